Context: an optimization exercise on an open-source flow, tuned for small area. The choices shown serve that exercise and are no tape-out recipe.
The RTL was checked by simulation tests, not by an equivalence proof against the original design.
Order is by start time. A run may have started before the one above it ended, and the first run may already hold edits.
Some runs may be left out. An edit can pass the tests and still lose a function that they never use.
The clock port is modelled as an ideal driver; clocking choices that lean on that would not hold on a real chip.
Power is estimated from default activity; no workload was simulated.

File: config.mk
export PLATFORM = sky130hd
export DESIGN_NAME = pcore_id
export DESIGN_NICKNAME = pcore_id
export VERILOG_FILES = /design/flow/design.v
export SDC_FILE = /design/flow/constraint.sdc
export NUM_CORES = 4
export LEC_CHECK = 0
export CAP_MARGIN = 20
export CORE_MARGIN = 2
export CORE_UTILIZATION = 40
export SETUP_SLACK_MARGIN = 0.3
export SLEW_MARGIN = 20
File: constraint.sdc
create_clock -name core_clock -period 10.0 [get_ports {clk}]
set_input_delay 2.0000 -clock core_clock [delete_from_list [all_inputs] [get_ports {clk}]]
set_output_delay 2.0000 -clock core_clock [all_outputs]
set_load 0.01 [all_outputs]
File: design.v
typedef enum logic [16-1:0] {
    MTIME_LOW_R     = 16'hbff8,
    MTIME_HIGH_R    = 16'hbffc,
    MTIMECMP_LOW_R  = 16'h4000,
    MTIMECMP_HIGH_R = 16'h4004
} type_mtime_regs_e;
localparam int unsigned CSR_MTVEC_BASE_ALIGN_VECTOR = 6;
localparam int unsigned CSR_MTVEC_BASE_ALIGN_DIRECT = 2;
localparam int unsigned MODE_BIT = 0;
localparam int unsigned CSR_STVEC_BASE_ALIGN_VECTOR = 6;
localparam int unsigned CSR_STVEC_BASE_ALIGN_DIRECT = 2;
typedef enum logic [11:0] {
    CSR_ADDR_MVENDORID  = 12'hF11,
    CSR_ADDR_MARCHID    = 12'hF12,
    CSR_ADDR_MIMPID     = 12'hF13,
    CSR_ADDR_MHARTID    = 12'hF14,
    CSR_ADDR_MSTATUS    = 12'h300,   
    CSR_ADDR_MISA       = 12'h301,   
    CSR_ADDR_MEDELEG    = 12'h302,   
    CSR_ADDR_MIDELEG    = 12'h303,   
    CSR_ADDR_MIE        = 12'h304,   
    CSR_ADDR_MTVEC      = 12'h305,   
    CSR_ADDR_MCOUNTEREN = 12'h306,   
    CSR_ADDR_MSTATUSH   = 12'h310,   
    CSR_ADDR_MSCRATCH   = 12'h340,   
    CSR_ADDR_MEPC       = 12'h341,   
    CSR_ADDR_MCAUSE     = 12'h342,   
    CSR_ADDR_MTVAL      = 12'h343,   
    CSR_ADDR_MIP        = 12'h344,   
    CSR_ADDR_SSTATUS    = 12'h100,
    CSR_ADDR_SIE        = 12'h104,
    CSR_ADDR_STVEC      = 12'h105,
    CSR_ADDR_SCOUNTEREN = 12'h106,
    CSR_ADDR_SSCRATCH   = 12'h140,
    CSR_ADDR_SEPC       = 12'h141,
    CSR_ADDR_SCAUSE     = 12'h142,
    CSR_ADDR_STVAL      = 12'h143,
    CSR_ADDR_SIP        = 12'h144,
    CSR_ADDR_SATP       = 12'h180,
    CSR_ADDR_PMPCFG0   = 12'h3A0,
    CSR_ADDR_PMPADDR0  = 12'h3B0,
    CSR_ADDR_PMPADDR1  = 12'h3B1,
    CSR_ADDR_PMPADDR2  = 12'h3B2,
    CSR_ADDR_PMPADDR3  = 12'h3B3,
    CSR_ADDR_MCYCLE        = 12'hB00,
    CSR_ADDR_MINSTRET      = 12'hB02,
    CSR_ADDR_MHPMCOUNTER3  = 12'hB03,
    CSR_ADDR_MINSTRETH     = 12'hB82,
    CSR_ADDR_MCYCLEH       = 12'hB80,
    CSR_ADDR_MHPMCOUNTER3H = 12'hB83,
    CSR_ADDR_MCOUNTINHIBIT = 12'h320,
    CSR_ADDR_CYCLE         = 12'hC00,
    CSR_ADDR_TIME          = 12'hC01,
    CSR_ADDR_INSTRET       = 12'hC02,
    CSR_ADDR_CYCLEH        = 12'hC80,
    CSR_ADDR_TIMEH         = 12'hC81,
    CSR_ADDR_INSTRETH      = 12'hC82
} type_csr_addr_e;
localparam int unsigned EXC_CODE_WIDTH = 4;
typedef enum logic [EXC_CODE_WIDTH-1:0] {
    EXC_CODE_INSTR_MISALIGN        = 4'd0,      
    EXC_CODE_INSTR_ACCESS_FAULT    = 4'd1,      
    EXC_CODE_ILLEGAL_INSTR         = 4'd2,      
    EXC_CODE_BREAKPOINT            = 4'd3,      
    EXC_CODE_LD_ADDR_MISALIGN      = 4'd4,      
    EXC_CODE_LD_ACCESS_FAULT       = 4'd5,      
    EXC_CODE_ST_ADDR_MISALIGN      = 4'd6,      
    EXC_CODE_ST_ACCESS_FAULT       = 4'd7,      
    EXC_CODE_ECALL_UMODE           = 4'd8,      
    EXC_CODE_ECALL_SMODE           = 4'd9,      
    EXC_CODE_ECALL_MMODE           = 4'd11,     
    EXC_CODE_INST_PAGE_FAULT       = 4'd12,     
    EXC_CODE_LD_PAGE_FAULT         = 4'd13,     
    EXC_CODE_ST_PAGE_FAULT         = 4'd15,     
    EXC_CODE_NO_EXCEPTION          = 4'd14      
} type_exc_code_e;
localparam int unsigned S_SOFT_INT_IDX  = 1;
localparam int unsigned M_SOFT_INT_IDX  = 3;
localparam int unsigned S_TIMER_INT_IDX = 5;
localparam int unsigned M_TIMER_INT_IDX = 7;
localparam int unsigned S_EXT_INT_IDX   = 9;
localparam int unsigned M_EXT_INT_IDX   = 11;
localparam logic [32-1:0] MIE_SSIP = 1 << S_SOFT_INT_IDX;
localparam logic [32-1:0] MIE_MSIP = 1 << M_SOFT_INT_IDX;
localparam logic [32-1:0] MIE_STIP = 1 << S_TIMER_INT_IDX;
localparam logic [32-1:0] MIE_MTIP = 1 << M_TIMER_INT_IDX;
localparam logic [32-1:0] MIE_SEIP = 1 << S_EXT_INT_IDX;
localparam logic [32-1:0] MIE_MEIP = 1 << M_EXT_INT_IDX;
localparam logic [32-1:0] MIE_MASK = MIE_SSIP | MIE_STIP | MIE_SEIP | MIE_MSIP | MIE_MTIP | MIE_MEIP;
localparam logic [32-1:0] MIP_MASK = MIE_MASK;
localparam logic [32-1:0] SIE_MASK = MIE_SSIP | MIE_STIP | MIE_SEIP;
localparam logic [32-1:0] SIP_MASK = SIE_MASK;
localparam logic [32-1:0] SIE_SSIP = MIE_SSIP;
localparam logic [32-1:0] SIP_SSIP = SIE_SSIP;
localparam int unsigned IRQ_CODE_WIDTH = 4;
typedef enum logic [IRQ_CODE_WIDTH-1:0] {
    IRQ_CODE_NONE       = 4'd0,
    IRQ_CODE_S_SOFTWARE = 4'd1,      
    IRQ_CODE_M_SOFTWARE = 4'd3,      
    IRQ_CODE_S_TIMER    = 4'd5,      
    IRQ_CODE_M_TIMER    = 4'd7,      
    IRQ_CODE_S_EXTERNAL = 4'd9,      
    IRQ_CODE_M_EXTERNAL = 4'd11      
} type_irq_code_e;
typedef enum logic[1:0] {
    PRIV_MODE_M = 2'b11,
    PRIV_MODE_S = 2'b01,
    PRIV_MODE_U = 2'b00
} type_priv_mode_e;
 typedef struct packed {
    logic              sd;      
    logic [7:0]        wpri3;   
    logic              tsr;     
    logic              tw;      
    logic              tvm;     
    logic              mxr;     
    logic              sum;     
    logic              mprv;    
    logic [1:0]        xs;      
    logic [1:0]        fs;      
    type_priv_mode_e   mpp;     
    logic [1:0]        vs;      
    logic              spp;     
    logic              mpie;    
    logic              ube;     
    logic              spie;    
    logic              wpri2;   
    logic              mie;     
    logic              wpri1;   
    logic              sie;     
    logic              wpri0;   
} type_status_reg_s;
localparam logic [32-1:0] STATUS_SIE  = 'h00000002;
localparam logic [32-1:0] STATUS_SPIE = 'h00000020;
localparam logic [32-1:0] STATUS_UBE  = 'h00000040;
localparam logic [32-1:0] STATUS_SPP  = 'h00000100;
localparam logic [32-1:0] STATUS_VS   = 'h00000600;
localparam logic [32-1:0] STATUS_FS   = 'h00006000;
localparam logic [32-1:0] STATUS_XS   = 'h00018000;
localparam logic [32-1:0] STATUS_SUM  = 'h00040000;
localparam logic [32-1:0] STATUS_MXR  = 'h00080000;
localparam logic [32-1:0] STATUS_SD   = 'h80000000;
localparam logic [32-1:0] SSTATUS_READ_MASK  = STATUS_SIE | STATUS_SPIE
                                                | STATUS_UBE | STATUS_SPP
                                                | STATUS_VS  | STATUS_FS
                                                | STATUS_XS  | STATUS_SUM
                                                | STATUS_MXR | STATUS_SD;
localparam logic [32-1:0] SSTATUS_WRITE_MASK = STATUS_SIE | STATUS_SPIE
                                                | STATUS_SPP | STATUS_FS
                                                | STATUS_SUM | STATUS_MXR;
localparam logic [32-1:0] SATP_ASID_MASK  = 'h803FFFFF;
localparam SATP_MODE_WIDTH = 1;
localparam SATP_ASID_WIDTH = 9;
localparam SATP_PPN_WIDTH  = 22;
localparam MODE_SV32       = 1;
typedef struct packed {
    logic [SATP_MODE_WIDTH-1:0] mode;
    logic [SATP_ASID_WIDTH-1:0] asid;
    logic [SATP_PPN_WIDTH-1:0]  ppn;
} type_satp_reg_s;
localparam TVEC_MODE_WIDTH = 2;
localparam TVEC_BASE_WIDTH = 30;
typedef struct packed {
    logic [TVEC_BASE_WIDTH-1:0] base;
    logic [TVEC_MODE_WIDTH-1:0] mode;
} type_tvec_reg_s;
typedef struct packed {
    logic [14:0]                warl7;    
    logic                       uart;
    logic [3:0]                 warl6;
    logic                       meie;     
    logic                       warl5;
    logic                       seie;     
    logic                       warl4;
    logic                       mtie;     
    logic                       warl3;
    logic                       stie;     
    logic                       warl2;
    logic                       msie;     
    logic                       warl1;
    logic                       ssie;     
    logic                       warl0;
} type_mie_reg_s;
typedef struct packed {
    logic [14:0]                warl7;    
    logic                       uart;
    logic [3:0]                 warl6;
    logic                       meip;     
    logic                       warl5;
    logic                       seip;     
    logic                       warl4;
    logic                       mtip;     
    logic                       warl3;
    logic                       stip;     
    logic                       warl2;
    logic                       msip;     
    logic                       warl1;
    logic                       ssip;     
    logic                       warl0;
} type_mip_reg_s;
typedef struct packed {
    logic [14:0]                warl10;    
    logic                       uart;
    logic [3:0]                 warl9;
    logic                       warl8;   
    logic                       warl7;
    logic                       seie;     
    logic                       warl6;
    logic                       warl5;    
    logic                       warl4;
    logic                       stie;     
    logic                       warl3;
    logic                       warl2;    
    logic                       warl1;
    logic                       ssie;     
    logic                       warl0;
} type_sie_reg_s;
typedef struct packed {
    logic [14:0]                warl10;    
    logic                       uart;
    logic [3:0]                 warl9;
    logic                       warl8;   
    logic                       warl7;
    logic                       seip;     
    logic                       warl6;
    logic                       warl5;    
    logic                       warl4;
    logic                       stip;     
    logic                       warl3;
    logic                       warl2;    
    logic                       warl1;
    logic                       ssip;     
    logic                       warl0;
} type_sip_reg_s;
typedef struct packed {
    logic [27:0]               warl1;
    logic                       hpm3;
    logic                       ir;
    logic                       warl0;
    logic                       cy;
} type_mcountinhibit_reg_s;
 typedef enum logic [3:0] {
    AMO_OPS_NONE = '0,
    AMO_OPS_LR,
    AMO_OPS_SC,
    AMO_OPS_SWAP,
    AMO_OPS_ADD,
    AMO_OPS_XOR,
    AMO_OPS_AND,
    AMO_OPS_OR,
    AMO_OPS_MIN,
    AMO_OPS_MAX,
    AMO_OPS_MINU,
    AMO_OPS_MAXU
} type_amo_ops_e;
typedef enum logic [2:0] {
    AMO_IDLE  = 3'h0,
    AMO_LOAD  = 3'h1,
    AMO_OP    = 3'h2,
    AMO_ST    = 3'h3,
    AMO_DONE  = 3'h4
} type_amo_states_e;
typedef struct packed {                            
    type_amo_ops_e                   amo_ops;              
    logic                            is_amo; 
    logic                            amo_flush; 
    logic                            ack;  
} type_lsu2amo_ctrl_s;
typedef struct packed {                            
    logic [32-1:0]                lsu_addr;
    logic [32-1:0]                rs2_operand;
    logic [32-1:0]                r_data; 
} type_lsu2amo_data_s;
typedef struct packed {                      
    logic                            amo_done;      
    logic                            ld_req;     
    logic                            st_req; 
    logic                            rd_wr_req;
} type_amo2lsu_ctrl_s;
typedef struct packed {                            
    logic [32-1:0]                w_data; 
    logic [32-1:0]                amo_wrb_data; 
} type_amo2lsu_data_s;
typedef enum logic [4:0] {
    OPCODE_LOAD_INST      = 5'b00000,
    OPCODE_STORE_INST     = 5'b01000,
    OPCODE_MEM_FENCE_INST = 5'b00011,
    OPCODE_IMM_INST       = 5'b00100,
    OPCODE_AUIPC_INST     = 5'b00101,
    OPCODE_ARITH_INST     = 5'b01100,
    OPCODE_LUI_INST       = 5'b01101,
    OPCODE_BRANCH_INST    = 5'b11000,
    OPCODE_JALR_INST      = 5'b11001,
    OPCODE_JAL_INST       = 5'b11011,
    OPCODE_AMO_INST       = 5'b01011,
    OPCODE_SYSTEM_INST    = 5'b11100
} type_rv_opcode_e;
typedef enum logic {
    ALU_OPR1_PC = '0,        
    ALU_OPR1_REG             
} type_alu_opr1_sel_e;
typedef enum logic {
    ALU_OPR2_IMM = '0,      
    ALU_OPR2_REG            
} type_alu_opr2_sel_e;
typedef enum logic {
    ALU_CMP_OPR2_IMM = '0,  
    ALU_CMP_OPR2_REG        
} type_alu_cmp_opr2_sel_e;
typedef enum logic [3:0] {
    ALU_I_OPS_NONE = '0,    
    ALU_I_OPS_ADD,           
    ALU_I_OPS_SUB,           
    ALU_I_OPS_AND,           
    ALU_I_OPS_OR,            
    ALU_I_OPS_XOR,           
    ALU_I_OPS_SLT,           
    ALU_I_OPS_SLTU,          
    ALU_I_OPS_SLL,           
    ALU_I_OPS_SRL,           
    ALU_I_OPS_SRA,           
    ALU_I_OPS_COPY_OPR1,     
    ALU_I_OPS_COPY_OPR2      
} type_alu_i_ops_e;
typedef enum logic [2:0] {
    ALU_M_OPS_NONE   = '0,    
    ALU_M_OPS_MUL    =  3'b100,         
    ALU_M_OPS_MULHU  =  3'b101,         
    ALU_M_OPS_MULHSU =  3'b110,         
    ALU_M_OPS_MULH   =  3'b111          
} type_alu_m_ops_e;
typedef enum logic [2:0] {
    ALU_D_OPS_NONE   = '0,    
    ALU_D_OPS_DIV    =  3'b100,          
    ALU_D_OPS_DIVU   =  3'b101,          
    ALU_D_OPS_REM    =  3'b110,          
    ALU_D_OPS_REMU   =  3'b111           
} type_alu_d_ops_e;
typedef enum logic [2:0] {
    BR_OPS_NONE = '0,   
    BR_OPS_EQ,           
    BR_OPS_NE,           
    BR_OPS_GE,           
    BR_OPS_GEU,          
    BR_OPS_LT,           
    BR_OPS_LTU           
} type_br_ops_e;
typedef enum logic [2:0] {
    LD_OPS_NONE = '0,
    LD_OPS_LB,
    LD_OPS_LBU,
    LD_OPS_LH,
    LD_OPS_LHU,
    LD_OPS_LW
} type_ld_ops_e;
typedef enum logic [1:0] {
    ST_OPS_NONE = '0,
    ST_OPS_SB,
    ST_OPS_SH,
    ST_OPS_SW
} type_st_ops_e;
typedef enum logic [2:0] {
    RD_WRB_NONE = '0,
    RD_WRB_ALU,                            
    RD_WRB_INC_PC,                         
    RD_WRB_DMEM,                           
    RD_WRB_CSR,                            
    RD_WRB_D_ALU                           
} type_rd_wrb_sel_e;
 typedef enum logic [2:0] {
    SYS_OPS_NONE = '0,
    SYS_OPS_SFENCE_VMA,
    SYS_OPS_SRET,
    SYS_OPS_MRET,
    SYS_OPS_WFI 
} type_sys_ops_e;
 typedef enum logic [1:0] {
    CSR_OPS_NONE = '0,
    CSR_OPS_WRITE,
    CSR_OPS_SET,
    CSR_OPS_CLEAR
} type_csr_ops_e;
typedef enum logic {
    CSR_OPR_REG = '0,        
    CSR_OPR_IMM              
} type_csr_opr_sel_e;
typedef struct packed {                            
    logic [32-1:0]                addr;
    logic                            req; 
} type_if2imem_s;
typedef struct packed {                            
    logic [32-1:0]                r_data;
    logic                            ack;  
} type_imem2if_s;
typedef struct packed {                            
    logic [32-1:0]                instr;
    logic [32-1:0]                pc;
    logic [32-1:0]                pc_next;
    type_exc_code_e                  exc_code;
    logic                            instr_flushed;
} type_if2id_data_s;
typedef struct packed {                            
    logic                            exc_req;
    logic                            irq_req;
} type_if2id_ctrl_s;
typedef struct packed {                            
    logic [32-1:0]                rs1_data;     
    logic [32-1:0]                rs2_data;
    logic [32-1:0]                instr;
    logic [32-1:0]                pc;
    logic [32-1:0]                pc_next;
    logic [32-1:0]                imm;  
    type_exc_code_e                  exc_code;
    logic                            instr_flushed;   
} type_id2exe_data_s;
typedef struct packed {                           
    type_alu_i_ops_e                 alu_i_ops;
    type_alu_m_ops_e                 alu_m_ops;
    type_alu_d_ops_e                 alu_d_ops;
    type_ld_ops_e                    ld_ops;
    type_st_ops_e                    st_ops;
    type_br_ops_e                    branch_ops;
    type_csr_ops_e                   csr_ops;
    type_amo_ops_e                   amo_ops;
    type_sys_ops_e                   sys_ops;
    type_alu_opr1_sel_e              alu_opr1_sel;
    type_alu_opr2_sel_e              alu_opr2_sel;
    type_alu_cmp_opr2_sel_e          alu_cmp_opr2_sel;
    type_csr_opr_sel_e               csr_opr_sel;
    type_rd_wrb_sel_e                rd_wrb_sel;
    logic                            exc_req;
    logic                            rd_wr_req;
    logic                            jump_req;
    logic                            branch_req;
    logic                            fence_i_req;
    logic                            fence_req;
    logic                            irq_req;
} type_id2exe_ctrl_s;
typedef struct packed {                            
    logic [32-1:0]                alu_result;
    logic [32-1:0]                pc_next;
    logic [32-1:0]                rs2_data;
} type_exe2lsu_data_s;
typedef struct packed {  
    logic [4:0]                      rd_addr;                         
    type_rd_wrb_sel_e                rd_wrb_sel;
    type_ld_ops_e                    ld_ops;
    type_st_ops_e                    st_ops;
    type_amo_ops_e                   amo_ops;
    logic                            rd_wr_req;
    logic                            jump_req;
    logic                            branch_req;
    logic                            fence_req;
} type_exe2lsu_ctrl_s;
typedef struct packed {                            
    logic [11:0]                     csr_addr;
    logic [32-1:0]                pc;
    logic [32-1:0]                instr;
    logic [32-1:0]                csr_wdata;  
    type_exc_code_e                  exc_code; 
    logic                            instr_flushed;     
} type_exe2csr_data_s;
typedef struct packed {                           
    type_csr_ops_e                   csr_ops;
    type_sys_ops_e                   sys_ops;
    logic                            exc_req;
    logic                            irq_req;
    logic                            csr_rd_req;
    logic                            csr_wr_req;
    logic                            fence_i_req;
} type_exe2csr_ctrl_s;
typedef struct packed {                           
    type_ld_ops_e                    ld_ops;
    type_st_ops_e                    st_ops;
    logic                            ld_page_fault;
    logic                            st_page_fault;
    logic                            dcache_flush_ack;  
} type_lsu2csr_ctrl_s;
typedef struct packed {                            
    logic [32-1:0]                dbus_addr;
    logic [32-1:0]                pc_next; 
} type_lsu2csr_data_s;
typedef struct packed {                            
    logic [32-1:0]                csr_rdata;     
} type_csr2wrb_data_s;
typedef struct packed { 
    logic [32-1:0]                csr_mhartid;                           
    logic [1:0]                      ext_irq;   
    logic                            timer_irq;   
    logic                            soft_irq; 
    logic                            uart_irq;    
} type_pipe2csr_s;
typedef struct packed {                            
    logic [32-1:0]                alu_result;
    logic [32-1:0]                pc_next;
    logic [32-1:0]                r_data;  
    logic [5-1:0]           rd_addr; 
} type_lsu2wrb_data_s;
typedef struct packed {                           
    type_rd_wrb_sel_e                rd_wrb_sel;
    logic                            rd_wr_req;
} type_lsu2wrb_ctrl_s;
typedef struct packed {                            
    logic [32-1:0]                addr;
    logic [32-1:0]                w_data;
    type_st_ops_e                    st_ops;
    logic                            ld_req;  
    logic                            st_req;  
} type_lsu2dbus_s;
typedef struct packed {                            
    logic [32-1:0]                r_data;
    logic                            ack;  
} type_dbus2lsu_s;
typedef struct packed {                            
    logic [32-1:0]                addr;
    logic [32-1:0]                w_data;
    logic [3:0]                      sel_byte;  
    logic                            w_en;  
    logic                            req;
} type_dbus2peri_s;
typedef struct packed {                            
    logic [32-1:0]                r_data;
    logic                            ack;  
} type_peri2dbus_s;
typedef struct packed {                            
    logic [32-1:0]                pc_new;
} type_exe2if_fb_s;
typedef struct packed {                            
    logic [32-1:0]                pc_new;
    logic                            icache_flush; 
    logic                            irq_req;
} type_csr2if_fb_s;
typedef struct packed {                            
    type_priv_mode_e                 priv_mode;
} type_csr2id_fb_s;
typedef struct packed {                            
    logic [32-1:0]                rd_data;
    logic [5-1:0]           rd_addr;
    logic                            rd_wr_req;  
} type_wrb2id_fb_s;
typedef struct packed {                        
    logic [5-1:0]           rd_addr;
    logic                            rd_wr_req;  
    logic                            lsu_req;
    logic                            lsu_ack;   
} type_lsu2fwd_s;
typedef struct packed {                            
    logic [5-1:0]           rd_addr;
    logic                            rd_wr_req;    
} type_wrb2fwd_s;
typedef struct packed {                            
    logic [5-1:0]           rs1_addr;
    logic [5-1:0]           rs2_addr;
    logic                            new_pc_req;  
    logic                            use_rs1;
    logic                            use_rs2; 
} type_exe2fwd_s;
typedef struct packed {                            
    logic                            new_pc_req; 
    logic                            irq_flush_lsu;
    logic                            wfi_req; 
    logic                            csr_read_req;
} type_csr2fwd_s;
typedef struct packed {  
    logic                            exe_new_pc_req;                            
    logic                            csr_new_pc_req;
    logic                            wfi_req; 
    logic                            if_stall;
} type_fwd2if_s;
typedef struct packed {                            
    logic                            fwd_wrb_rs1;
    logic                            fwd_wrb_rs2; 
    logic                            fwd_lsu_rs1;
    logic                            fwd_lsu_rs2; 
} type_fwd2exe_s;
typedef struct packed {  
    logic                            if2id_pipe_flush; 
    logic                            if2id_pipe_stall;
    logic                            id2exe_pipe_flush;  
    logic                            id2exe_pipe_stall; 
    logic                            exe2lsu_pipe_stall;
    logic                            exe2lsu_pipe_flush;
    logic                            lsu2wrb_pipe_flush; 
    logic                            pipe_fwd_wrb_rs1; 
    logic                            pipe_fwd_wrb_rs2;                          
} type_fwd2ptop_s;
typedef struct packed {  
    logic                            pipe_stall; 
} type_fwd2csr_s;
typedef struct packed {  
    logic                            lsu_flush;                           
} type_fwd2lsu_s;
typedef struct packed {                            
    logic [22-1:0]           satp_ppn;  
    logic                            en_vaddr;
    logic                            en_ld_st_vaddr;
    logic                            mxr; 
    logic                            lsu_flush;  
    logic                            tlb_flush;
    logic                            dcache_flush;
} type_csr2lsu_data_s;
typedef struct packed {                            
    logic [32-1:0]                timer_val_low;  
    logic [32-1:0]                timer_val_high;  
} type_clint2csr_s;
typedef struct packed {                            
    logic [32-1:0]                reg_data;
    logic [5-1:0]           reg_addr;
    logic                            reg_wr_req;  
} type_debug_port_s;
module reg_file (
    input   logic                      rst_n,                
    input   logic                      clk,                  
    input   logic [5-1:0]     id2rf_rs1_addr_i,     
    input   logic [5-1:0]     id2rf_rs2_addr_i,     
    output  logic [32-1:0]          rf2id_rs1_data_o,     
    output  logic [32-1:0]          rf2id_rs2_data_o,     
    input   logic                      id2rf_rd_wr_req_i,    
    input   logic [5-1:0]     id2rf_rd_addr_i,      
    input   logic [32-1:0]          id2rf_rd_data_i      
);
logic   [32-1:0][32-1:0] register_file;
logic                        rs1_addr_valid;
logic                        rs2_addr_valid;
logic                        rf_wr_valid;
assign  rs1_addr_valid   = |id2rf_rs1_addr_i;
assign  rs2_addr_valid   = |id2rf_rs2_addr_i;
assign  rf_wr_valid      = (|id2rf_rd_addr_i) & id2rf_rd_wr_req_i;
assign  rf2id_rs1_data_o = (rs1_addr_valid) 
                         ? register_file[id2rf_rs1_addr_i] 
                         : '0;
assign  rf2id_rs2_data_o = (rs2_addr_valid) 
                         ? register_file[id2rf_rs2_addr_i] 
                         : '0;
always_ff @( negedge clk) begin
    if (~rst_n) begin
        register_file <= '0;
    end else if (rf_wr_valid) begin
        register_file[id2rf_rd_addr_i] <= id2rf_rd_data_i;
    end
end
endmodule
module decode (
    input   logic                             rst_n,                   
    input   logic                             clk,                     
    input wire type_if2id_data_s              if2id_data_i,
    input wire type_if2id_ctrl_s              if2id_ctrl_i,
    output type_id2exe_data_s                 id2exe_data_o,
    output type_id2exe_ctrl_s                 id2exe_ctrl_o,           
    input wire type_csr2id_fb_s               csr2id_fb_i,
    input wire type_wrb2id_fb_s               wrb2id_fb_i
);
logic [5-1:0]               id2rf_rs1_addr;             
logic [5-1:0]               id2rf_rs2_addr;             
logic [32-1:0]                    instr_codeword;
logic [32-1:0]                    rf2id_rs1_data;             
logic [32-1:0]                    rf2id_rs2_data;             
logic                                illegal_instr;
logic [2:0]                          funct3_opcode;
logic [6:0]                          funct7_opcode;
logic [4:0]                          funct5_opcode;
logic [4:0]                          shift_amt;  
type_if2id_ctrl_s                    if2id_ctrl;
type_if2id_data_s                    if2id_data;
type_id2exe_ctrl_s                   id2exe_ctrl;
type_id2exe_data_s                   id2exe_data;
type_csr2id_fb_s                     csr2id_fb;
type_rv_opcode_e                     instr_opcode;
assign if2id_ctrl = if2id_ctrl_i;
assign if2id_data = if2id_data_i;
assign csr2id_fb  = csr2id_fb_i;
assign instr_codeword = if2id_data.instr;
assign instr_opcode   = type_rv_opcode_e'(instr_codeword[6:2]); 
assign funct7_opcode  = instr_codeword[31:25];
assign funct3_opcode  = instr_codeword[14:12];
assign funct5_opcode  = instr_codeword[24:20];
assign id2rf_rs1_addr = instr_codeword[19:15];
assign id2rf_rs2_addr = instr_codeword[24:20];
assign shift_amt      = instr_codeword[24:20]; 
always_comb begin
    id2exe_ctrl.alu_i_ops  = ALU_I_OPS_NONE;
    id2exe_ctrl.alu_m_ops  = ALU_M_OPS_NONE;
    id2exe_ctrl.alu_d_ops  = ALU_D_OPS_NONE;
    id2exe_ctrl.ld_ops     = LD_OPS_NONE;
    id2exe_ctrl.st_ops     = ST_OPS_NONE;
    id2exe_ctrl.branch_ops = BR_OPS_NONE;
    id2exe_ctrl.csr_ops    = CSR_OPS_NONE;
    id2exe_ctrl.amo_ops    = AMO_OPS_NONE;
    id2exe_ctrl.sys_ops    = SYS_OPS_NONE;
    id2exe_ctrl.alu_opr1_sel     = ALU_OPR1_PC;
    id2exe_ctrl.alu_opr2_sel     = ALU_OPR2_IMM;
    id2exe_ctrl.alu_cmp_opr2_sel = ALU_CMP_OPR2_REG;
    id2exe_ctrl.csr_opr_sel      = CSR_OPR_REG;
    id2exe_ctrl.rd_wrb_sel       = RD_WRB_NONE;
    id2exe_ctrl.rd_wr_req        = 1'b0;
    id2exe_ctrl.jump_req         = 1'b0;
    id2exe_ctrl.branch_req       = 1'b0;
    id2exe_ctrl.exc_req          = 1'b0;
    id2exe_ctrl.fence_i_req      = 1'b0;
    id2exe_ctrl.fence_req        = 1'b0;
    id2exe_ctrl.irq_req          = if2id_ctrl.irq_req;
    id2exe_data.imm      = {{21{instr_codeword[31]}}, instr_codeword[30:20]};
    id2exe_data.rs1_data = rf2id_rs1_data;    
    id2exe_data.rs2_data = rf2id_rs2_data;    
    id2exe_data.instr    = instr_codeword;
    id2exe_data.pc       = if2id_data.pc;
    id2exe_data.pc_next  = if2id_data.pc_next;
    id2exe_data.exc_code = EXC_CODE_NO_EXCEPTION;
    id2exe_data.instr_flushed = if2id_data.instr_flushed;
    illegal_instr       = 1'b0;
       case (instr_opcode)
            OPCODE_ARITH_INST  : begin
                id2exe_ctrl.rd_wrb_sel       = RD_WRB_ALU;
                id2exe_ctrl.alu_opr1_sel     = ALU_OPR1_REG;
                id2exe_ctrl.alu_opr2_sel     = ALU_OPR2_REG;
                id2exe_ctrl.alu_cmp_opr2_sel = ALU_CMP_OPR2_REG;
                id2exe_ctrl.rd_wr_req        = 1'b1;
                 case (funct7_opcode)
                    7'b0000000 : begin
                        case (funct3_opcode)
                            3'b000 : id2exe_ctrl.alu_i_ops = ALU_I_OPS_ADD;    
                            3'b001 : id2exe_ctrl.alu_i_ops = ALU_I_OPS_SLL;    
                            3'b010 : id2exe_ctrl.alu_i_ops = ALU_I_OPS_SLT;    
                            3'b011 : id2exe_ctrl.alu_i_ops = ALU_I_OPS_SLTU;   
                            3'b100 : id2exe_ctrl.alu_i_ops = ALU_I_OPS_XOR;    
                            3'b101 : id2exe_ctrl.alu_i_ops = ALU_I_OPS_SRL;    
                            3'b110 : id2exe_ctrl.alu_i_ops = ALU_I_OPS_OR;     
                            3'b111 : id2exe_ctrl.alu_i_ops = ALU_I_OPS_AND;    
                        endcase  
                    end  
                    7'b0100000 : begin
                        case (funct3_opcode)
                            3'b000  : id2exe_ctrl.alu_i_ops = ALU_I_OPS_SUB;
                            3'b101  : id2exe_ctrl.alu_i_ops = ALU_I_OPS_SRA;
                            default : illegal_instr         = 1'b1;
                        endcase  
                    end  
                    7'b0000001 : begin
                        if (funct3_opcode[2]) begin
                            id2exe_ctrl.rd_wrb_sel = RD_WRB_D_ALU;
                        end
                        case (funct3_opcode)
                            3'b000 : id2exe_ctrl.alu_m_ops = ALU_M_OPS_MUL;
                            3'b001 : id2exe_ctrl.alu_m_ops = ALU_M_OPS_MULH;
                            3'b010 : id2exe_ctrl.alu_m_ops = ALU_M_OPS_MULHSU;
                            3'b011 : id2exe_ctrl.alu_m_ops = ALU_M_OPS_MULHU;
                            3'b100 : id2exe_ctrl.alu_d_ops = ALU_D_OPS_DIV;
                            3'b101 : id2exe_ctrl.alu_d_ops = ALU_D_OPS_DIVU;
                            3'b110 : id2exe_ctrl.alu_d_ops = ALU_D_OPS_REM;
                            3'b111 : id2exe_ctrl.alu_d_ops = ALU_D_OPS_REMU;
                        endcase  
                    end  
                    default : illegal_instr = 1'b1;
                endcase  
            end  
            OPCODE_IMM_INST : begin
                id2exe_ctrl.rd_wrb_sel       = RD_WRB_ALU;
                id2exe_ctrl.alu_opr1_sel     = ALU_OPR1_REG;
                id2exe_ctrl.alu_opr2_sel     = ALU_OPR2_IMM;
                id2exe_ctrl.alu_cmp_opr2_sel = ALU_CMP_OPR2_IMM;
                id2exe_ctrl.rd_wr_req        = 1'b1;
                case (funct3_opcode)
                    3'b000 : id2exe_ctrl.alu_i_ops = ALU_I_OPS_ADD;            
                    3'b010 : id2exe_ctrl.alu_i_ops = ALU_I_OPS_SLT;            
                    3'b011 : id2exe_ctrl.alu_i_ops = ALU_I_OPS_SLTU;           
                    3'b100 : id2exe_ctrl.alu_i_ops = ALU_I_OPS_XOR;            
                    3'b110 : id2exe_ctrl.alu_i_ops = ALU_I_OPS_OR;             
                    3'b111 : id2exe_ctrl.alu_i_ops = ALU_I_OPS_AND;            
                    3'b001 : begin
                              id2exe_data.imm     = 32'(shift_amt);      
                              id2exe_ctrl.alu_i_ops = ALU_I_OPS_SLL;            
                    end
                    3'b101 : begin
                        case (funct7_opcode)
                            7'b0000000 : begin
                                id2exe_data.imm     = 32'(shift_amt);   
                                id2exe_ctrl.alu_i_ops = ALU_I_OPS_SRL;           
                            end
                            7'b0100000 : begin
                                id2exe_data.imm     = 32'(shift_amt);   
                                id2exe_ctrl.alu_i_ops = ALU_I_OPS_SRA;           
                            end
                            default : illegal_instr  =  1'b1;
                        endcase  
                    end
                endcase  
            end  
            OPCODE_AUIPC_INST : begin
                id2exe_ctrl.rd_wrb_sel   = RD_WRB_ALU;
                id2exe_ctrl.alu_opr1_sel = ALU_OPR1_PC;
                id2exe_ctrl.alu_opr2_sel = ALU_OPR2_IMM;
                id2exe_ctrl.alu_i_ops    = ALU_I_OPS_ADD;
                id2exe_ctrl.rd_wr_req    = 1'b1;                 
                id2exe_data.imm          = {instr_codeword[31:12], 12'b0};
            end  
            OPCODE_LUI_INST : begin
                id2exe_ctrl.rd_wrb_sel   = RD_WRB_ALU;
                id2exe_ctrl.alu_opr2_sel = ALU_OPR2_IMM;
                id2exe_ctrl.alu_i_ops    = ALU_I_OPS_COPY_OPR2;
                id2exe_ctrl.rd_wr_req    = 1'b1;                
                id2exe_data.imm          = {instr_codeword[31:12], 12'b0};
            end  
            OPCODE_LOAD_INST : begin
                id2exe_ctrl.rd_wrb_sel   = RD_WRB_DMEM;
                id2exe_ctrl.alu_opr1_sel = ALU_OPR1_REG;
                id2exe_ctrl.alu_opr2_sel = ALU_OPR2_IMM;
                id2exe_ctrl.alu_i_ops    = ALU_I_OPS_ADD;
                id2exe_ctrl.rd_wr_req    = 1'b1;
                case (funct3_opcode)
                    3'b000  : id2exe_ctrl.ld_ops = LD_OPS_LB;             
                    3'b001  : id2exe_ctrl.ld_ops = LD_OPS_LH;             
                    3'b010  : id2exe_ctrl.ld_ops = LD_OPS_LW;             
                    3'b100  : id2exe_ctrl.ld_ops = LD_OPS_LBU;            
                    3'b101  : id2exe_ctrl.ld_ops = LD_OPS_LHU;            
                    default : illegal_instr      =  1'b1;                 
                endcase  
            end  
            OPCODE_STORE_INST : begin
                id2exe_ctrl.alu_opr1_sel = ALU_OPR1_REG;
                id2exe_ctrl.alu_opr2_sel = ALU_OPR2_IMM;
                id2exe_ctrl.alu_i_ops    = ALU_I_OPS_ADD;
                id2exe_data.imm          = {{21{instr_codeword[31]}}, instr_codeword[30:25], instr_codeword[11:7]};
                case (funct3_opcode)
                    3'b000  : id2exe_ctrl.st_ops = ST_OPS_SB;             
                    3'b001  : id2exe_ctrl.st_ops = ST_OPS_SH;             
                    3'b010  : id2exe_ctrl.st_ops = ST_OPS_SW;             
                    default : illegal_instr      =  1'b1;                 
                endcase  
            end  
            OPCODE_MEM_FENCE_INST : begin
                case (funct3_opcode)
                    3'b000  : id2exe_ctrl.fence_req = 1'b1;               
                    3'b001  : id2exe_ctrl.fence_i_req = 1'b1;             
                    default : illegal_instr           = 1'b1;             
                endcase  
            end  
            OPCODE_BRANCH_INST : begin
                id2exe_ctrl.alu_opr1_sel     = ALU_OPR1_PC;
                id2exe_ctrl.alu_opr2_sel     = ALU_OPR2_IMM;
                id2exe_ctrl.alu_cmp_opr2_sel = ALU_CMP_OPR2_REG;
                id2exe_ctrl.alu_i_ops        = ALU_I_OPS_ADD;
                id2exe_ctrl.branch_req       = 1'b1;
                id2exe_data.imm              = {{20{instr_codeword[31]}}, instr_codeword[7], instr_codeword[30:25], instr_codeword[11:8], 1'b0};
                case (funct3_opcode)
                    3'b000  : id2exe_ctrl.branch_ops = BR_OPS_EQ;             
                    3'b001  : id2exe_ctrl.branch_ops = BR_OPS_NE;             
                    3'b100  : id2exe_ctrl.branch_ops = BR_OPS_LT;             
                    3'b101  : id2exe_ctrl.branch_ops = BR_OPS_GE;             
                    3'b110  : id2exe_ctrl.branch_ops = BR_OPS_LTU;            
                    3'b111  : id2exe_ctrl.branch_ops = BR_OPS_GEU;            
                    default : begin                                           
                        illegal_instr          = 1'b1;
                        id2exe_ctrl.branch_req = 1'b0;
                    end
                endcase  
            end  
            OPCODE_JALR_INST : begin
                id2exe_ctrl.rd_wrb_sel   = RD_WRB_INC_PC;
                id2exe_ctrl.alu_opr1_sel = ALU_OPR1_REG;
                id2exe_ctrl.alu_opr2_sel = ALU_OPR2_IMM;
                id2exe_ctrl.alu_i_ops    = ALU_I_OPS_ADD;
                id2exe_ctrl.rd_wr_req    = 1'b1;
                id2exe_ctrl.jump_req     = 1'b1;
            end  
            OPCODE_JAL_INST : begin
                id2exe_ctrl.rd_wrb_sel   = RD_WRB_INC_PC;
                id2exe_ctrl.alu_opr1_sel = ALU_OPR1_PC;
                id2exe_ctrl.alu_opr2_sel = ALU_OPR2_IMM;
                id2exe_ctrl.alu_i_ops    = ALU_I_OPS_ADD;
                id2exe_ctrl.rd_wr_req    = 1'b1;
                id2exe_ctrl.jump_req     = 1'b0;  
                id2exe_data.imm          = {{12{instr_codeword[31]}}, instr_codeword[19:12], instr_codeword[20], instr_codeword[30:21], 1'b0};
            end  
            OPCODE_SYSTEM_INST : begin
                case (funct3_opcode)
                    3'b001 : begin               
                        id2exe_ctrl.alu_opr1_sel = ALU_OPR1_REG;
                        id2exe_ctrl.rd_wrb_sel   = RD_WRB_CSR;
                        id2exe_ctrl.csr_ops      = CSR_OPS_WRITE;
                        id2exe_ctrl.csr_opr_sel  = CSR_OPR_REG;
                    end
                    3'b010 : begin               
                        id2exe_ctrl.alu_opr1_sel = ALU_OPR1_REG;
                        id2exe_ctrl.rd_wrb_sel   = RD_WRB_CSR;
                        id2exe_ctrl.csr_ops      = CSR_OPS_SET;
                        id2exe_ctrl.csr_opr_sel  = CSR_OPR_REG;
                    end
                    3'b011 : begin              
                        id2exe_ctrl.alu_opr1_sel = ALU_OPR1_REG;
                        id2exe_ctrl.rd_wrb_sel   = RD_WRB_CSR;
                        id2exe_ctrl.csr_ops      = CSR_OPS_CLEAR;
                        id2exe_ctrl.csr_opr_sel  = CSR_OPR_REG;
                    end
                    3'b101 : begin              
                        id2exe_ctrl.rd_wrb_sel  = RD_WRB_CSR;
                        id2exe_ctrl.csr_ops     = CSR_OPS_WRITE;
                        id2exe_ctrl.csr_opr_sel = CSR_OPR_IMM;
                    end
                    3'b110 : begin              
                        id2exe_ctrl.rd_wrb_sel  = RD_WRB_CSR;
                        id2exe_ctrl.csr_ops     = CSR_OPS_SET;
                        id2exe_ctrl.csr_opr_sel = CSR_OPR_IMM;
                    end
                    3'b111 : begin              
                        id2exe_ctrl.rd_wrb_sel  = RD_WRB_CSR;
                        id2exe_ctrl.csr_ops     = CSR_OPS_CLEAR;
                        id2exe_ctrl.csr_opr_sel = CSR_OPR_IMM;
                    end
                    3'b000 : begin
                        case (funct7_opcode)
                            7'b0000000 : begin        
                                case (funct5_opcode)
                                    5'b00000 : begin   
                                        id2exe_ctrl.exc_req  = 1'b1;
                                        id2exe_data.exc_code = EXC_CODE_ECALL_MMODE;
                                        case (csr2id_fb.priv_mode)
                                            PRIV_MODE_M: id2exe_data.exc_code = EXC_CODE_ECALL_MMODE;
                                            PRIV_MODE_S: id2exe_data.exc_code = EXC_CODE_ECALL_SMODE;
                                            PRIV_MODE_U: id2exe_data.exc_code = EXC_CODE_ECALL_UMODE;
                                            default:       ;  
                                        endcase
                                    end
                                    5'b00001 : begin   
                                        id2exe_ctrl.exc_req  = 1'b1;
                                        id2exe_data.exc_code = EXC_CODE_BREAKPOINT;
                                    end
                                    default : illegal_instr  =  1'b1; 
                                endcase  
                            end
                            7'b0001000 : begin        
                                case (funct5_opcode)
                                    5'b00010 : begin   
                                        id2exe_ctrl.sys_ops    = SYS_OPS_SRET;
                                    end
                                    5'b00101 : begin   
                                        id2exe_ctrl.sys_ops    = SYS_OPS_WFI;  
                                    end
                                    default : illegal_instr  =  1'b1; 
                                endcase  
                            end
                            7'b0011000 : begin         
                                id2exe_ctrl.sys_ops    = SYS_OPS_MRET;                               
                            end
                            7'b0001001 : begin         
                                id2exe_ctrl.sys_ops    = SYS_OPS_SFENCE_VMA;                               
                            end
                            default : illegal_instr = 1'b1;
                        endcase  
                    end
                    default : illegal_instr = 1'b1;    
                endcase  
            end  
            OPCODE_AMO_INST : begin
                id2exe_ctrl.rd_wrb_sel   = RD_WRB_DMEM;   
                id2exe_ctrl.alu_opr1_sel = ALU_OPR1_REG;
                id2exe_ctrl.alu_opr2_sel = ALU_OPR2_REG;
                id2exe_ctrl.ld_ops       = LD_OPS_LW;     
                id2exe_ctrl.st_ops       = ST_OPS_SW;     
                id2exe_ctrl.alu_i_ops    = ALU_I_OPS_COPY_OPR1;
                id2exe_ctrl.rd_wr_req    = 1'b1;         
                if (funct3_opcode == 3'b010) begin              
                    case (funct7_opcode[6:2])
                        5'b00000  : id2exe_ctrl.amo_ops = AMO_OPS_ADD;                   
                        5'b00001  : id2exe_ctrl.amo_ops = AMO_OPS_SWAP;                  
                        5'b00010  : begin 
                            id2exe_ctrl.amo_ops = AMO_OPS_LR;                            
                            id2exe_ctrl.st_ops  = ST_OPS_NONE;                           
                            if (funct5_opcode != '0) illegal_instr = 1'b1;
                        end
                        5'b00011  : id2exe_ctrl.amo_ops = AMO_OPS_SC;                    
                        5'b00100  : id2exe_ctrl.amo_ops = AMO_OPS_XOR;                   
                        5'b01000  : id2exe_ctrl.amo_ops = AMO_OPS_OR;                    
                        5'b01100  : id2exe_ctrl.amo_ops = AMO_OPS_AND;                   
                        5'b10000  : id2exe_ctrl.amo_ops = AMO_OPS_MIN;                   
                        5'b10100  : id2exe_ctrl.amo_ops = AMO_OPS_MAX;                   
                        5'b11000  : id2exe_ctrl.amo_ops = AMO_OPS_MINU;                  
                        5'b11100  : id2exe_ctrl.amo_ops = AMO_OPS_MAXU;                  
                        default   : illegal_instr       = 1'b1;                          
                    endcase  
                end else begin
                    illegal_instr = 1'b1;
                end  
            end  
            default : begin
                illegal_instr = 1'b1;
            end
        endcase  
   if(illegal_instr | if2id_ctrl.exc_req)  begin
     id2exe_ctrl.alu_i_ops   = ALU_I_OPS_NONE;
     id2exe_ctrl.alu_m_ops   = ALU_M_OPS_NONE;
     id2exe_ctrl.alu_d_ops   = ALU_D_OPS_NONE;
     id2exe_ctrl.ld_ops      = LD_OPS_NONE;
     id2exe_ctrl.st_ops      = ST_OPS_NONE;
     id2exe_ctrl.branch_ops  = BR_OPS_NONE;
     id2exe_ctrl.csr_ops     = CSR_OPS_NONE;
     id2exe_ctrl.amo_ops     = AMO_OPS_NONE;
     id2exe_ctrl.sys_ops     = SYS_OPS_NONE;
     id2exe_ctrl.rd_wrb_sel  = RD_WRB_NONE;
     id2exe_ctrl.exc_req     = 1'b1;
     id2exe_ctrl.rd_wr_req   = 1'b0;
     id2exe_ctrl.jump_req    = 1'b0;
     id2exe_ctrl.branch_req  = 1'b0;
     id2exe_ctrl.fence_i_req = 1'b0;
     id2exe_ctrl.fence_req   = 1'b0;
     if (if2id_ctrl.exc_req) begin
         id2exe_data.exc_code = if2id_data.exc_code; 
     end else begin
     id2exe_data.exc_code    = EXC_CODE_ILLEGAL_INSTR;
     end
   end
end  
assign id2exe_ctrl_o = id2exe_ctrl;
assign id2exe_data_o = id2exe_data; 
reg_file rf_module (
   .rst_n                (rst_n            ),
   .clk                  (clk              ),
   .id2rf_rs1_addr_i     (id2rf_rs1_addr),
   .rf2id_rs1_data_o     (rf2id_rs1_data),
   .id2rf_rs2_addr_i     (id2rf_rs2_addr),
   .rf2id_rs2_data_o     (rf2id_rs2_data),
   .id2rf_rd_wr_req_i    (wrb2id_fb_i.rd_wr_req),
   .id2rf_rd_addr_i      (wrb2id_fb_i.rd_addr ),
   .id2rf_rd_data_i      (wrb2id_fb_i.rd_data)
);
endmodule
module pcore_id (
    input  logic          clk,
    input  logic          rst_n,                  
    input  logic [100:0]  if2id_data_i,           
    input  logic [1:0]    if2id_ctrl_i,           
    input  logic [1:0]    csr2id_fb_i,            
    input  logic [37:0]   wrb2id_fb_i,            
    output logic [196:0]  id2exe_data_o,          
    output logic [40:0]   id2exe_ctrl_o           
);
type_id2exe_data_s    id2exe_data;
type_id2exe_ctrl_s    id2exe_ctrl;
decode decode_module (
    .rst_n          (rst_n),
    .clk            (clk),
    .if2id_data_i   (type_if2id_data_s'(if2id_data_i)),
    .if2id_ctrl_i   (type_if2id_ctrl_s'(if2id_ctrl_i)),
    .id2exe_data_o  (id2exe_data),
    .id2exe_ctrl_o  (id2exe_ctrl),
    .csr2id_fb_i    (type_csr2id_fb_s'(csr2id_fb_i)),
    .wrb2id_fb_i    (type_wrb2id_fb_s'(wrb2id_fb_i))
);
always_ff @(posedge clk) begin
    if (~rst_n) begin
        id2exe_data_o <= '0;
        id2exe_ctrl_o <= '0;
    end else begin
        id2exe_data_o <= id2exe_data;
        id2exe_ctrl_o <= id2exe_ctrl;
    end
end
endmodule
File: run.sh
#!/bin/bash
# synth_recipe.tcl (not shown) runs the flow's synth.tcl, then flattens the netlist and writes it again
# the make line also repeats each setting of config.mk as NAME=value (left out here)
make -C /OpenROAD-flow-scripts/flow DESIGN_CONFIG=/design/flow/config.mk WORK_HOME=/design/flow/orfs CLKGATE_MAP_FILE= SYNTH_SCRIPT=/design/flow/synth_recipe.tcl finish
==> qor.txt, run 1 <==
sequential element share of the synthesized area: 0.431
top post-synthesis cells by area: dfxtp_1 (43%), mux4_2 (25%), nand2_1 (12%), a21oi_1 (7.9%), clkbuf_1 (2.8%)
clock buffer depth: 3
placed insts: 8047
Die X: 387 µm
largest net degree at the start of global routing: 132
ys async rst share: 0
run status: timing/DRC/antenna clean
WL/cell: 24.0 µm
Post-synth top flop: dfxtp_1
WL final: 224000 µm
CP max FO: 17
Post-CTS Setup Inserts: 0
CP delay by family, top: buffers and inverters
grt total ovfl: 0
global-route wire length before repair: 333000 µm
H-tree depth: 4
Max IR drop VDD: 0.000174 V
vias per cell: 5.76
Buf/Inv on CP: 4
Hold Path Stages: 2
post_cts resized: 0
DRC violations left: 0
initial antenna violation count: 14
Hold EP: decode_module.rf_module.register_file[221]$_SDFFE_NN0P_
clock latency at the later pin of the worst-skew pair: 810 ps
Slew HR: 0.261
FP Rows: 140
final slew viol count: 0
Final Instance Count excl. Fillers: 9337
Hold Violations, Final: 0
reg-to-reg startpoint: decode_module.rf_module.register_file[871]$_SDFFE_NN0P_
Tot GR Track Use: 0.295
RSZ-0062 raised after global routing: false
Slew @ Worst Pin: 1110 ps
Num CTS Buffers: 146
distinct cell type count after synthesis: 66
Synth top area share: 0.431
clk slew on worst S/H paths: 30 ps
Yosys warnings: 3
leading area contributor after synthesis: dfxtp_1
cts hold-fix bufs: 0
Layout area overhead: 26.8%
R2R Setup Slk: 2890 ps
I/O pins: 383
Die Y: 387 µm
synthesized flop and latch total: 1262
HP Class: flip-flop to flip-flop
HPWL Detailed: 131000 µm
Mapped Area: 0.0586 mm²
pwr dens: 181 mW/mm²
Final setup violation count: 0
CP arrival: 4780 ps
final setup skew: 60.7 ps
setup TNS: 0 ps
Num Clock Sinks: 1262
CP cell instances: clkdlybuf4s50_1 -> inv_1 -> ha_1 -> nand2b_1 -> nor2_1 -> ha_1 -> nor3_2 -> buf_4 -> nand2_1 -> nor2_4 -> buf_12 -> mux2i_1 -> nor2_1
Final #Nets: 7452
vias in the first global route: 54800
Worst Setup SP: wrb2id_fb_i[2]
Post-Syn Instances: 6125
share of cells above drive strength 1: 0.158
number of flops mapped to enable cells by yosys: 0
required time of the critical path: 5630 ps
net count after synthesis: 6276
final estimated routing congestion in global placement: 0.904
DIE AREA: 0.149 mm²
CP max stage delay: 550 ps
Starting Density: 0.402
Static Leak: 0.0285 µW
Crit-path slowest cell: clkdlybuf4s50_1
Max Cap Viol: 0
Root Driver: clkbuf_16
R2R depth: 4
crit start category: primary input
core area: 0.146 mm²
IO Port Bufs: 382
CTS tree: built
WS Path Type: primary input to flip-flop
syn_area_per_cell: 9.56 µm²
Routed Antenna Nets: 0
DR pass1 iterations: 6
Starting DRT DRC Count: 5954
via count: 53800
hold wc startpoint: decode_module.rf_module.register_file[221]$_SDFFE_NN0P_
CP endpoint kind: flip-flop
reg2reg end: id2exe_data_o[172]$_SDFF_PN0_
[cells in the mapped netlist (all sizes together) (24+ instances only)]
library cell and number:
mux4 640, inv 92, and2 123, nand3 24, a21oi 928, buf 162, nor2 184, mux2i 96
o21ai 90, dfxtp 1262, clkbuf 431, nand2 1928, nor3 24
[per-stage QoR]
step / instance area, µm² / total power (µW) / hold WS [ps] / util / setup WS [ps]
6_report: 74200 / 13400 / 460 / 0.510 / 857
5_1_grt: 74200 / 14200 / 480 / 0.510 / 729
4_1_cts: 74200 / 13600 / 460 / 0.510 / 907
3_5_place_dp: 65300 / 6780 / 456 / 0.449 / 118
3_3_place_gp: 65300 / 6780 / 448 / 0.449 / 111
2_1_floorplan: 58600 / 6370 / 443 / - / 1040
[worst max path at each step]
stage,to,slack (ps),cells past startpoint
3_3_place_gp,decode_module.rf_module.register_file[363]$_SDFFE_NN0P_,110,13
3_5_place_dp,decode_module.rf_module.register_file[364]$_SDFFE_NN0P_,120,13
5_1_grt,decode_module.rf_module.register_file[383]$_SDFFE_NN0P_,730,13
4_1_cts,decode_module.rf_module.register_file[363]$_SDFFE_NN0P_,910,13
2_1_floorplan,decode_module.rf_module.register_file[320]$_SDFFE_NN0P_,1040,12
6_report,decode_module.rf_module.register_file[360]$_SDFFE_NN0P_,860,13
[layer usage]
layer	part of all wire	track usage
met4	0.056	0.183
met2	0.48	0.475
met1	0.36	0.344
met3	0.11	0.0908
met5	0.00011	0
[state kept, by name, indices dropped and copies added, names as in the netlist]
signal	count
decode_module.rf_module.register_file	1024
id2exe_data_o	197
id2exe_ctrl_o	41
[cell type report]
class / count / area [µm²]
Antenna cell: 7 / 17.5
Clock buffer: 161 / 3830
Multi-Input combinational cell: 4178 / 30800
Tap cell: 1917 / 2400
Fill cell: 13200 / 71300
Sequential cell: 1262 / 25300
Inverter: 91 / 349
Clock inverter: 1123 / 5040
Timing Repair Buffer: 598 / 6500
[cell families (layout without fill, tap and decap cells)]
logic type               Yosys count  count (layout)  share of synthesized area
AND/OR/NAND/NOR                 2360            2360                      0.162
flip-flops                      1262            1262                      0.431
AO/OA/AOI/OAI                   1073            1073                     0.0947
multiplexers                     736             736                      0.263
buffers and inverters            685            1973                     0.0471
adder cells (fa/ha/maj)            6               6                    0.00128
XOR/XNOR                           3               3                   0.000449
other                              0               7                          0
[placed cells by master, fill, tap and decap left out, drive strengths merged, types with 123 or more instances in the layout]
cell type      instances
buf                  227
nor2                 184
a21oi                928
inv                 1151
dfxtp               1262
and2                 123
nand2               1928
mux4                 640
clkdlybuf4s50        371
clkbuf               161
[worst min-delay path, delay by kind of cell, from the launching register on]
family,cells,cell delay [ps]
DFF,1,300
and+or+nand+nor,1,50
AOI/OAI and AO/OA,1,50
[report_power, final]
group | switching [µW] | internal, µW | leakage [µW]
Combinational | 588 | 351 | 0.0104
Clock | 3410 | 3890 | 0.00794
Sequential | 34.1 | 5130 | 0.0102
Total | 4040 | 9380 | 0.0285
==> run 2, diff against run 1 <==
--- a/design.v
+++ b/design.v
@@ -612,36 +612,46 @@
     input   logic                      rst_n,                
     input   logic                      clk,                  
-    input   logic [5-1:0]     id2rf_rs1_addr_i,     
-    input   logic [5-1:0]     id2rf_rs2_addr_i,     
-    output  logic [32-1:0]          rf2id_rs1_data_o,     
-    output  logic [32-1:0]          rf2id_rs2_data_o,     
-    input   logic                      id2rf_rd_wr_req_i,    
-    input   logic [5-1:0]     id2rf_rd_addr_i,      
-    input   logic [32-1:0]          id2rf_rd_data_i      
+    input   logic [5-1:0]     rs1_addr_i,           
+    input   logic [5-1:0]     rs2_addr_i,           
+    output  logic [32-1:0]          rs1_data_o,           
+    output  logic [32-1:0]          rs2_data_o,           
+    input   logic                      rd_wr_req_i,          
+    input   logic [5-1:0]     rd_addr_i,            
+    input   logic [32-1:0]          rd_data_i             
 );
-logic   [32-1:0][32-1:0] register_file;
-logic                        rs1_addr_valid;
-logic                        rs2_addr_valid;
-logic                        rf_wr_valid;
-assign  rs1_addr_valid   = |id2rf_rs1_addr_i;
-assign  rs2_addr_valid   = |id2rf_rs2_addr_i;
-assign  rf_wr_valid      = (|id2rf_rd_addr_i) & id2rf_rd_wr_req_i;
-assign  rf2id_rs1_data_o = (rs1_addr_valid) 
-                         ? register_file[id2rf_rs1_addr_i] 
-                         : '0;
-assign  rf2id_rs2_data_o = (rs2_addr_valid) 
-                         ? register_file[id2rf_rs2_addr_i] 
-                         : '0;
-always_ff @( negedge clk) begin
-    if (~rst_n) begin
-        register_file <= '0;
-    end else if (rf_wr_valid) begin
-        register_file[id2rf_rd_addr_i] <= id2rf_rd_data_i;
+logic   [32-1:1][32-1:0] register_file;
+logic                        wb_en;
+logic [5-1:0]       wb_addr;
+logic [32-1:0]            wb_data;
+always_ff @(negedge clk) begin
+    wb_en   <= ~rst_n | (rd_wr_req_i & (|rd_addr_i));
+    wb_addr <= rd_addr_i & {5{rst_n}};
+    wb_data <= rd_data_i & {32{rst_n}};
+end
+logic                        wb_clr;
+assign wb_clr = wb_en & (wb_addr == '0);
+logic   [32-1:1]            row_we, row_keep;
+always_comb begin
+    for (int i = 1; i < 32; i++) begin
+        row_we[i]   = wb_en & (wb_addr == i);
+        row_keep[i] = ~(wb_en & ((wb_addr == i) | (wb_addr == '0)));
+    end
+end
+always_ff @(posedge clk) begin
+    for (int i = 1; i < 32; i++) begin
+        register_file[i] <= (register_file[i] & {32{row_keep[i]}})
+                          | (wb_data & {32{row_we[i]}});
+    end
+end
+always_comb begin
+    rs1_data_o = '0;
+    rs2_data_o = '0;
+    for (int i = 1; i < 32; i++) begin
+        rs1_data_o = rs1_data_o | (register_file[i] & {32{rs1_addr_i == i}});
+        rs2_data_o = rs2_data_o | (register_file[i] & {32{rs2_addr_i == i}});
     end
 end
 endmodule
 module decode (
-    input   logic                             rst_n,                   
-    input   logic                             clk,                     
     input wire type_if2id_data_s              if2id_data_i,
     input wire type_if2id_ctrl_s              if2id_ctrl_i,
@@ -649,11 +659,10 @@
     output type_id2exe_ctrl_s                 id2exe_ctrl_o,           
     input wire type_csr2id_fb_s               csr2id_fb_i,
-    input wire type_wrb2id_fb_s               wrb2id_fb_i
+    input wire [32-1:0]                    rf2id_rs1_data,
+    input wire [32-1:0]                    rf2id_rs2_data
 );
 logic [5-1:0]               id2rf_rs1_addr;             
 logic [5-1:0]               id2rf_rs2_addr;             
 logic [32-1:0]                    instr_codeword;
-logic [32-1:0]                    rf2id_rs1_data;             
-logic [32-1:0]                    rf2id_rs2_data;             
 logic                                illegal_instr;
 logic [2:0]                          funct3_opcode;
@@ -718,14 +727,12 @@
                  case (funct7_opcode)
                     7'b0000000 : begin
-                        case (funct3_opcode)
-                            3'b000 : id2exe_ctrl.alu_i_ops = ALU_I_OPS_ADD;    
-                            3'b001 : id2exe_ctrl.alu_i_ops = ALU_I_OPS_SLL;    
-                            3'b010 : id2exe_ctrl.alu_i_ops = ALU_I_OPS_SLT;    
-                            3'b011 : id2exe_ctrl.alu_i_ops = ALU_I_OPS_SLTU;   
-                            3'b100 : id2exe_ctrl.alu_i_ops = ALU_I_OPS_XOR;    
-                            3'b101 : id2exe_ctrl.alu_i_ops = ALU_I_OPS_SRL;    
-                            3'b110 : id2exe_ctrl.alu_i_ops = ALU_I_OPS_OR;     
-                            3'b111 : id2exe_ctrl.alu_i_ops = ALU_I_OPS_AND;    
-                        endcase  
+                        id2exe_ctrl.alu_i_ops = (funct3_opcode == 3'b000) ? ALU_I_OPS_ADD
+                                              : (funct3_opcode == 3'b001) ? ALU_I_OPS_SLL
+                                              : (funct3_opcode == 3'b010) ? ALU_I_OPS_SLT
+                                              : (funct3_opcode == 3'b011) ? ALU_I_OPS_SLTU
+                                              : (funct3_opcode == 3'b100) ? ALU_I_OPS_XOR
+                                              : (funct3_opcode == 3'b101) ? ALU_I_OPS_SRL
+                                              : (funct3_opcode == 3'b110) ? ALU_I_OPS_OR
+                                              :                             ALU_I_OPS_AND;
                     end  
                     7'b0100000 : begin
@@ -740,14 +747,9 @@
                             id2exe_ctrl.rd_wrb_sel = RD_WRB_D_ALU;
                         end
-                        case (funct3_opcode)
-                            3'b000 : id2exe_ctrl.alu_m_ops = ALU_M_OPS_MUL;
-                            3'b001 : id2exe_ctrl.alu_m_ops = ALU_M_OPS_MULH;
-                            3'b010 : id2exe_ctrl.alu_m_ops = ALU_M_OPS_MULHSU;
-                            3'b011 : id2exe_ctrl.alu_m_ops = ALU_M_OPS_MULHU;
-                            3'b100 : id2exe_ctrl.alu_d_ops = ALU_D_OPS_DIV;
-                            3'b101 : id2exe_ctrl.alu_d_ops = ALU_D_OPS_DIVU;
-                            3'b110 : id2exe_ctrl.alu_d_ops = ALU_D_OPS_REM;
-                            3'b111 : id2exe_ctrl.alu_d_ops = ALU_D_OPS_REMU;
-                        endcase  
+                        if (funct3_opcode[2]) begin
+                            id2exe_ctrl.alu_d_ops = type_alu_d_ops_e'({1'b1, funct3_opcode[1:0]});
+                        end else begin
+                            id2exe_ctrl.alu_m_ops = type_alu_m_ops_e'({1'b1, funct3_opcode[1] ^ funct3_opcode[0], funct3_opcode[0]});
+                        end
                     end  
                     default : illegal_instr = 1'b1;
@@ -1012,15 +1014,4 @@
 assign id2exe_ctrl_o = id2exe_ctrl;
 assign id2exe_data_o = id2exe_data; 
-reg_file rf_module (
-   .rst_n                (rst_n            ),
-   .clk                  (clk              ),
-   .id2rf_rs1_addr_i     (id2rf_rs1_addr),
-   .rf2id_rs1_data_o     (rf2id_rs1_data),
-   .id2rf_rs2_addr_i     (id2rf_rs2_addr),
-   .rf2id_rs2_data_o     (rf2id_rs2_data),
-   .id2rf_rd_wr_req_i    (wrb2id_fb_i.rd_wr_req),
-   .id2rf_rd_addr_i      (wrb2id_fb_i.rd_addr ),
-   .id2rf_rd_data_i      (wrb2id_fb_i.rd_data)
-);
 endmodule
 module pcore_id (
@@ -1034,24 +1025,52 @@
     output logic [40:0]   id2exe_ctrl_o           
 );
+type_wrb2id_fb_s      wrb2id_fb;
+assign wrb2id_fb = type_wrb2id_fb_s'(wrb2id_fb_i);
+logic                 valid_q;                
+logic [100:0]         if2id_data_q;
+logic [1:0]           if2id_ctrl_q;
+logic [1:0]           csr2id_fb_q;
+always_ff @(posedge clk) begin
+    if (~rst_n) begin
+        valid_q      <= 1'b0;
+        if2id_data_q <= '0;
+        if2id_ctrl_q <= '0;
+        csr2id_fb_q  <= '0;
+    end else begin
+        valid_q      <= 1'b1;
+        if2id_data_q <= if2id_data_i;
+        if2id_ctrl_q <= if2id_ctrl_i;
+        csr2id_fb_q  <= csr2id_fb_i;
+    end
+end
+type_if2id_data_s     if2id_data;
+assign if2id_data = type_if2id_data_s'(if2id_data_q);
+logic [32-1:0]     rs1_data, rs2_data;
+reg_file rf_module (
+    .rst_n          (rst_n),
+    .clk            (clk),
+    .rs1_addr_i     (if2id_data.instr[19:15]),
+    .rs2_addr_i     (if2id_data.instr[24:20]),
+    .rs1_data_o     (rs1_data),
+    .rs2_data_o     (rs2_data),
+    .rd_wr_req_i    (wrb2id_fb.rd_wr_req),
+    .rd_addr_i      (wrb2id_fb.rd_addr),
+    .rd_data_i      (wrb2id_fb.rd_data)
+);
 type_id2exe_data_s    id2exe_data;
 type_id2exe_ctrl_s    id2exe_ctrl;
 decode decode_module (
-    .rst_n          (rst_n),
-    .clk            (clk),
-    .if2id_data_i   (type_if2id_data_s'(if2id_data_i)),
-    .if2id_ctrl_i   (type_if2id_ctrl_s'(if2id_ctrl_i)),
+    .if2id_data_i   (if2id_data),
+    .if2id_ctrl_i   (type_if2id_ctrl_s'(if2id_ctrl_q)),
     .id2exe_data_o  (id2exe_data),
     .id2exe_ctrl_o  (id2exe_ctrl),
-    .csr2id_fb_i    (type_csr2id_fb_s'(csr2id_fb_i)),
-    .wrb2id_fb_i    (type_wrb2id_fb_s'(wrb2id_fb_i))
+    .csr2id_fb_i    (type_csr2id_fb_s'(csr2id_fb_q)),
+    .rf2id_rs1_data (rs1_data),
+    .rf2id_rs2_data (rs2_data)
 );
-always_ff @(posedge clk) begin
-    if (~rst_n) begin
-        id2exe_data_o <= '0;
-        id2exe_ctrl_o <= '0;
-    end else begin
-        id2exe_data_o <= id2exe_data;
-        id2exe_ctrl_o <= id2exe_ctrl;
-    end
+always_comb begin
+    id2exe_data_o = id2exe_data;
+    id2exe_ctrl_o = valid_q ? id2exe_ctrl : '0;
+    if (~valid_q) id2exe_data_o[4:1] = '0;
 end
 endmodule
==> flow/run.sh (new file) <==
#!/bin/bash
# Standard ORFS layout (standard.sh) with two changes:
#  - ports are buffered with the smallest buffer (buf_1) instead of ORFS's default pick
#  - clock tree synthesis inserts no dummy loads
set -euo pipefail
bash standard.sh \
  "BUFFER_PORTS_ARGS=-buffer_cell sky130_fd_sc_hd__buf_1" \
  "CTS_ARGS=-sink_clustering_enable -repair_clock_nets -dont_use_dummy_load" \
  finish > standard_flow.log 2>&1
==> standard.sh (new file) <==
#!/bin/bash
# synth_recipe.tcl (not shown) runs the flow's synth.tcl, then flattens the netlist and writes it again
# the make line also repeats each setting of config.mk as NAME=value (left out here)
make -C /OpenROAD-flow-scripts/flow DESIGN_CONFIG=/design/flow/config.mk WORK_HOME=/design/flow/orfs CLKGATE_MAP_FILE= SYNTH_SCRIPT=/design/flow/synth_recipe.tcl "${@:-finish}"
--- a/config.mk
+++ b/config.mk
@@ -7,6 +7,10 @@
 export LEC_CHECK = 0
 export CAP_MARGIN = 20
+export CELL_PAD_IN_SITES_DETAIL_PLACEMENT = 1
+export CELL_PAD_IN_SITES_GLOBAL_PLACEMENT = 1
 export CORE_MARGIN = 2
-export CORE_UTILIZATION = 40
+export CORE_UTILIZATION = 35
+export CTS_BUF_LIST = sky130_fd_sc_hd__clkbuf_4
+export PLACE_DENSITY = 0.45
 export SETUP_SLACK_MARGIN = 0.3
 export SLEW_MARGIN = 20
removed: run.sh
==> run 2 against run 1 <==
  * Still clean on timing, DRC and antenna
  * Via count fell by 4.2%
  * Routed wire length is 49% higher
  * Combinational power grew 6.2%
  * Clock-buffer cell count is 24 lower
  * Total power is 24% lower
  * Synthesized area decreased by 18%
  * Highest routed layer unchanged
==> qor.txt, run 2 <==
Slew HR: 0.134
Die Y: 374 µm
Biggest register: rf_module.register_file
pre-CTS setup slack: 1630 ps
final setup skew: 85.1 ps
R2R Setup Slk: 1630 ps
Post-synth top flop: dfxtp_1
global-route wire length before repair: 440000 µm
core area: 0.136 mm²
Post-CTS Setup Inserts: 0
Num Clock Sinks: 1136
clk slew on worst S/H paths: 60 ps
Num CTS Buffers: 137
Tot GR Track Use: 0.457
commonest non-fill, non-tap cells in the layout: dfxtp_1 (1122), a22o_1 (1017), a22oi_1 (782)
Layout area overhead: 14.8%
via count: 51600
number of flops mapped to enable cells by yosys: 0
DRC violations left: 0
WL/cell: 49.0 µm
Hold Slack: 494 ps
Starting DRT DRC Count: 9956
cts hold-fix bufs: 0
final slew viol count: 0
XOR/XNOR share of the synthesized area: 0.000549
vias per cell: 7.57
Worst Setup SP: rf_module.wb_addr[4]$_DFF_N_
number of flip-flops under the largest register name: 992
final estimated routing congestion in global placement: 0.900
clock latency at the later pin of the worst-skew pair: 790 ps
Post-Syn Instances: 4907
Yosys warnings: 3
net count after synthesis: 5056
synthesized-area fraction occupied by adder cells: 0.00105
Slew @ Worst Pin: 1300 ps
crit start category: flip-flop
run status: timing/DRC/antenna clean
RSZ-0062 raised after global routing: false
Worst Setup Slack, final: 1630 ps
Final #Nets: 5167
synthesized flop and latch total: 1136
reg2reg end: rf_module.register_file[241]$_DFF_P_
Mapped Area: 0.0479 mm²
Hold Violations, Final: 0
distinct cell type count after synthesis: 71
CP cell instances: nor2b_1 -> nand2_1 -> nor3_2 -> buf_12 -> nor2_4 -> buf_4 -> a22o_1
sequential element share of the synthesized area: 0.475
Pint: 7320 µW
clock buffer depth: 3
grt total ovfl: 0
Max Cap Viol: 0
Max IR drop VDD: 0.000114 V
post_cts resized: 0
IO Port Bufs: 382
CP arrival: 9080 ps
Die X: 374 µm
HP Class: flip-flop to flip-flop
top post-synthesis cells by count: dfxtp_1 (1136), a22o_1 (1017), a22oi_1 (782)
top flop regs: rf_module.register_file x992, if2id_data_q x101, rf_module.wb_data x32
CP delay by family, top: simple AND/OR/NAND/NOR gates
I/O pins: 383
pwr dens: 187 mW/mm²
top post-synthesis cells by area: dfxtp_1 (47%), a22o_1 (19%), a22oi_1 (12%), clkbuf_1 (3.6%), nand2_1 (2.4%)
most common cell after layout, fill and taps aside: dfxtp_1
Psw: 2940 µW
Clk pwr share: 0.431
Synth top area share: 0.475
mux cell area share after synthesis: 0.00212
WS Path Type: flip-flop to flip-flop
leading area contributor after synthesis: dfxtp_1
CP max stage delay: 970 ps
H-tree depth: 4
Root Driver: clkbuf_16
post-synthesis simple-gate area fraction: 0.114
required time of the critical path: 10700 ps
initial antenna violation count: 13
Final setup violation count: 0
Crit-path slowest cell: nor2_4
Routed Antenna Nets: 0
share of cells above drive strength 1: 0.101
top-count cell post-synth: dfxtp_1
largest family of logic cells by synthesized area: compound AO/OA/AOI/OAI gates
Starting Density: 0.353
vias in the first global route: 47900
CP endpoint kind: flip-flop
Synth Area in Compound Gates: 0.347
fillers: 15100
ys async rst share: 0
Static Leak: 0.0202 µW
DR pass1 iterations: 9
FP Rows: 135
largest net degree at the start of global routing: 69
WL final: 334000 µm
CP max FO: 30
worst setup path endpoint: rf_module.register_file[241]$_DFF_P_
Reg power frac: 0.472
Switching Share: 0.286
HPWL Detailed: 187000 µm
reg-to-reg startpoint: rf_module.wb_addr[4]$_DFF_N_
setup TNS: 0 ps
syn_area_per_cell: 9.76 µm²
R2R depth: 7
Buf/Inv on CP: 2
CTS tree: built
Gate power share: 0.097
critical path depth in cells: 7
DIE AREA: 0.140 mm²
run 2: cell types whose count changed after synthesis, moves of 87 or more:
cell	before	now
nand2_1	1927	301
a22o_1	0	1017
a21oi_1	928	36
a22oi_1	0	782
mux4_2	640	0
dfxtp_1	1262	1136
nand4_1	3	96
buf_4	9	98
mux2i_1	96	9
run 2: worst min-delay path, delay by kind of cell, from the launching register on:
family             cells  cell delay (ps)
AOI/OAI and AO/OA      1               60
and+or+nand+nor        1               60
DFF                    1              330
run 2: area by class of cell:
cell class              instances  area, µm²  area share
multi-input cells            3110      23100       0.421
flip-flops and latches       1136      22800       0.414
clock buffers                 137       3430      0.0624
repair buffers                579       3170      0.0577
well taps                    1781       2230      0.0405
clock inverters                38        143     0.00259
inverters                      16       60.1     0.00109
diodes                         12       30.0    0.000546
run 2: power by group through the flow:
stage / combinational [µW] / sequential, µW / clock (µW)
6_report: 997 / 4840 / 4420
5_1_grt: 980 / 4840 / 4610
4_1_cts: 942 / 4820 / 4420
3_5_place_dp: 940 / 4920 / 23.8
3_3_place_gp: 921 / 4920 / 23.8
2_1_floorplan: 457 / 4840 / 23.8
run 2: cell families after synthesis:
kind of cell	count (synthesis)
compound gates	2045
xor+xnor	3
fa+ha+maj	4
buf+inv	661
flops	1136
mux	10
simple gates	1048
run 2: layer usage:
metal / part of all wire / track usage / wire (µm) / vias to the layer above
met3: 0.13 / 0.148 / 44100 / 1285
li1: - / - / - / 19200
met2: 0.41 / 0.651 / 136000 / 4824
met4: 0.072 / 0.278 / 23900 / 6
met5: 0.000093 / 0 / 31 / -
met1: 0.39 / 0.596 / 130000 / 26200
run 2: worst min path at each step:
stage	from	slack [ps]	cells after the start	end
2_1_floorplan	rf_module.register_file[497]$_DFF_P_	450	2	rf_module.register_file[497]$_DFF_P_
3_3_place_gp	rf_module.register_file[493]$_DFF_P_	470	2	rf_module.register_file[493]$_DFF_P_
3_5_place_dp	rf_module.register_file[492]$_DFF_P_	480	2	rf_module.register_file[492]$_DFF_P_
4_1_cts	rf_module.register_file[492]$_DFF_P_	490	2	rf_module.register_file[492]$_DFF_P_
5_1_grt	rf_module.register_file[648]$_DFF_P_	520	1	rf_module.register_file[648]$_DFF_P_
6_report	rf_module.register_file[493]$_DFF_P_	490	2	rf_module.register_file[493]$_DFF_P_
run 2: stage by stage:
stage	total power [µW]	utilization	instance area [µm²]	instances
after global routing	10400	0.405	54900	6797
after global placement	5860	0.377	51100	6612
after CTS	10200	0.405	54900	6795
after detailed placement	5880	0.378	51300	6621
final	10300	0.405	55000	6809
after floorplan	5320	-	47900	4907
==> run 3, diff against run 2 <==
==> flow/run.sh (replaced) <==
#!/bin/bash
# Standard ORFS layout (standard.sh) with these changes:
#  - ports are buffered with the smallest buffer (buf_1) instead of ORFS's default pick
#  - clock tree: clkbuf_4 buffers, small sink clusters, no dummy loads
set -euo pipefail
bash standard.sh \
  "BUFFER_PORTS_ARGS=-buffer_cell sky130_fd_sc_hd__buf_1" \
  "CTS_ARGS=-sink_clustering_enable -repair_clock_nets -dont_use_dummy_load -buf_list sky130_fd_sc_hd__clkbuf_4 -sink_clustering_size 8 -sink_clustering_max_diameter 50" \
  finish > standard_flow.log 2>&1
==> run 3 against run 2 <==
  * Still clean
  * Total power decreased by 18%
  * Via count increased by 0.77%
  * Sequential share of layout area is 1.6 points higher
  * Critical path depth stayed put
  * Final cell count is 0.72% higher
  * Critical endpoint is now rf_module.register_file[980]$_DFF_P_
  * Largest power group unchanged
==> qor.txt, run 3 <==
leading area contributor after synthesis: dfxtp_1
Root Driver: clkbuf_4
global-route wire length before repair: 441000 µm
pwr dens: 160 mW/mm²
DR pass1 iterations: 8
share of cells above drive strength 1: 0.108
via count: 52000
clock buffer depth: 3
Max IR drop VDD: 0.000102 V
commonest non-fill, non-tap cells in the layout: dfxtp_1 (1122), a22o_1 (1017), a22oi_1 (782)
required time of the critical path: 11170 ps
largest net degree at the start of global routing: 69
number of flip-flops under the largest register name: 992
HPWL Detailed: 187000 µm
Buf/Inv on CP: 2
Max Cap Viol: 0
DIE AREA: 0.140 mm²
final setup skew: 239 ps
Routed Antenna Nets: 0
top post-synthesis cells by area: dfxtp_1 (47%), a22o_1 (19%), a22oi_1 (12%), clkbuf_1 (3.6%), nand2_1 (2.4%)
post-synthesis simple-gate area fraction: 0.114
Synth Area in Compound Gates: 0.347
placed insts: 6621
WS Path Type: flip-flop to flip-flop
Mapped Area: 0.0479 mm²
top post-synthesis cells by count: dfxtp_1 (1136), a22o_1 (1017), a22oi_1 (782)
clk slew on worst S/H paths: 80 ps
FP Rows: 135
WL final: 334000 µm
Static Leak: 0.0193 µW
DP Area: 0.0513 mm²
Slew HR: 0.153
RSZ-0062 raised after global routing: false
CP max stage delay: 1010 ps
Post-Syn Instances: 4907
Final Instance Count excl. Fillers: 6858
top-count cell post-synth: dfxtp_1
final instance area: 0.0529 mm²
Starting Density: 0.353
largest family of logic cells by synthesized area: compound AO/OA/AOI/OAI gates
distinct cell type count after synthesis: 71
run status: timing/DRC/antenna clean
cts hold-fix bufs: 0
Tot GR Track Use: 0.457
CP delay by family, top: simple AND/OR/NAND/NOR gates
CP max FO: 30
vias in the first global route: 48000
CP arrival: 9380 ps
synthesized flop and latch total: 1136
IO Port Bufs: 382
Yosys warnings: 3
I/O pins: 383
Post-CTS Setup Inserts: 0
final estimated routing congestion in global placement: 0.900
crit start category: flip-flop
synthesized-area fraction occupied by adder cells: 0.00105
Layout area overhead: 10.5%
H-tree depth: 4
core area: 0.136 mm²
post_cts resized: 0
HP Class: flip-flop to flip-flop
Num CTS Buffers: 176
Die Y: 374 µm
Biggest register: rf_module.register_file
Die X: 374 µm
Post-synth top flop: dfxtp_1
XOR/XNOR share of the synthesized area: 0.000549
Num Clock Sinks: 1136
DRC violations left: 0
mux cell area share after synthesis: 0.00212
net count after synthesis: 5056
WL/cell: 48.6 µm
top flop regs: rf_module.register_file x992, if2id_data_q x101, rf_module.wb_data x32
setup TNS: 0 ps
CP endpoint kind: flip-flop
Final setup violation count: 0
final slew viol count: 0
Synth top area share: 0.475
clock latency at the later pin of the worst-skew pair: 1280 ps
ys async rst share: 0
grt total ovfl: 0
most common cell after layout, fill and taps aside: dfxtp_1
CP cell instances: nor2b_1 -> nand2_1 -> nor3_2 -> buf_12 -> nor2_4 -> buf_4 -> a22o_1
Final #Nets: 5207
CTS tree: built
Crit-path slowest cell: nor2_4
Slew @ Worst Pin: 1270 ps
number of flops mapped to enable cells by yosys: 0
Core Util, Final: 0.390
Hold Violations, Final: 0
Hold Slack: 494 ps
sequential element share of the synthesized area: 0.475
vias per cell: 7.58
Starting DRT DRC Count: 9622
syn_area_per_cell: 9.76 µm²
initial antenna violation count: 16
==> run 3: final timing paths <==
check | startpoint | end | slack [ps] | cells past startpoint
worst min register to register | rf_module.register_file[493]$_DFF_P_ | rf_module.register_file[493]$_DFF_P_ | 490 | 2
worst max register to register | rf_module.wb_addr[4]$_DFF_N_ | rf_module.register_file[980]$_DFF_P_ | 1780 | 7
worst min-delay path | rf_module.register_file[493]$_DFF_P_ | rf_module.register_file[493]$_DFF_P_ | 490 | 2
worst max-delay path | rf_module.wb_addr[4]$_DFF_N_ | rf_module.register_file[980]$_DFF_P_ | 1780 | 7
==> run 3: stage by stage <==
step	worst slack, ps	total power, µW
after floorplan	2190	5320
after global placement	1720	5860
after detailed placement	1630	5880
after CTS	1730	8380
after global routing	1860	8630
final	1780	8450
==> run 3: layer usage <==
layer,GRT usage,vias to the layer above,routed length [µm]
li1,-,19300,-
met1,0.594,26300,129000
met2,0.652,4985,136000
met3,0.150,1337,44500
met4,0.280,14,23800
met5,0,-,87
==> run 3: report_power, final <==
group          internal [µW]  switching (µW)
combinational            237             762
clock                    822            1800
sequential              4660             168
==> run 3: cell type report <==
cell class | instances | area, µm²
Fill cell | 15400 | 82700
Multi-Input combinational cell | 3110 | 23100
Sequential cell | 1136 | 22800
Timing Repair Buffer | 580 | 3210
Tap cell | 1781 | 2230
Clock buffer | 176 | 1320
Clock inverter | 38 | 143
Inverter | 16 | 60.1
Antenna cell | 21 | 52.6
==> run 3: logic make-up after synthesis <==
group,count (synthesis)
compound gates,2045
simple gates,1048
mux,10
buf+inv,661
xor+xnor,3
fa+ha+maj,4
flops,1136
==> run 3: worst reg2reg max path, stage by stage (launching register included) <==
cell and delay, ps:
dfxtp_4 640, nor2b_1 190, nand2_1 310, nor3_2 100
buf_12 230, nor2_4 1060, buf_4 550, a22o_1 210
==> run 4, diff against run 3 <==
--- a/design.v
+++ b/design.v
@@ -627,5 +627,5 @@
     wb_en   <= ~rst_n | (rd_wr_req_i & (|rd_addr_i));
     wb_addr <= rd_addr_i & {5{rst_n}};
-    wb_data <= rd_data_i & {32{rst_n}};
+    wb_data <= rd_data_i;
 end
 logic                        wb_clr;
--- a/flow/run.sh
+++ b/flow/run.sh
@@ -3,7 +3,9 @@
 #  - ports are buffered with the smallest buffer (buf_1) instead of ORFS's default pick
 #  - clock tree: clkbuf_4 buffers, small sink clusters, no dummy loads
+#  - after clock tree synthesis, cells with spare slack are downsized (flow/post_cts.tcl)
 set -euo pipefail
 bash standard.sh \
   "BUFFER_PORTS_ARGS=-buffer_cell sky130_fd_sc_hd__buf_1" \
   "CTS_ARGS=-sink_clustering_enable -repair_clock_nets -dont_use_dummy_load -buf_list sky130_fd_sc_hd__clkbuf_4 -sink_clustering_size 8 -sink_clustering_max_diameter 50" \
+  "POST_CTS_TCL=$PWD/flow/post_cts.tcl" \
   finish > standard_flow.log 2>&1
==> flow/post_cts.tcl (new file) <==
# Downsize cells that have timing slack to spare (power recovery also
# shrinks area), then legalize the placement again.
repair_timing -recover_power 100 -setup_margin 0.3 -match_cell_footprint
detailed_placement
check_placement -verbose
--- a/config.mk
+++ b/config.mk
@@ -6,11 +6,10 @@
 export NUM_CORES = 4
 export LEC_CHECK = 0
-export CAP_MARGIN = 20
+export CAP_MARGIN = 10
 export CELL_PAD_IN_SITES_DETAIL_PLACEMENT = 1
 export CELL_PAD_IN_SITES_GLOBAL_PLACEMENT = 1
 export CORE_MARGIN = 2
 export CORE_UTILIZATION = 35
-export CTS_BUF_LIST = sky130_fd_sc_hd__clkbuf_4
 export PLACE_DENSITY = 0.45
 export SETUP_SLACK_MARGIN = 0.3
-export SLEW_MARGIN = 20
+export SLEW_MARGIN = 10
==> run 4 against run 3 <==
  * Clock skew grew 1.3 ps
  * Clock power is essentially flat
  * Critical path depth is the same
  * Global-route usage shrank 0.083 points
  * Via count shrank 0.72%
  * Combinational power grew 6%
  * Largest power group unchanged
==> qor.txt, run 4 <==
vias per cell: 7.50
WS Path Type: flip-flop to flip-flop
Psw: 2830 µW
synthesized flop and latch total: 1136
sequential element share of the synthesized area: 0.477
most common cell after layout, fill and taps aside: dfxtp_1
global-route wire length before repair: 442000 µm
Reg power frac: 0.576
DIE AREA: 0.139 mm²
CP max stage delay: 860 ps
Slew HR: 0.0203
Mapped Area: 0.0477 mm²
CP arrival: 10440 ps
CP delay by family, top: simple AND/OR/NAND/NOR gates
Gate power share: 0.123
crit start category: flip-flop
number of flip-flops under the largest register name: 992
XOR/XNOR share of the synthesized area: 0.000551
CTS tree: built
grt total ovfl: 0
run status: timing/DRC/antenna clean
Post-Syn Instances: 4924
CP endpoint kind: flip-flop
via count: 51600
CP cell instances: nor2b_1 -> nand2_1 -> nor2_4 -> buf_1 -> nor2_4 -> buf_2 -> a22o_1
FP Rows: 135
Tot GR Track Use: 0.456
HPWL Detailed: 187000 µm
setup TNS: 0 ps
RSZ-0062 raised after global routing: false
Slew @ Worst Pin: 1470 ps
Num Clock Sinks: 1136
top flop regs: rf_module.register_file x992, if2id_data_q x101, rf_module.wb_data x32
I/O pins: 383
final slew viol count: 0
pre-CTS setup slack: 1450 ps
final estimated routing congestion in global placement: 0.919
commonest non-fill, non-tap cells in the layout: dfxtp_1 (1131), a22o_1 (982), a22oi_1 (857)
top post-synthesis cells by area: dfxtp_1 (48%), a22o_1 (18%), a22oi_1 (13%), clkbuf_1 (3.7%), nand2_1 (3.0%)
Layout area overhead: 10.3%
initial antenna violation count: 27
Crit-path slowest cell: buf_1
DR pass1 iterations: 7
Synth Area in Compound Gates: 0.348
Clk pwr share: 0.301
CP max FO: 37
core area: 0.135 mm²
Pint: 5850 µW
distinct cell type count after synthesis: 64
top post-synthesis cells by count: dfxtp_1 (1136), a22o_1 (982), a22oi_1 (857)
Biggest register: rf_module.register_file
Die X: 373 µm
Die Y: 373 µm
Synth top area share: 0.477
largest family of logic cells by synthesized area: compound AO/OA/AOI/OAI gates
Yosys warnings: 3
Final setup violation count: 0
Final #Nets: 5229
share of cells above drive strength 1: 0.102
Buf/Inv on CP: 2
Static Leak: 0.0197 µW
pwr dens: 165 mW/mm²
clk slew on worst S/H paths: 100 ps
ys async rst share: 0
leading area contributor after synthesis: dfxtp_1
top-count cell post-synth: dfxtp_1
cell repeated most along the worst path: nor2_4
clock latency at the later pin of the worst-skew pair: 1240 ps
Worst Setup Slack, final: 629 ps
required time of the critical path: 11070 ps
post-synthesis simple-gate area fraction: 0.111
net count after synthesis: 5073
WL final: 330000 µm
Starting DRT DRC Count: 10000
Post-synth top flop: dfxtp_1
final setup skew: 240 ps
Hold Violations, Final: 0
WL/cell: 48.0 µm
Core Util, Final: 0.389
Max IR drop VDD: 0.000112 V
number of flops mapped to enable cells by yosys: 0
vias in the first global route: 48700
Hold Slack: 496 ps
Routed Antenna Nets: 0
IO Port Bufs: 382
mux cell area share after synthesis: 0.00244
DRC violations left: 0
Starting Density: 0.352
HP Class: flip-flop to flip-flop
synthesized-area fraction occupied by adder cells: 0.00105
Max Cap Viol: 0
syn_area_per_cell: 9.68 µm²
largest net degree at the start of global routing: 74
Switching Share: 0.326
## run 4: cell types whose count changed after synthesis, moves of 10 or more
cell      previous run  this run
a22o_1            1017       982
nand2_1            301       375
a21oi_1             36        20
a221oi_1            54        16
or4_1               31        16
nor4_1              29        39
buf_1               45        59
buf_2               42         6
and2_1             150       116
nand4_1             96        77
nor2_1             165       193
a22oi_1            782       857
clkbuf_1           457       475
## run 4: worst paths after layout
path | from | to | slack [ps] | depth (start not counted)
setup / recovery | rf_module.wb_addr[4]$_DFF_N_ | rf_module.register_file[629]$_DFF_P_ | 630 | 7
hold / removal | rf_module.register_file[480]$_DFF_P_ | rf_module.register_file[480]$_DFF_P_ | 500 | 2
setup reg to reg | rf_module.wb_addr[4]$_DFF_N_ | rf_module.register_file[629]$_DFF_P_ | 630 | 7
hold reg to reg | rf_module.register_file[480]$_DFF_P_ | rf_module.register_file[480]$_DFF_P_ | 500 | 2
## run 4: tightest hold or removal path, delay by kind of cell, from the launching register on
kind            cells  cell delay, ps
flops               1             340
simple gates        1              50
compound gates      1              60
## run 4: cell families (layout without fill, tap and decap cells)
logic type	Yosys count	count (layout)
AOI/OAI and AO/OA	2043	2043
xor gates and xnor gates	3	3
adders and majority gates	4	4
buffers and inverters	654	808
DFF	1136	1136
muxes	10	10
other	0	17
and+or+nand+nor	1074	1074
## run 4: through the flow
step	area, µm²	power [µW]	cells
floorplan	47700	5520	4924
global placement	50800	6100	6622
detailed placement	51000	6120	6632
global route	52600	8890	6866
finish	52600	8680	6876
## run 4: cell type report
class	count	area, µm²
fillers	15300	82700
multi-input cells	3134	22900
clock inverters	38	143
clock buffers	176	1320
repair buffers	582	3170
inverters	12	45.0
diodes	17	42.5
flip-flops and latches	1136	22800
well taps	1781	2230
## run 4: power groups by stage
stage	logic, µW	clock network, µW	registers (µW)
after detailed placement	1010	23.8	5080
final	1060	2610	5000
after global routing	1070	2810	5010
after global placement	990	23.8	5090
after floorplan	536	23.8	4960
## run 4: routing by layer
layer | part of all wire | routed length (µm) | GRT usage | vias up
met5 | 0.00050 | 164 | 0 | -
met4 | 0.073 | 24100 | 0.286 | 22
met3 | 0.13 | 42400 | 0.140 | 1402
met2 | 0.41 | 135000 | 0.654 | 4750
met1 | 0.39 | 128000 | 0.594 | 26100
li1 | - | - | - | 19300
==> run 5, diff against run 4 <==
--- a/design.v
+++ b/design.v
@@ -621,19 +621,9 @@
 );
 logic   [32-1:1][32-1:0] register_file;
-logic                        wb_en;
-logic [5-1:0]       wb_addr;
-logic [32-1:0]            wb_data;
-always_ff @(negedge clk) begin
-    wb_en   <= ~rst_n | (rd_wr_req_i & (|rd_addr_i));
-    wb_addr <= rd_addr_i & {5{rst_n}};
-    wb_data <= rd_data_i;
-end
-logic                        wb_clr;
-assign wb_clr = wb_en & (wb_addr == '0);
 logic   [32-1:1]            row_we, row_keep;
 always_comb begin
     for (int i = 1; i < 32; i++) begin
-        row_we[i]   = wb_en & (wb_addr == i);
-        row_keep[i] = ~(wb_en & ((wb_addr == i) | (wb_addr == '0)));
+        row_we[i]   = rst_n & rd_wr_req_i & (rd_addr_i == i);
+        row_keep[i] = rst_n & ~(rd_wr_req_i & (rd_addr_i == i));
     end
 end
@@ -641,5 +631,5 @@
     for (int i = 1; i < 32; i++) begin
         register_file[i] <= (register_file[i] & {32{row_keep[i]}})
-                          | (wb_data & {32{row_we[i]}});
+                          | (rd_data_i & {32{row_we[i]}});
     end
 end
==> run 5 against run 4 <==
  * Largest cell class unchanged
  * Now fails the layout checks on capacitance limit, slew limit
  * Hold slack improved by 14 ps
  * Cell area is 2.2% lower
  * Critical endpoint is now id2exe_data_o[170]
  * Sequential power shrank about 10%
  * Highest routed layer unchanged
  * Critical path type is now flip-flop to output pin
==> qor.txt, run 5 <==
vias in the first global route: 47300
syn_area_per_cell: 9.67 µm²
Register Area: 0.0220 mm²
distinct cell type count after synthesis: 68
Die Y: 370 µm
global-route wire length before repair: 427000 µm
Final Cycle Share: 0.786
CP arrival: 5860 ps
I/O pins: 383
Slew HR: -0.0168
CP max FO: 23
run status: finished with violations
Post-Syn Instances: 4856
WS Path Type: flip-flop to output pin
RSZ-0062 raised after global routing: false
Pint: 5340 µW
largest net degree at the start of global routing: 80
commonest non-fill, non-tap cells in the layout: dfxtp_1 (1098), a22o_1 (999), a22oi_1 (862)
Synth top area share: 0.468
Final min period: 7860 ps
Reg power frac: 0.585
Psw: 2310 µW
final estimated routing congestion in global placement: 0.917
top flop regs: rf_module.register_file x992, if2id_data_q x101
final instance area: 0.0514 mm²
share of cells above drive strength 1: 0.0990
leading area contributor after synthesis: dfxtp_1
Post-synth top flop: dfxtp_1
clock latency at the later pin of the worst-skew pair: 1270 ps
crit start category: flip-flop
DP Area: 0.0500 mm²
setup TNS: 0 ps
number of flip-flops under the largest register name: 992
Max Cap Viol: 1
Num Clock Sinks: 1098
via count: 50800
Static Leak: 0.0192 µW
fillers: 15100
CTS tree: built
initial antenna violation count: 23
Routed Antenna Nets: 0
HP Class: flip-flop to flip-flop
Slew @ Worst Pin: 1530 ps
Biggest register: rf_module.register_file
Final #Nets: 5111
Starting Density: 0.352
most common cell after layout, fill and taps aside: dfxtp_1
HPWL Detailed: 177000 µm
Gate power share: 0.094
net count after synthesis: 5005
Switching Share: 0.302
Die X: 370 µm
Clk pwr share: 0.321
Layout area overhead: 9.45%
top post-synthesis cells by area: dfxtp_1 (47%), a22o_1 (19%), a22oi_1 (14%), clkbuf_1 (3.6%), nand2_1 (2.7%)
Hold Slack: 509 ps
pwr dens: 149 mW/mm²
final slew viol count: 26
Hold Violations, Final: 0
layout check faults: capacitance limit, slew limit
FP Rows: 134
number of flops mapped to enable cells by yosys: 0
Final setup violation count: 0
Max IR drop VDD: 0.000120 V
top-count cell post-synth: dfxtp_1
grt total ovfl: 0
WL/cell: 47.9 µm
Tot GR Track Use: 0.454
IO Port Bufs: 382
ys async rst share: 0
sequential element share of the synthesized area: 0.468
required time of the critical path: 8000 ps
synthesized flop and latch total: 1098
vias per cell: 7.52
DR pass1 iterations: 8
Final Instance Count excl. Fillers: 6754
DIE AREA: 0.137 mm²
WL final: 324000 µm
Yosys warnings: 3
CP endpoint kind: output pin
Starting DRT DRC Count: 9678
clk slew on worst S/H paths: 90 ps
DRC violations left: 0
Multi-input gate area: 0.0228 mm²
Mapped Area: 0.0470 mm²
core area: 0.133 mm²
top post-synthesis cells by count: dfxtp_1 (1098), a22o_1 (999), a22oi_1 (862)
final setup skew: 0 ps
placed insts: 6543
highest clock rate: 127 MHz
==> run 5: path summary, 6_finish.rpt <==
check	start	end	slack [ps]	cells after the start
worst min-delay path	rf_module.register_file[108]$_DFF_P_	rf_module.register_file[108]$_DFF_P_	510	1
worst min register to register	rf_module.register_file[108]$_DFF_P_	rf_module.register_file[108]$_DFF_P_	510	1
worst max-delay path	if2id_data_q[86]$_SDFF_PN0_	id2exe_data_o[170]	2140	8
worst max register to register	rf_module.register_file[200]$_DFF_P_	rf_module.register_file[200]$_DFF_P_	9190	1
==> run 5: critical path, cell delays in order (launching register included) <==
cell and delay (ps):
dfxtp_1 600, clkbuf_2 700, nand3_1 520, nor2_4 840, buf_2 1040, a22oi_1 230
and3_1 210, nand3_1 230, buf_1 200
==> run 5: per-layer routing <==
metal / vias to the layer above / track usage / wire length [µm]
li1: 19100 / - / -
met1: 25700 / 0.595 / 126000
met2: 4753 / 0.646 / 133000
met3: 1270 / 0.144 / 42500
met4: 20 / 0.274 / 22400
met5: - / 0.000699 / 168
==> run 5: power by group through the flow <==
stage / Clock [µW] / Combinational, µW / Sequential (µW)
floorplan: 0 / 331 / 4550
global placement: 0 / 673 / 4580
detailed placement: 0 / 675 / 4580
global route: 2640 / 703 / 4490
finish: 2460 / 716 / 4480
==> run 5: stage by stage <==
| stage | setup slack, ps | power, µW | util |
|---|---|---|---|
| 2_1_floorplan | 5550 | 4880 | - |
| 3_3_place_gp | 4190 | 5250 | 0.375 |
| 3_5_place_dp | 4140 | 5250 | 0.375 |
| 5_1_grt | 2240 | 7830 | 0.385 |
| 6_report | 2140 | 7660 | 0.386 |
==> run 5: cells by family after synthesis <==
kind of cell             Yosys count  synth area share
AO/OA/AOI/OAI                   2085             0.362
XOR/XNOR                           3          0.000559
adder cells (fa/ha/maj)            4           0.00107
buffers and inverters            655            0.0620
flip-flops                      1098             0.468
multiplexers                       8           0.00200
AND/OR/NAND/NOR                 1003             0.105
==> run 5: layout make-up <==
cell class	instances	share of cell area
flip-flops and latches	1098	0.428
inverters	17	0.00124
multi-input cells	3103	0.444
diodes	26	0.00127
repair buffers	571	0.0583
well taps	1768	0.0430
clock buffers	171	0.0250
==> run 6, diff against run 5 <==
==> flow/run.sh (replaced) <==
#!/bin/bash
# Standard ORFS layout (standard.sh) with these changes:
#  - ports are buffered with the smallest buffer (buf_1) instead of ORFS's default pick
#  - clock tree: clkbuf_4 buffers, small sink clusters, no dummy loads
set -euo pipefail
bash standard.sh \
  "BUFFER_PORTS_ARGS=-buffer_cell sky130_fd_sc_hd__buf_1" \
  "CTS_ARGS=-sink_clustering_enable -repair_clock_nets -dont_use_dummy_load -buf_list sky130_fd_sc_hd__clkbuf_4 -sink_clustering_size 8 -sink_clustering_max_diameter 50" \
  finish > standard_flow.log 2>&1
removed: flow/post_cts.tcl
==> run 6 against run 5 <==
  * Clock power about the same
  * Clock skew unchanged
  * Critical path depth down 1
  * Worst setup slack better by 510 ps
  * Combinational power about the same
  * Non-clock buffer count down 14
  * Now clean on timing, DRC and antenna
==> qor.txt, run 6 <==
run status: timing/DRC/antenna clean
cts hold-fix bufs: 0
Num Clock Sinks: 1098
share of cells above drive strength 1: 0.0997
WL/cell: 48.1 µm
Starting DRT DRC Count: 9887
WS Path Type: flip-flop to output pin
commonest non-fill, non-tap cells in the layout: dfxtp_1 (1098), a22o_1 (999), a22oi_1 (862)
CP arrival: 5350 ps
pwr dens: 149 mW/mm²
Post-Syn Instances: 4856
leading area contributor after synthesis: dfxtp_1
Slew HR: 0.0417
number of flip-flops under the largest register name: 992
top flop regs: rf_module.register_file x992, if2id_data_q x101
Biggest register: rf_module.register_file
clock buffer depth: 3
required time of the critical path: 8000 ps
DR pass1 iterations: 10
Hold Violations, Final: 0
clock latency at the later pin of the worst-skew pair: 1290 ps
Final setup violation count: 0
final estimated routing congestion in global placement: 0.917
CP max stage delay: 1050 ps
syn_area_per_cell: 9.67 µm²
Worst Setup Slack, final: 2650 ps
Final #Nets: 5097
CTS tree: built
top post-synthesis cells by count: dfxtp_1 (1098), a22o_1 (999), a22oi_1 (862)
highest clock rate: 136 MHz
final setup skew: 0 ps
Die X: 370 µm
Post-CTS Setup Inserts: 0
post-synthesis simple-gate area fraction: 0.105
Multi-input gate area: 0.0230 mm²
largest family of logic cells by synthesized area: compound AO/OA/AOI/OAI gates
Tot GR Track Use: 0.454
Synth Area in Compound Gates: 0.362
CP endpoint kind: output pin
FP Rows: 134
IO Port Bufs: 382
sequential element share of the synthesized area: 0.468
Root Driver: clkbuf_4
I/O pins: 383
Post-synth top flop: dfxtp_1
Die Y: 370 µm
XOR/XNOR share of the synthesized area: 0.000559
Register Area: 0.0220 mm²
mux cell area share after synthesis: 0.00200
Final min period: 7350 ps
CP delay by family, top: simple AND/OR/NAND/NOR gates
WL final: 324000 µm
DRC violations left: 0
final slew viol count: 0
HP Class: flip-flop to flip-flop
core area: 0.133 mm²
DIE AREA: 0.137 mm²
Slew @ Worst Pin: 1430 ps
top post-synthesis cells by area: dfxtp_1 (47%), a22o_1 (19%), a22oi_1 (14%), clkbuf_1 (3.6%), nand2_1 (2.7%)
setup TNS: 0 ps
synthesized flop and latch total: 1098
Max Cap Viol: 0
crit start category: flip-flop
global-route wire length before repair: 427000 µm
most common cell after layout, fill and taps aside: dfxtp_1
distinct cell type count after synthesis: 68
net count after synthesis: 5005
vias per cell: 7.55
top-count cell post-synth: dfxtp_1
Static Leak: 0.0191 µW
fillers: 15100
H-tree depth: 4
Yosys warnings: 3
via count: 50900
vias in the first global route: 47300
grt total ovfl: 0
Final Cycle Share: 0.735
RSZ-0062 raised after global routing: false
Layout area overhead: 9.28%
Synth top area share: 0.468
initial antenna violation count: 20
post_cts resized: 0
HPWL Detailed: 177000 µm
largest net degree at the start of global routing: 80
Num CTS Buffers: 171
CP max FO: 17
Max IR drop VDD: 0.000125 V
Routed Antenna Nets: 0
CP cell instances: nand2_1 -> nor2_4 -> buf_4 -> a22oi_1 -> nand4_1 -> or4_1 -> buf_1
pre-CTS setup slack: 4140 ps
Starting Density: 0.352
Crit-path slowest cell: nor2_4
clk slew on worst S/H paths: 70 ps
Buf/Inv on CP: 2
Mapped Area: 0.0470 mm²
number of flops mapped to enable cells by yosys: 0
synthesized-area fraction occupied by adder cells: 0.00107
ys async rst share: 0
## run 6: power breakdown
group / switching [µW] / total [µW] / internal, µW
Sequential: 58.8 / 4480 / 4420
Combinational: 580 / 717 / 137
Clock: 1680 / 2460 / 780
Total: 2320 / 7660 / 5340
## run 6: cells by family after synthesis
kind of cell,after synthesis
AO/OA/AOI/OAI,2085
XOR/XNOR,3
adder cells (fa/ha/maj),4
buffers and inverters,655
flip-flops,1098
multiplexers,8
AND/OR/NAND/NOR,1003
## run 6: through the flow
stage                     instance area [µm²]   util  std cells  total power (µW)  hold slack, ps
after CTS                               51300  0.385       6714              7620             507
after floorplan                         47000      -       4856              4880             456
final                                   51300  0.385       6740              7660             514
after detailed placement                50000  0.375       6543              5250             486
after global placement                  50000  0.375       6543              5250             480
after global routing                    51300  0.385       6724              7830             524
## run 6: final timing paths
path                                        start                                    to  slack (ps)  depth (start not counted)
max                   if2id_data_q[88]$_SDFF_PN0_                    id2exe_data_o[183]        2650                          7
min          rf_module.register_file[991]$_DFF_P_  rf_module.register_file[991]$_DFF_P_         510                          1
max reg2reg  rf_module.register_file[200]$_DFF_P_  rf_module.register_file[200]$_DFF_P_        9190                          1
min reg2reg  rf_module.register_file[991]$_DFF_P_  rf_module.register_file[991]$_DFF_P_         510                          1
## run 6: cell type report
type / count / share of cell area
Multi-Input combinational cell: 3103 / 0.448
Sequential cell: 1098 / 0.428
Timing Repair Buffer: 557 / 0.0536
Tap cell: 1768 / 0.0431
Clock buffer: 171 / 0.0250
Antenna cell: 26 / 0.00127
Inverter: 17 / 0.00124
## run 6: layer usage
| layer | track usage | share of wire |
|---|---|---|
| met4 | 0.272 | 0.070 |
| met2 | 0.647 | 0.41 |
| met3 | 0.141 | 0.13 |
| met5 | 0.000699 | 0.00053 |
| met1 | 0.597 | 0.39 |
==> run 7, diff against run 6 <==
--- a/flow/run.sh
+++ b/flow/run.sh
@@ -6,4 +6,4 @@
 bash standard.sh \
   "BUFFER_PORTS_ARGS=-buffer_cell sky130_fd_sc_hd__buf_1" \
-  "CTS_ARGS=-sink_clustering_enable -repair_clock_nets -dont_use_dummy_load -buf_list sky130_fd_sc_hd__clkbuf_4 -sink_clustering_size 8 -sink_clustering_max_diameter 50" \
+  "CTS_ARGS=-sink_clustering_enable -repair_clock_nets -dont_use_dummy_load -buf_list sky130_fd_sc_hd__clkbuf_4 -sink_clustering_size 6 -sink_clustering_max_diameter 50" \
   finish > standard_flow.log 2>&1
==> run 7 against run 6 <==
  * First-iteration DRC count down 3.8%
  * Total power up 2.8%
  * Clock skew unchanged
  * Worst setup slack better by 24 ps
  * Critical path depth unchanged
  * Synthesized area unchanged
  * Highest routed layer unchanged
  * Clock power up 8.9%
  * Largest cell class unchanged
  * Largest power group unchanged
  * Sequential share of layout area down 0.21 points
  * Utilization up 0.19 points
==> qor.txt, run 7 <==
DR pass1 iterations: 9
DIE AREA: 0.137 mm²
ys async rst share: 0
hold wc startpoint: rf_module.register_file[214]$_DFF_P_
post_cts resized: 0
IO Port Bufs: 382
Tot GR Track Use: 0.454
Die Y: 370 µm
Starting Density: 0.352
Root Driver: clkbuf_4
Reg power frac: 0.569
CP cell instances: nand2_1 -> nor2_4 -> buf_4 -> a22oi_1 -> nand4_1 -> or4_1 -> buf_1
most common cell after layout, fill and taps aside: dfxtp_1
WS Path Type: flip-flop to output pin
leading area contributor after synthesis: dfxtp_1
global-route wire length before repair: 428000 µm
Num CTS Buffers: 208
top post-synthesis cells by count: dfxtp_1 (1098), a22o_1 (999), a22oi_1 (862)
CP endpoint kind: output pin
CP arrival: 5320 ps
Gate power share: 0.091
share of cells above drive strength 1: 0.106
Biggest register: rf_module.register_file
syn_area_per_cell: 9.67 µm²
via count: 51200
reg-to-reg startpoint: rf_module.register_file[200]$_DFF_P_
commonest non-fill, non-tap cells in the layout: dfxtp_1 (1098), a22o_1 (999), a22oi_1 (862)
Synth top area share: 0.468
Slew @ Worst Pin: 1400 ps
Post-CTS Setup Inserts: 0
Routed Antenna Nets: 0
crit start category: flip-flop
CP max FO: 18
Psw: 2370 µW
run status: timing/DRC/antenna clean
FP Rows: 134
Buf/Inv on CP: 2
cts hold-fix bufs: 0
CP max stage delay: 1050 ps
Hold Path Stages: 1
WL final: 324000 µm
Post-synth top flop: dfxtp_1
I/O pins: 383
Mapped Area: 0.0470 mm²
clock latency at the later pin of the worst-skew pair: 1330 ps
CTS tree: built
largest net degree at the start of global routing: 80
Max IR drop VDD: 0.000111 V
Max Cap Viol: 0
CP delay by family, top: simple AND/OR/NAND/NOR gates
Die X: 370 µm
HPWL Detailed: 177000 µm
number of flops mapped to enable cells by yosys: 0
initial antenna violation count: 16
H-tree depth: 4
Hold Violations, Final: 0
Pint: 5500 µW
clk slew on worst S/H paths: 80 ps
Crit-path slowest cell: nor2_4
Post-Syn Instances: 4856
Final min period: 7320 ps
Starting DRT DRC Count: 9510
Clk pwr share: 0.340
final setup skew: 0 ps
R2R depth: 1
placed insts: 6543
top post-synthesis cells by area: dfxtp_1 (47%), a22o_1 (19%), a22oi_1 (14%), clkbuf_1 (3.6%), nand2_1 (2.7%)
top-count cell post-synth: dfxtp_1
synthesized flop and latch total: 1098
Yosys warnings: 3
Hold EP: rf_module.register_file[214]$_DFF_P_
final slew viol count: 0
R2R Setup Slk: 9190 ps
top flop regs: rf_module.register_file x992, if2id_data_q x101
RSZ-0062 raised after global routing: false
DP Area: 0.0500 mm²
Layout area overhead: 9.83%
clock buffer depth: 3
Final setup violation count: 0
Static Leak: 0.0192 µW
vias per cell: 7.56
required time of the critical path: 8000 ps
WL/cell: 47.9 µm
sequential element share of the synthesized area: 0.468
Slew HR: 0.0617
grt total ovfl: 0
reg2reg end: rf_module.register_file[200]$_DFF_P_
highest clock rate: 137 MHz
Num Clock Sinks: 1098
core area: 0.133 mm²
final estimated routing congestion in global placement: 0.917
number of flip-flops under the largest register name: 992
vias in the first global route: 47600
net count after synthesis: 5005
distinct cell type count after synthesis: 68
Switching Share: 0.302
DRC violations left: 0
final instance area: 0.0516 mm²
Final Cycle Share: 0.732
Final Instance Count excl. Fillers: 6769
setup TNS: 0 ps
pwr dens: 153 mW/mm²
HP Class: flip-flop to flip-flop
Final #Nets: 5134
Hold Slack: 510 ps
[run 7: cell counts after synthesis]
Identical to the previous run, type by type.
[run 7: power by group through the flow]
stage               registers [µW]  logic (µW)  clock network [µW]
finish                        4480         717                2680
global route                  4480         704                2870
detailed placement            4580         675                   0
global placement              4580         673                   0
CTS                           4480         677                2680
floorplan                     4550         331                   0
[run 7: how the worst max path moves through the flow]
stage	start	endpoint	depth (start not counted)
after floorplan	if2id_data_q[81]$_SDFF_PN0_	id2exe_ctrl_o[31]	11
after detailed placement	if2id_data_q[88]$_SDFF_PN0_	id2exe_data_o[183]	7
after CTS	if2id_data_q[88]$_SDFF_PN0_	id2exe_data_o[183]	7
after global routing	if2id_data_q[88]$_SDFF_PN0_	id2exe_data_o[183]	7
after global placement	if2id_data_q[88]$_SDFF_PN0_	id2exe_data_o[171]	8
final	if2id_data_q[88]$_SDFF_PN0_	id2exe_data_o[183]	7
[run 7: final cells by class]
type | instances | area, µm²
clock buffers | 208 | 1560
flip-flops and latches | 1098 | 22000
well taps | 1768 | 2210
multi-input cells | 3103 | 23000
diodes | 18 | 45.0
fillers | 15100 | 81700
repair buffers | 557 | 2750
inverters | 17 | 63.8
[run 7: cells by family after synthesis]
group / synth area share
compound gates: 0.362
buf+inv: 0.0620
flops: 0.468
mux: 0.00200
simple gates: 0.105
fa+ha+maj: 0.00107
xor+xnor: 0.000559
[run 7: metrics by stage]
| step | power [µW] | util | setup slack, ps |
|---|---|---|---|
| floorplan | 4880 | - | 5550 |
| global placement | 5250 | 0.375 | 4190 |
| detailed placement | 5250 | 0.375 | 4140 |
| CTS | 7830 | 0.387 | 2820 |
| global route | 8050 | 0.387 | 2750 |
| finish | 7870 | 0.387 | 2680 |
[run 7: layer usage]
layer	vias up	routed length (µm)	GRT usage
li1	19100	-	-
met1	25900	126000	0.593
met2	4781	132000	0.644
met3	1318	42300	0.146
met4	24	23100	0.284
met5	-	161	0.000699
==> run 8, diff against run 7 <==
--- a/flow/run.sh
+++ b/flow/run.sh
@@ -6,4 +6,4 @@
 bash standard.sh \
   "BUFFER_PORTS_ARGS=-buffer_cell sky130_fd_sc_hd__buf_1" \
-  "CTS_ARGS=-sink_clustering_enable -repair_clock_nets -dont_use_dummy_load -buf_list sky130_fd_sc_hd__clkbuf_4 -sink_clustering_size 6 -sink_clustering_max_diameter 50" \
+  "CTS_ARGS=-sink_clustering_enable -repair_clock_nets -dont_use_dummy_load -buf_list sky130_fd_sc_hd__clkbuf_4 -sink_clustering_size 8 -sink_clustering_max_diameter 50" \
   finish > standard_flow.log 2>&1
--- a/config.mk
+++ b/config.mk
@@ -10,6 +10,6 @@
 export CELL_PAD_IN_SITES_GLOBAL_PLACEMENT = 1
 export CORE_MARGIN = 2
-export CORE_UTILIZATION = 35
-export PLACE_DENSITY = 0.45
+export CORE_UTILIZATION = 40
+export PLACE_DENSITY = 0.6
 export SETUP_SLACK_MARGIN = 0.3
 export SLEW_MARGIN = 10
==> run 8 against run 7 <==
  * The layout now fails its checks (capacitance limit, slew limit)
  * Via count rose by 1.0%
  * Fmax decreased by 1.8%
  * Synthesized cell count did not move
  * Register-to-register slack improved by 30 ps
  * Largest power group unchanged
  * Clock power fell by 9.0%
  * Worst setup slack lost 140 ps
==> qor.txt, run 8 <==
synthesized-area fraction occupied by adder cells: 0.00107
Core Util, Final: 0.438
Mapped Area: 0.0470 mm²
HPWL Detailed: 158000 µm
Starting Density: 0.404
I/O pins: 383
run status: finished with violations
top post-synthesis cells by count: dfxtp_1 (1098), a22o_1 (999), a22oi_1 (862)
via count: 51700
XOR/XNOR share of the synthesized area: 0.000559
WL/cell: 47.0 µm
Die Y: 347 µm
sequential element share of the synthesized area: 0.468
fillers: 13200
final slew viol count: 3
post-synthesis simple-gate area fraction: 0.105
distinct cell type count after synthesis: 68
Biggest register: rf_module.register_file
RSZ-0062 raised after global routing: false
clk slew on worst S/H paths: 90 ps
most common cell after layout, fill and taps aside: dfxtp_1
Final min period: 7460 ps
top-count cell post-synth: dfxtp_1
top post-synthesis cells by area: dfxtp_1 (47%), a22o_1 (19%), a22oi_1 (14%), clkbuf_1 (3.6%), nand2_1 (2.7%)
Post-CTS Setup Inserts: 0
CP arrival: 5460 ps
largest family of logic cells by synthesized area: compound AO/OA/AOI/OAI gates
CTS tree: built
post_cts resized: 0
crit start category: flip-flop
core area: 0.116 mm²
H-tree depth: 4
Layout area overhead: 8.57%
Starting DRT DRC Count: 11400
required time of the critical path: 8000 ps
final estimated routing congestion in global placement: 0.922
clock buffer depth: 3
Final setup violation count: 0
commonest non-fill, non-tap cells in the layout: dfxtp_1 (1098), a22o_1 (999), a22oi_1 (862)
Final #Nets: 5091
Synth Area in Compound Gates: 0.362
vias per cell: 7.97
Synth top area share: 0.468
final setup skew: 0 ps
Routed Antenna Nets: 0
grt total ovfl: 0
mux cell area share after synthesis: 0.00200
global-route wire length before repair: 408000 µm
DRC violations left: 0
cts hold-fix bufs: 0
top flop regs: rf_module.register_file x992, if2id_data_q x101
DP Area: 0.0496 mm²
syn_area_per_cell: 9.67 µm²
WL final: 305000 µm
WS Path Type: flip-flop to output pin
Max IR drop VDD: 0.000102 V
ys async rst share: 0
share of cells above drive strength 1: 0.0982
synthesized flop and latch total: 1098
Final Cycle Share: 0.746
Num Clock Sinks: 1098
DR pass1 iterations: 9
highest clock rate: 134 MHz
Root Driver: clkbuf_4
number of flip-flops under the largest register name: 992
Slew @ Worst Pin: 1510 ps
Multi-input gate area: 0.0230 mm²
Slew HR: -0.0118
Hold Violations, Final: 0
largest net degree at the start of global routing: 75
Die X: 347 µm
leading area contributor after synthesis: dfxtp_1
FP Rows: 125
DIE AREA: 0.120 mm²
pwr dens: 149 mW/mm²
Static Leak: 0.0190 µW
R2R Setup Slk: 9220 ps
Max Cap Viol: 1
final instance area: 0.0510 mm²
net count after synthesis: 5005
IO Port Bufs: 382
vias in the first global route: 48000
number of flops mapped to enable cells by yosys: 0
CP endpoint kind: output pin
Num CTS Buffers: 170
Tot GR Track Use: 0.484
setup TNS: 0 ps
CP max FO: 20
Post-synth top flop: dfxtp_1
HP Class: flip-flop to flip-flop
Register Area: 0.0220 mm²
Post-Syn Instances: 4856
Yosys warnings: 3
initial antenna violation count: 21
clock latency at the later pin of the worst-skew pair: 1190 ps
layout check faults: capacitance limit, slew limit
## run 8: cell counts after synthesis
Identical to the previous run, type by type.
## run 8: cells by family after synthesis
kind of cell	after synthesis
AOI/OAI and AO/OA	2085
xor gates and xnor gates	3
and+or+nand+nor	1003
muxes	8
buffers and inverters	655
DFF	1098
adders and majority gates	4
## run 8: per-stage QoR
stage               hold slack, ps  cells  power [µW]  setup slack [ps]
finish                         514   6487        7620              2540
detailed placement             482   6292        5230              4140
global placement               478   6292        5220              4190
floorplan                      456   4856        4880              5550
CTS                            510   6462        7550              2890
global route                   518   6474        7760              2710
## run 8: critical path: stages (launching register included)
cell	delay, ps
dfxtp_1	880
nand2b_1	650
nor2_4	920
buf_4	730
a22oi_1	260
and3_1	250
nand4_1	90
or3_1	300
buf_1	190
## run 8: layer usage
metal  global-route usage  part of all wire  vias up
met4                0.313             0.077       12
met3                0.200              0.16     1541
met1                0.620              0.37    25500
met2                0.664              0.39     5580
met5               0.0100           0.00087        -
li1                     -                 -    19000
## run 8: path summary, 6_finish.rpt
kind | endpoint | from | cells past startpoint
max reg2reg | rf_module.register_file[215]$_DFF_P_ | rf_module.register_file[215]$_DFF_P_ | 1
max | id2exe_data_o[171] | if2id_data_q[88]$_SDFF_PN0_ | 8
min reg2reg | rf_module.register_file[340]$_DFF_P_ | rf_module.register_file[340]$_DFF_P_ | 1
min | rf_module.register_file[340]$_DFF_P_ | rf_module.register_file[340]$_DFF_P_ | 1
## run 8: report_power, final
group	switching [µW]	leakage, µW	internal [µW]
clock	1660	0.000782	775
sequential	59.5	0.00888	4420
combinational	564	0.00938	139
total	2280	0.0190	5340
## run 8: final cells by class
type | instances | share of cell area
Multi-Input combinational cell | 3103 | 0.450
Antenna cell | 23 | 0.00113
Timing Repair Buffer | 552 | 0.0540
Inverter | 17 | 0.00125
Clock buffer | 170 | 0.0250
Sequential cell | 1098 | 0.431
Tap cell | 1524 | 0.0374
==> run 9, diff against run 8 <==
--- a/config.mk
+++ b/config.mk
@@ -6,5 +6,5 @@
 export NUM_CORES = 4
 export LEC_CHECK = 0
-export CAP_MARGIN = 10
+export CAP_MARGIN = 20
 export CELL_PAD_IN_SITES_DETAIL_PLACEMENT = 1
 export CELL_PAD_IN_SITES_GLOBAL_PLACEMENT = 1
@@ -13,3 +13,3 @@
 export PLACE_DENSITY = 0.6
 export SETUP_SLACK_MARGIN = 0.3
-export SLEW_MARGIN = 10
+export SLEW_MARGIN = 20
==> run 9 against run 8 <==
  * The run now finishes clean
  * Hold slack lost 2.1 ps
  * Utilization is essentially flat
  * Total power is 0.18% lower
  * Worst setup slack better by 70 ps
  * Sequential power hardly changed
  * Combinational power about the same
  * Register-to-register slack about the same
  * Final cell count shrank 0.20%
  * Routed wire length is 0.13% lower
  * Critical path depth is the same
  * Clock power hardly changed
  * Die area is the same
  * Critical path type unchanged
  * Highest routed layer unchanged
==> qor.txt, run 9 <==
run status: timing/DRC/antenna clean
Max Cap Viol: 0
RSZ-0062 raised after global routing: false
Synth top area share: 0.468
cts hold-fix bufs: 0
Num Clock Sinks: 1098
Final min period: 7390 ps
crit start category: flip-flop
syn_area_per_cell: 9.67 µm²
pwr dens: 149 mW/mm²
Starting DRT DRC Count: 10700
CP max stage delay: 1230 ps
Static Leak: 0.0190 µW
clock buffer depth: 3
CTS tree: built
final setup skew: 0 ps
most common cell after layout, fill and taps aside: dfxtp_1
Root Driver: clkbuf_4
Synth Area in Compound Gates: 0.362
Num CTS Buffers: 167
vias in the first global route: 47600
WL/cell: 47.0 µm
largest net degree at the start of global routing: 75
highest clock rate: 135 MHz
fillers: 13100
final estimated routing congestion in global placement: 0.922
HPWL Detailed: 159000 µm
Die Y: 347 µm
I/O pins: 383
post_cts resized: 0
number of flip-flops under the largest register name: 992
CP cell instances: nand2_1 -> nor2_4 -> buf_4 -> a22oi_1 -> nand4_1 -> nor2_1 -> nand3_1 -> buf_1
initial antenna violation count: 14
Final setup violation count: 0
Tot GR Track Use: 0.485
Routed Antenna Nets: 0
largest family of logic cells by synthesized area: compound AO/OA/AOI/OAI gates
DR pass1 iterations: 8
CP arrival: 5390 ps
ys async rst share: 0
CP max FO: 21
DIE AREA: 0.120 mm²
Final Cycle Share: 0.739
Multi-input gate area: 0.0230 mm²
leading area contributor after synthesis: dfxtp_1
global-route wire length before repair: 408000 µm
Biggest register: rf_module.register_file
commonest non-fill, non-tap cells in the layout: dfxtp_1 (1098), a22o_1 (999), a22oi_1 (862)
Layout area overhead: 8.55%
number of flops mapped to enable cells by yosys: 0
clk slew on worst S/H paths: 90 ps
net count after synthesis: 5005
Post-CTS Setup Inserts: 0
required time of the critical path: 8000 ps
WL final: 305000 µm
Post-synth top flop: dfxtp_1
share of cells above drive strength 1: 0.0982
Worst Setup Slack, final: 2610 ps
sequential element share of the synthesized area: 0.468
WS Path Type: flip-flop to output pin
Max IR drop VDD: 0.000119 V
via count: 51200
Final #Nets: 5090
DRC violations left: 0
Mapped Area: 0.0470 mm²
IO Port Bufs: 382
vias per cell: 7.90
H-tree depth: 4
XOR/XNOR share of the synthesized area: 0.000559
grt total ovfl: 0
final slew viol count: 0
top-count cell post-synth: dfxtp_1
Slew HR: 0.0891
mux cell area share after synthesis: 0.00200
Starting Density: 0.404
pre-CTS setup slack: 4130 ps
core area: 0.116 mm²
top post-synthesis cells by area: dfxtp_1 (47%), a22o_1 (19%), a22oi_1 (14%), clkbuf_1 (3.6%), nand2_1 (2.7%)
Die X: 347 µm
FP Rows: 125
CP endpoint kind: output pin
synthesized-area fraction occupied by adder cells: 0.00107
Crit-path slowest cell: nor2_4
Post-Syn Instances: 4856
HP Class: flip-flop to flip-flop
Yosys warnings: 3
Hold Violations, Final: 0
Buf/Inv on CP: 2
synthesized flop and latch total: 1098
distinct cell type count after synthesis: 68
Core Util, Final: 0.438
CP delay by family, top: simple AND/OR/NAND/NOR gates
setup TNS: 0 ps
top post-synthesis cells by count: dfxtp_1 (1098), a22o_1 (999), a22oi_1 (862)
Slew @ Worst Pin: 1360 ps
Final Instance Count excl. Fillers: 6474
post-synthesis simple-gate area fraction: 0.105
placed insts: 6294
Register Area: 0.0220 mm²
top flop regs: rf_module.register_file x992, if2id_data_q x101
clock latency at the later pin of the worst-skew pair: 1250 ps
==> run 9: cell counts after synthesis <==
Identical to the previous run, type by type.
==> run 9: final timing paths <==
| check | startpoint | end | slack [ps] | cells past startpoint |
|---|---|---|---|---|
| setup reg to reg | rf_module.register_file[272]$_DFF_P_ | rf_module.register_file[272]$_DFF_P_ | 9210 | 1 |
| hold / removal | rf_module.register_file[761]$_DFF_P_ | rf_module.register_file[761]$_DFF_P_ | 510 | 1 |
| setup / recovery | if2id_data_q[84]$_SDFF_PN0_ | id2exe_data_o[170] | 2610 | 8 |
| hold reg to reg | rf_module.register_file[761]$_DFF_P_ | rf_module.register_file[761]$_DFF_P_ | 510 | 1 |
==> run 9: per-layer routing <==
layer / vias up / wire length [µm] / GRT usage / share of wire
met3: 1522 / 48200 / 0.189 / 0.16
li1: 19000 / - / - / -
met5: - / 405 / 0.0172 / 0.0013
met4: 20 / 23900 / 0.305 / 0.078
met2: 5293 / 120000 / 0.667 / 0.39
met1: 25400 / 113000 / 0.630 / 0.37
==> run 9: final cells by class <==
cell class,count,share of cell area
Inverter,17,0.00125
Clock buffer,167,0.0246
Timing Repair Buffer,554,0.0548
Antenna cell,11,0.000540
Tap cell,1524,0.0374
Multi-Input combinational cell,3103,0.450
Sequential cell,1098,0.431
==> run 9: kinds of logic after synthesis <==
group           count (synthesis)
flops                        1098
simple gates                 1003
fa+ha+maj                       4
xor+xnor                        3
buf+inv                       655
mux                             8
compound gates               2085
==> run 9: stage by stage <==
| step | total power [µW] | hold slack [ps] | instance area [µm²] |
|---|---|---|---|
| final | 7610 | 512 | 51000 |
| after global routing | 7750 | 530 | 51000 |
| after CTS | 7540 | 509 | 50900 |
| after detailed placement | 5230 | 485 | 49700 |
| after global placement | 5220 | 478 | 49600 |
| after floorplan | 4880 | 456 | 47000 |
==> run 9: power by group <==
group	internal, µW	leakage [µW]	switching (µW)	total, µW
Combinational	139	0.00940	563	703
Clock	762	0.000768	1660	2420
Sequential	4420	0.00888	59.4	4480
Total	5320	0.0190	2280	7610
==> run 10, diff against run 9 <==
--- a/design.v
+++ b/design.v
@@ -621,9 +621,19 @@
 );
 logic   [32-1:1][32-1:0] register_file;
+logic                        wb_en;
+logic [5-1:0]       wb_addr;
+logic [32-1:0]            wb_data;
+always_ff @(negedge clk) begin
+    wb_en   <= ~rst_n | (rd_wr_req_i & (|rd_addr_i));
+    wb_addr <= rd_addr_i & {5{rst_n}};
+    wb_data <= rd_data_i;
+end
+logic                        wb_clr;
+assign wb_clr = wb_en & (wb_addr == '0);
 logic   [32-1:1]            row_we, row_keep;
 always_comb begin
     for (int i = 1; i < 32; i++) begin
-        row_we[i]   = rst_n & rd_wr_req_i & (rd_addr_i == i);
-        row_keep[i] = rst_n & ~(rd_wr_req_i & (rd_addr_i == i));
+        row_we[i]   = wb_en & (wb_addr == i);
+        row_keep[i] = ~(wb_en & ((wb_addr == i) | (wb_addr == '0)));
     end
 end
@@ -631,5 +641,5 @@
     for (int i = 1; i < 32; i++) begin
         register_file[i] <= (register_file[i] & {32{row_keep[i]}})
-                          | (rd_data_i & {32{row_we[i]}});
+                          | (wb_data & {32{row_we[i]}});
     end
 end
==> run 10 against run 9 <==
  * Via count fell by 0.22%
  * Final cell count rose by 2.3%
  * Non-clock buffer count increased by 20
  * Register-to-register slack got worse by 7700 ps
  * Clock power up 5%
  * Sequential share of layout area increased by 0.37 points
  * Combinational power increased by 48%
  * Clock skew rose by 220 ps
==> qor.txt, run 10 <==
run status: timing/DRC/antenna clean
Starting DRT DRC Count: 10200
Gate power share: 0.121
Die Y: 349 µm
required time of the critical path: 11050 ps
clock buffer depth: 3
HPWL Detailed: 179000 µm
mux cell area share after synthesis: 0.00244
ys async rst share: 0
CP cell instances: nor2b_1 -> nand2_1 -> nor2_4 -> buf_4 -> nor2_4 -> buf_4 -> a22o_1
Slew @ Worst Pin: 1330 ps
commonest non-fill, non-tap cells in the layout: dfxtp_1 (1126), a22o_1 (982), a22oi_1 (857)
I/O pins: 383
Routed Antenna Nets: 0
Post-synth top flop: dfxtp_1
H-tree depth: 4
pwr dens: 164 mW/mm²
most common cell after layout, fill and taps aside: dfxtp_1
setup TNS: 0 ps
IO Port Bufs: 382
Buf/Inv on CP: 2
Final Instance Count excl. Fillers: 6621
CP max FO: 23
net count after synthesis: 5073
Static Leak: 0.0197 µW
CP arrival: 9580 ps
Final setup violation count: 0
Final #Nets: 5216
DR pass1 iterations: 9
Worst Setup SP: rf_module.wb_en$_DFF_N_
Slew HR: 0.115
global-route wire length before repair: 408000 µm
top post-synthesis cells by count: dfxtp_1 (1136), a22o_1 (982), a22oi_1 (857)
placed insts: 6391
Reg power frac: 0.583
CP endpoint kind: flip-flop
final instance area: 0.0523 mm²
post-synthesis simple-gate area fraction: 0.111
Max Cap Viol: 0
Layout area overhead: 9.82%
Yosys warnings: 3
Multi-input gate area: 0.0230 mm²
FP Rows: 126
grt total ovfl: 0
largest net degree at the start of global routing: 76
Tot GR Track Use: 0.478
number of flops mapped to enable cells by yosys: 0
post_cts resized: 0
cts hold-fix bufs: 0
Root Driver: clkbuf_4
XOR/XNOR share of the synthesized area: 0.000551
top flop regs: rf_module.register_file x992, if2id_data_q x101, rf_module.wb_data x32
core area: 0.118 mm²
WL final: 302000 µm
reg-to-reg startpoint: rf_module.wb_en$_DFF_N_
Starting Density: 0.404
vias per cell: 7.71
Worst Setup Slack, final: 1470 ps
CP max stage delay: 850 ps
largest family of logic cells by synthesized area: compound AO/OA/AOI/OAI gates
number of flip-flops under the largest register name: 992
RSZ-0062 raised after global routing: false
Post-Syn Instances: 4924
DRC violations left: 0
top-count cell post-synth: dfxtp_1
Num Clock Sinks: 1136
Die X: 349 µm
DIE AREA: 0.122 mm²
final estimated routing congestion in global placement: 0.951
HP Class: flip-flop to flip-flop
Post-CTS Setup Inserts: 0
Max IR drop VDD: 0.000126 V
initial antenna violation count: 16
hold wc startpoint: rf_module.register_file[493]$_DFF_P_
CP delay by family, top: simple AND/OR/NAND/NOR gates
Hold Path Stages: 2
DP Area: 0.0508 mm²
via count: 51100
syn_area_per_cell: 9.68 µm²
Synth Area in Compound Gates: 0.348
clock latency at the later pin of the worst-skew pair: 1290 ps
Num CTS Buffers: 171
vias in the first global route: 47700
distinct cell type count after synthesis: 64
synthesized flop and latch total: 1136
R2R depth: 7
share of cells above drive strength 1: 0.105
WS Path Type: flip-flop to flip-flop
Synth top area share: 0.477
Core Util, Final: 0.443
WL/cell: 45.6 µm
critical path depth in cells: 7
Hold Violations, Final: 0
final setup skew: 223 ps
Register Area: 0.0228 mm²
Mapped Area: 0.0477 mm²
CTS tree: built
Psw: 2740 µW
clk slew on worst S/H paths: 70 ps
fillers: 13300
sequential element share of the synthesized area: 0.477
final slew viol count: 0
synthesized-area fraction occupied by adder cells: 0.00105
top post-synthesis cells by area: dfxtp_1 (48%), a22o_1 (18%), a22oi_1 (13%), clkbuf_1 (3.7%), nand2_1 (3.0%)
Crit-path slowest cell: nor2_4
Pint: 5840 µW
Clk pwr share: 0.296
crit start category: flip-flop
Biggest register: rf_module.register_file
Switching Share: 0.319
pre-CTS setup slack: 1540 ps
leading area contributor after synthesis: dfxtp_1
-- run 10: cell types whose count changed after synthesis, sizes merged, moves of 14 or more --
| cell | change |
|---|---|
| a22o | -17 |
| dfxtp | +38 |
| buf | -18 |
| a21boi | -16 |
| clkbuf | +21 |
| o21a | -14 |
| o21ai | +29 |
| nor2 | +21 |
| nand3 | -18 |
| nand2 | +40 |
-- run 10: worst register-to-register path, stage by stage, from the launching register on --
cell     delay, ps
dfxtp_1        560
nor2b_1        310
nand2_1        280
nor2_4         850
buf_4          580
nor2_4         200
buf_4          320
a22o_1         370
-- run 10: final timing paths --
path,end,slack [ps]
min reg2reg,rf_module.register_file[493]$_DFF_P_,490
min,rf_module.register_file[493]$_DFF_P_,490
max reg2reg,rf_module.register_file[319]$_DFF_P_,1470
max,rf_module.register_file[319]$_DFF_P_,1470
-- run 10: power by group through the flow --
stage	combinational (µW)	sequential, µW	clock (µW)
after floorplan	536	4960	23.8
after global placement	945	5080	23.8
after detailed placement	979	5080	23.8
after CTS	980	4980	2540
after global routing	1040	5010	2730
final	1040	5000	2540
-- run 10: logic make-up after synthesis --
family / after synthesis
xor gates and xnor gates: 3
muxes: 10
AOI/OAI and AO/OA: 2043
DFF: 1136
adders and majority gates: 4
buffers and inverters: 654
and+or+nand+nor: 1074
-- run 10: layout make-up --
class                      count  area share
tap                         1536      0.0367
clock buffer                 171      0.0245
sequential                  1136       0.435
timing repair buffer         574      0.0602
multi-input combinational   3134       0.439
inverter                      12    0.000861
antenna                       20    0.000956
clock inverter                38     0.00273
-- run 10: through the flow --
step / hold slack [ps] / total power (µW)
global placement: 461 / 6050
global route: 515 / 8780
detailed placement: 471 / 6080
finish: 489 / 8570
CTS: 485 / 8500
floorplan: 448 / 5520
-- run 10: per-layer routing --
layer	part of all wire	global-route usage
met1	0.38	0.620
met2	0.40	0.660
met3	0.15	0.189
met4	0.071	0.288
met5	0.00013	0

## re-timing with driven ports
No port has a modelled driver above. Below, the same layouts with a new extraction and two added sets of constraints. Step 1: set_driving_cell puts a clkbuf_16 on clk and a buf_2 on each other input, an assumption about the parent block. Step 2 adds t to the input delays and takes it off the output delays; t is the mean of the earliest and latest rising clock arrival at the registers after step 1. Input paths then give back, and output paths get back, about the clock's delay inside the block. Three values: ideal, step 1, step 2; two values: the first two.
run | t (ns) | setup slack, ns | hold WS [ns] | latest minus earliest clock arrival (ns) | worst data-port slew with drivers (ns)
run 5 | 1.317 | 2.142 / 2.068 / 3.385 | 0.509 / 0.509 / 0.509 | 0.111 / 0.111 | 0.20
run 6 | 1.339 | 2.653 / 2.578 / 3.918 | 0.514 / 0.514 / 0.514 | 0.114 / 0.113 | 0.20
run 7 | 1.329 | 2.677 / 2.606 / 3.936 | 0.510 / 0.510 / 0.510 | 0.142 / 0.143 | 0.18
run 8 | 1.218 | 2.540 / 2.459 / 3.678 | 0.514 / 0.514 / 0.514 | 0.129 / 0.129 | 0.06
run 9 | 1.284 | 2.610 / 2.528 / 3.812 | 0.512 / 0.512 / 0.512 | 0.164 / 0.163 | 0.07
